This design comes from an exercise in tuning for small area on the open sky130 flow, not from production work. Where RTL was checked, it was by simulation tests only, not by an equivalence proof against the original. Order is by start time. A run may have started before the one above it ended, and the first run may already hold edits. Not every run is shown, and edits may drop behaviour that the tests do not exercise. Function not checked in runs 2 to 4, 6 to 9 and 11: the RTL went through the layout flow alone. No activity file was given, so power comes from the tool's default toggle rates.

**design/flow/config.mk**
```make
export PLATFORM = sky130hd
export DESIGN_NAME = ro_puf_ctrl
export DESIGN_NICKNAME = ro_puf_ctrl
export VERILOG_FILES = /design/flow/design.v
export SDC_FILE = /design/flow/constraint.sdc
export NUM_CORES = 4
export LEC_CHECK = 0
export CAP_MARGIN = 20
export CORE_MARGIN = 2
export CORE_UTILIZATION = 40
export SLEW_MARGIN = 20
```
**design/flow/constraint.sdc**
```tcl
create_clock -name core_clock -period 12.0 [get_ports {clock}]
set_input_delay 2.4000 -clock core_clock [delete_from_list [all_inputs] [get_ports {clock}]]
set_output_delay 2.4000 -clock core_clock [all_outputs]
set_load 0.01 [all_outputs]
```
**design/flow/design.v**
```verilog
`timescale 1ns / 1ps
module PUF_FSM #(parameter CW = 12) (input clock, 
					input reset,
					input puf_out,
					input [CW-1:0] clockcounter_out,
					input [11:0] mux1_out,
					input [11:0] mux2_out,
					input start,
					input puf_request,
					output reg done,
					output [11:0] oc,
					output [255:0] crp,
					output [3:0] sel1,
					output [3:0] sel2,
					output reg [3:0] rng1,
					output reg [3:0] rng2);
	wire [11:0] muxin1, muxin2, mathstuff, CRP_count,CRP_index,onescount;
	reg clearmux2, clearmux1;
	reg clearcrpcountmux,clearindexmux,clearonescount,onescountenable;
	reg enablemux1,enablemux2;
	reg [3:0] rng1t,rng2t;
	reg setrngvals;
	reg [1:0] currentState;
	reg [1:0] nextState;
	wire CRP_DONE;
	reg indexenable;
	reg [255:0] pufgoodtemp, pufgoodmask,crptemp,crpmask;
	reg resetcrp;
	assign CRP_DONE=(&clockcounter_out) ? 1:0;
	assign crp=crptemp; 
	reg sel2mux;
	always @(posedge clock, posedge reset) begin
		if (reset) begin
			currentState<=2'd0;
			rng1<=4'd0;
			rng2<=4'd1;
			pufgoodtemp<=256'd0;
		end
		else begin
			if (setrngvals) begin
				rng1<=rng1t;
				rng2<=rng2t;
			end
			pufgoodtemp<=pufgoodtemp|pufgoodmask;
			currentState<=nextState;
		end
	end
	always @(posedge clock) begin
		if (!reset) begin
			if (resetcrp) begin
				crptemp<=256'd0;
			end
			else begin
				crptemp<=crptemp|crpmask;
			end
		end
	end
	reg [11:0] min_diff;
	reg [11:0] diff_to_add;
	reg [11:0] currentdiff;
	reg [11:0] prev_diff;
	reg resetdiff;
	reg updatediff;
	reg updatemindiff;
	reg diffneg;
		assign oc= currentdiff;
	always @(posedge clock, posedge reset) begin
			if(reset) begin
				min_diff<=12'h000;
				currentdiff<=12'd0;
				prev_diff<=12'd0;
			end
			else begin
				if (resetdiff) begin
					currentdiff<=12'd0;
					prev_diff<=12'd0;
				end
				else if (updatediff) begin
					if(CRP_count!=0)
						currentdiff<=currentdiff+(diff_to_add-prev_diff);
					prev_diff<=diff_to_add;
				end
				if (updatemindiff) begin
					if (diffneg)
						min_diff<=~currentdiff;
					else
						min_diff<=currentdiff;
				end
			end
	end
	always @(currentState or start or CRP_DONE or mathstuff or puf_out or onescount or CRP_count or CRP_index or muxin1 or mux1_out or mux2_out or muxin2 or puf_request or pufgoodtemp or currentdiff or min_diff) begin
		clearcrpcountmux=1'b0;
		enablemux1=1'b0;
		done=1'b0;
		enablemux2=1'b0;
		indexenable=1'b0;
		clearonescount=1'b0;
		clearindexmux=1'b0;
		clearmux2=1'b0;
		clearmux1=1'b0;
		setrngvals=1'b0;
		rng1t=4'd0;
		rng2t=4'd0;
		sel2mux=1'b0;
		crpmask=256'd0;
		pufgoodmask=256'd0;
		resetcrp=1'b0;
		onescountenable=1'b0;
		updatediff=1'b0;
		resetdiff=1'b0;
		updatemindiff=1'b0;
		diffneg=1'b0;
		diff_to_add=12'd0;
		case(currentState)
			2'd0: begin
				nextState=2'd0;
				clearcrpcountmux=1'b1;
				clearindexmux=1'b1;
				clearmux1=1'b1;
				clearmux2=1'b1;
				resetdiff=1'b1;
				if(start) begin
					nextState=2'd1;
				end
			end
			2'd1: begin
				nextState=2'd1;
				if (CRP_DONE) begin
					if (CRP_count==12'd50 || (muxin1[3:0]==muxin2[3:0])) begin
						if (muxin2[3:0]==4'hf) begin
							enablemux1=1'b1;
							clearmux2=1'b1;
							if (muxin1[3:0]==4'hF)
								clearmux1=1'b1;
						end
						enablemux2=1'b1;
						clearcrpcountmux=1'b1;
						indexenable=1'b1;
						clearonescount=1'b1;
						resetdiff=1'b1;
						if ((onescount>12'd45 || onescount<12'd5) && muxin2[3:0]!=muxin1[3:0]) begin
							pufgoodmask[CRP_index] = 1'b1;
						end
						if (muxin1[3:0] != muxin2[3:0]) begin
							if ((mux1_out>mux2_out && mux1_out-mux2_out<=2) ||(mux2_out>mux1_out && mux2_out-mux1_out<=2))begin 
								if (currentdiff[11] && ~currentdiff>=min_diff) begin
									setrngvals=1'b1;
									rng2t=muxin1[3:0];
									rng1t=mathstuff[3:0];
									updatemindiff=1'b1;
									diffneg=1'b1;
								end
								else if (~currentdiff[11] && currentdiff>=min_diff) begin
									setrngvals=1'b1;
									rng2t=muxin1[3:0];
									rng1t=mathstuff[3:0];
									updatemindiff=1'b1;
								end
							end
						end
					end
					if (puf_out)
						onescountenable=1'b1;
					diff_to_add=mux1_out-mux2_out;
					updatediff=1'b1;
				end
				if (CRP_index>=12'd256) begin
					nextState=2'd2;
					clearindexmux=1'b0;
					clearmux1=1'b1;
					clearmux2=1'b1;
					clearonescount=1'b1;
					clearcrpcountmux=1'b1;
				end
			end
			2'd2: begin
				nextState=2'd2;
				done=1'b1;
				if (puf_request) begin
					clearcrpcountmux=1'b1;
					clearonescount=1'b1;
					clearindexmux=1'b1;
					clearmux2=1'b1;
					clearmux1=1'b1;
					nextState=2'd3;
					resetcrp=1'b1;
				end
			end
			2'd3: begin
				nextState=2'd3;
				sel2mux=1'b1;
				if (CRP_DONE) begin
					if (CRP_count==12'd5 || (muxin1[3:0]==muxin2[3:0])) begin
						if (muxin2[3:0]==4'hf) begin
							enablemux1=1'b1;
							clearmux2=1'b1;
							if (muxin1[3:0]==4'hF)
								clearmux1=1'b1;
						end
						enablemux2=1'b1;
						clearcrpcountmux=1'b1;
						indexenable=1'b1;
						clearonescount=1'b1;
						if (~pufgoodtemp[CRP_index]) begin
							crpmask[CRP_index]=1'b0;
						end
						else if (onescount>=12'd3) begin
							crpmask[CRP_index]=1'b1;
						end
						else begin
							crpmask[CRP_index]=1'b0;
						end
					end
					if (puf_out)
						onescountenable=1'b1;
				end
				if (CRP_index>=12'd256) begin
					nextState=2'd2;
					clearindexmux=1'b1;
					clearmux1=1'b1;
					clearmux2=1'b1;
					clearonescount=1'b1;
					clearcrpcountmux=1'b1;
				end
			end
		endcase
	end
	assign mathstuff = muxin2; 
	counter12 muxincoconut  (muxin1, enablemux1, clock, reset, clearmux1);
	counter12 mux2incoconut (muxin2, enablemux2, clock, reset, clearmux2);
	assign sel1=muxin1[3:0];
	assign sel2=(sel2mux) ? mathstuff[3:0]:muxin2;
	counter12 onecounter  	(onescount, CRP_DONE & puf_out, clock, reset, clearonescount);
	counter12 CRP_Counter  	(CRP_count, CRP_DONE, clock, reset, clearcrpcountmux);
	counter12 CRP_index_count (CRP_index, indexenable, clock, reset, clearindexmux);
endmodule
module mux16_1_12(
								 input [11:0] in1,                
                         input [11:0]in2,                
                         input [11:0]in3,                
                         input [11:0]in4,
								 input [11:0]in5,                
                         input [11:0]in6,                
                         input [11:0]in7,                
                         input [11:0]in8,
								 input [11:0]in9,                
                         input [11:0]in10,                
                         input [11:0]in11,                
                         input [11:0]in12,
								 input [11:0]in13,                
                         input [11:0]in14,                
                         input [11:0]in15,                
                         input [11:0]in16,								 
                         input [3:0] sel,               
                         output [11:0]outfinal);             
reg [11:0] out;
assign outfinal=out;
always @(sel or in1 or in2 or in3 or in4 or in5 or in6 or in7 or in8 or in9 or in10 or in11 or in12 or in13 or in14 or in15 or in16)
 case(sel) 
    4'b0000 : out = in1;
    4'b0001 : out = in2;
    4'b0010 : out = in3;
	 4'b0011 : out = in4;
    4'b0100 : out = in5;
    4'b0101 : out = in6;
    4'b0110 : out = in7;
	 4'b0111 : out = in8;	
    4'b1000 : out = in9;
    4'b1001 : out = in10;
    4'b1010 : out = in11;
	 4'b1011 : out = in12;
    4'b1100 : out = in13;
    4'b1101 : out = in14;
    4'b1110 : out = in15;
	 4'b1111 : out = in16;	 
 endcase 
endmodule  
module counter12 #(parameter W = 12) (
    output [W-1:0] count,
    input enable,
    input clk,
    input reset, input clear
);
reg [W-1:0] temp;
assign count=temp;
always @(posedge clk, posedge reset)
if (reset) begin
  temp <= {W{1'b0}} ;
end else if (clear) begin
	temp<={W{1'b0}};
end else if (enable) begin
  temp <= temp + 1;
end
endmodule
`timescale 1ns / 1ps
`default_nettype none
module ro_puf_ctrl #(parameter CW = 6) (
    input  wire         clock,
    input  wire         reset,
    input  wire         enable,
    input  wire         puf_request,
    input  wire [3:0]   select1,
    input  wire [3:0]   select2,
    input  wire [191:0] counter_outs,
    output wire         puf_out,
    output wire         done,
    output wire [255:0] crp,
    output wire [11:0]  oc,
    output wire [3:0]   sel1,
    output wire [3:0]   sel2,
    output wire [3:0]   rng1,
    output wire [3:0]   rng2,
    output wire         ro_enable,
    output wire         ro_reset,
    output wire         cnt_enable,
    output wire         cnt_reset
);
	 wire [11:0] mux1_out, mux2_out;
	 wire [CW-1:0] clockcounter_out;
	 wire [3:0] muxmux, muxmux2;
	 mux16_1_12 mux1 (counter_outs[11:0],counter_outs[23:12],counter_outs[35:24],counter_outs[47:36],counter_outs[59:48],counter_outs[71:60],counter_outs[83:72],counter_outs[95:84],counter_outs[107:96],counter_outs[119:108],counter_outs[131:120],counter_outs[143:132],counter_outs[155:144],counter_outs[167:156],counter_outs[179:168],counter_outs[191:180], muxmux, mux1_out);
	 mux16_1_12 mux2 (counter_outs[11:0],counter_outs[23:12],counter_outs[35:24],counter_outs[47:36],counter_outs[59:48],counter_outs[71:60],counter_outs[83:72],counter_outs[95:84],counter_outs[107:96],counter_outs[119:108],counter_outs[131:120],counter_outs[143:132],counter_outs[155:144],counter_outs[167:156],counter_outs[179:168],counter_outs[191:180], muxmux2, mux2_out);
	 assign muxmux  = (~done) ? sel1:select1;
	 assign muxmux2 = (~done) ? sel2:select2;
	 assign cnt_enable = clockcounter_out != {CW{1'b1}};
	 assign cnt_reset  = (clockcounter_out == 2 || reset) ? 1:0;
	 PUF_FSM #(.CW(CW)) fsm(clock, reset, puf_out, clockcounter_out, mux1_out, mux2_out, enable, puf_request, done, oc, crp, sel1, sel2, rng1, rng2);
	 assign ro_enable = (enable && clockcounter_out > 2) || done ? 1:0;
	 assign ro_reset  = (reset || ((clockcounter_out <= 2) && ~done)) ? 1:0;
	 counter12 #(.W(CW)) clock_counter (clockcounter_out, enable, clock, reset, 1'b0);
	 assign puf_out = (mux1_out > mux2_out) ? 1:0;
endmodule
`default_nettype wire
```
**design/flow/run.sh**
```bash
#!/bin/bash
# synth_recipe.tcl (not shown) runs the flow's synth.tcl, then flattens the netlist and writes it again
# the make line also repeats each setting of config.mk as NAME=value (left out here)
make -C /OpenROAD-flow-scripts/flow DESIGN_CONFIG=/design/flow/config.mk WORK_HOME=/design/flow/orfs CLKGATE_MAP_FILE= SYNTH_SCRIPT=/design/flow/synth_recipe.tcl finish
```
==> results.yml, run 1 <==
timing:
  fmax_ghz: 0.104
  slew_headroom: 0.225
  hold_viol: 0
  fin_worst_skew_ns: 0.0469
  layout_min_cycle_time_ns: 9.60
  rsz0062_at_grt: "false"
  tns_ns: 0
  worst_pin_slew_ns: 1.16
  drv_slew: 0
  setup_viol: 0
  min_period_over_period: 0.800
die:
  io_pins: 494
  placementRows: 103
  core_um2: 78900
  die_w_um: 286
  die_area_um2: 81900
  dieHeight_um: 286
  start_util: 0.404
finish:
  regArea_um2: 16500
  multi_input_area_um2: 14100
  layout-drive-gt1-share: 0.0864
  final_area_um2: 39900
  nets: 3673
  fill_cells: 7095
  area_delta_synth_final_pct: 25.2
synthesis:
  synth_top_area_share: 0.276
  synth.ff_latch_count: 608
  synth_top_cell_by_area: "dfrtp_1"
  synth_cells: 2958
  syn_area_per_cell_um2: 10.8
  synth_ff_type: "dfrtp_1"
  ys_types: 89
  yosysMostFrequentCell: "nand2_1"
  synth.area.top_cells: "dfrtp_1, edfxtp_1, nand2_1"
  yosysSeqAreaShare: 0.518
  yosys_warnings: 4
  synth_edf_count: 256
  ys_top_cells_by_count: "nand2_1, dfrtp_1, edfxtp_1, o21ai_0, o21bai_1"
  synthArstFlopShare: 0.579
  syn_area_um2: 31900
critical_path:
  slowest_stage: "nor2_2"
  crit_top_cell: "clkdlybuf4s50_1"
  r2r_slack_ns: 4.58
  startpoint_type: "primary input"
  endpoint_kind: "output port"
  r2r-start: "fsm.currentState[0]$_DFF_PP0_"
  critPathArrivalTime_ns: 7.20
  max_stage_delay_ns: 0.84
  crit_path_cell_trace: "clkdlybuf4s50_1, nor4bb_1, a31oi_1, nor2_2, a22o_1, a221oi_1, and3_1, nand3_1, o21a_1, fa_1, a211oi_1, o21ai_0, a311oi_1, nor2_1, clkdlybuf4s50_1"
  cp.required_ns: 9.60
  critPathKind: "in -> out"
  cp_num_buf_inv: 2
  startpoint: "select1[1]"
  crit_family: "simple AND/OR/NAND/NOR gates"
  cp_max_fo: 12
global_route:
  grt_overflow: 0
  grt_pass1_vias: 27100
  grt_pass1_wl_um: 179000
  grt_max_degree: 256
  antenna_found_initial: 1
  grt_usage: 0.291
clock_tree:
  cts_tree: "done"
  ctsHoldBuffers: 0
  numCtsBuffers: 68
  clockBufferDepth: 3
  cts_max_level: 3
  cts_resized: 0
  cts-root-buf: "clkbuf_16"
  clk_latency_ns: 0.63
  post_cts_buffers: 0
  clock_sinks: 608
  clkTransAtPathRegs_ns: 0.05
pwr:
  power_leakage_nw: 16.4
  power_density_nw_per_um2: 145
  ir_drop_uv: 115
routing:
  vias: 26600
  wirelength_um: 122000
  drt-wirelength-per-cell_um: 27.1
  dr.pass1.iters: 6
  drc: 0
  drtIter0Drc: 2321
  postRouteAntennaNets: 0
  viasPerCell: 5.92
worst_hold_path:
  min-delay-path-class: "reg -> reg"
  hp-start: "fsm.pufgoodtemp[120]$_DFF_PP0_"
placement:
  dp_hpwl_um: 86600
  post_dp_cell_area_um2: 37700
  portBuffers: 493
  place.gp.congestion: 0.930
outcome:
  status: "finished clean"
flow_run:
  maxCapViolCount: 0
==> state kept, by name (all words and copies together) (netlist names) <==
name and cells:
fsm.min_diff 12, fsm.CRP_Counter.temp 12, fsm.currentdiff 12, fsm.rng2 4, fsm.CRP_index_count.temp 12, clock_counter.temp 6, fsm.prev_diff 12, fsm.onecounter.temp 12
fsm.crptemp 256, fsm.pufgoodtemp 256, fsm.currentState 2, fsm.mux2incoconut.temp 4, fsm.muxincoconut.temp 4, fsm.rng1 4
==> logic make-up after synthesis <==
family | after synthesis | share of synthesized area
AOI/OAI and AO/OA | 928 | 0.199
and+or+nand+nor | 854 | 0.123
DFF | 608 | 0.518
buffers and inverters | 301 | 0.0428
muxes | 105 | 0.0590
adders and majority gates | 86 | 0.0368
xor gates and xnor gates | 76 | 0.0213
==> per-stage QoR <==
step	setup slack [ns]	instances	utilization	total power, W	hold slack [ns]
floorplan	-2.44	2958	-	0.00325	0.423
global placement	2.53	4363	0.478	0.00374	0.432
detailed placement	2.51	4363	0.478	0.00375	0.440
CTS	2.49	4486	0.506	0.00582	0.454
global route	2.14	4487	0.506	0.00603	0.466
finish	2.40	4488	0.506	0.00579	0.449
==> cells in the final DEF (no fill, tap or decap), drive strengths merged, types with 26 or more instances in the layout <==
master | synthesis | routed
nor2 | 156 | 156
nand4 | 43 | 43
xor2 | 28 | 28
edfxtp | 256 | 256
o21ai | 304 | 304
xnor2 | 47 | 47
clkbuf | 113 | 97
o21bai | 200 | 200
nand2 | 446 | 446
ha | 73 | 73
and3 | 26 | 26
a21oi | 43 | 43
inv | 98 | 101
a22oi | 123 | 123
nand3 | 27 | 27
a21o | 45 | 45
dfrtp | 351 | 351
buf | 89 | 64
mux2i | 28 | 28
nor3 | 38 | 38
mux4 | 65 | 65
a22o | 31 | 31
clkdlybuf4s50 | 0 | 493
==> path summary, 6_finish.rpt <==
path / cells after the start / end
hold reg to reg: 1 / fsm.pufgoodtemp[120]$_DFF_PP0_
min in group asynchronous: 2 / fsm.CRP_index_count.temp[11]$_DFFE_PP0P_
hold / removal: 1 / fsm.pufgoodtemp[120]$_DFF_PP0_
max in group asynchronous: 6 / fsm.min_diff[2]$_DFFE_PP0P_
setup / recovery: 15 / puf_out
setup reg to reg: 24 / fsm.currentdiff[11]$_DFFE_PP0P_
==> report_power, final <==
group / internal [W] / total [W] / switching [W] / leakage, nW
Combinational: 0.000581 / 0.00137 / 0.000793 / 7.97
Sequential: 0.00227 / 0.00236 / 0.0000930 / 7.34
Clock: 0.00117 / 0.00205 / 0.000882 / 1.07
==> area by class of cell <==
type                    instances  area share
diodes                          2    0.000125
inverters                      99     0.00941
flip-flops and latches        608       0.414
well taps                    1050      0.0329
multi-input cells            2049       0.352
repair buffers                557       0.136
clock buffers                  97      0.0479
clock inverters                26     0.00721
==> routing by layer <==
metal | part of all wire | vias up | global-route usage
met5 | 0 | - | 0
met4 | 0.045 | 0 | 0.121
met3 | 0.055 | 291 | 0.0356
met2 | 0.49 | 1081 | 0.493
met1 | 0.41 | 13500 | 0.379
li1 | - | 11700 | -
==> inputs of run 2 (changes only) <==
==> design/flow/design.v (replaced) <==
`timescale 1ns / 1ps
module PUF_FSM (
    input  wire         clock,
    input  wire         reset,
    input  wire         start,
    input  wire         puf_request,
    input  wire         wdone,       
    input  wire         puf_out,     
    input  wire [11:0]  dm1,         
    output wire         done,
    output wire [255:0] crp,
    output wire [11:0]  oc,
    output reg  [3:0]   sel1,
    output reg  [3:0]   sel2,
    output reg  [3:0]   rng1,
    output reg  [3:0]   rng2
);
    reg  [1:0] st;
    reg        idx8;
    wire s0 = (st == 2'd0);
    wire s1 = (st == 2'd1);
    wire s2 = (st == 2'd2);
    wire s3 = (st == 2'd3);
    wire run = st[0];
    assign done = s2;
    reg [5:0] cnt;      
    reg [5:0] ones;     
    reg [11:0] pd;      
    reg [11:0] d0;      
    reg [10:0] md;      
    wire eq = (sel1 == sel2);
    wire last = s1 ? (cnt[5] & cnt[4] & cnt[1]) : (cnt[2] & cnt[0]);
    wire pe = run & wdone & (last | eq);           
    always @(posedge clock, posedge reset) begin
        if (reset) begin
            st   <= 2'd0;
            idx8 <= 1'b0;
            sel1 <= 4'd0;
            sel2 <= 4'd0;
        end else begin
            case (st)
                2'd0: if (start) st <= 2'd1;
                2'd1: if (idx8) st <= 2'd2;
                2'd2: if (puf_request) st <= 2'd3;
                2'd3: if (idx8) st <= 2'd2;
            endcase
            if (s0 | idx8) begin
                idx8 <= 1'b0;
                sel1 <= 4'd0;
                sel2 <= 4'd0;
            end else if (pe) begin
                {idx8, sel1, sel2} <= {1'b0, sel1, sel2} + 9'd1;
            end
        end
    end
    always @(posedge clock) begin
        if (!run | pe) begin
            cnt  <= 6'd0;
            ones <= 6'd0;
        end else if (wdone) begin
            cnt  <= cnt + 6'd1;
            ones <= ones + {5'd0, puf_out};
        end
    end
    wire [11:0] cd = pd - d0;
    assign oc = s0 ? 12'd0 : cd;
    always @(posedge clock) begin
        if (s0 | (s1 & pe)) begin
            pd <= 12'd0;
            d0 <= 12'd0;
        end else if (s1 & wdone) begin
            pd <= dm1;
            if (cnt == 6'd0)
                d0 <= dm1;
        end
    end
    wire close = (dm1[11:1] == 11'd0) | ((&dm1[11:2]) & (dm1[1] ^ dm1[0]));
    wire [10:0] cabs = cd[10:0] ^ {11{cd[11]}};
    wire setrng = s1 & pe & ~eq & close & (cabs >= md);
    always @(posedge clock) begin
        if (s0)
            md <= 11'd0;
        else if (setrng)
            md <= cabs;
    end
    always @(posedge clock, posedge reset) begin
        if (reset) begin
            rng1 <= 4'd0;
            rng2 <= 4'd1;
        end else if (setrng) begin
            rng1 <= sel2;
            rng2 <= sel1;
        end
    end
    wire good = (ones > 6'd45) | (ones < 6'd5);
    wire resp = (ones >= 6'd3);
    wire [15:0] row, col;
    genvar i, j;
    generate
        for (i = 0; i < 16; i = i + 1) begin : g_dec
            assign row[i] = (sel1 == i);
            assign col[i] = (sel2 == i);
        end
    endgenerate
    wire wg = s1 & pe & good;
    wire wr = s3 & pe & resp;
    wire clrcrp = s2 & puf_request;
    wire [255:0] pg, cr;
    generate
        for (i = 0; i < 16; i = i + 1) begin : g_row
            for (j = 0; j < 16; j = j + 1) begin : g_col
                if (i == j) begin : g_diag
                    assign pg[16*i+j] = 1'b0;
                    assign cr[16*i+j] = 1'b0;
                end else begin : g_bit
                    reg g, c;
                    always @(posedge clock) begin
                        if (s0)
                            g <= 1'b0;
                        else if (wg & row[i] & col[j])
                            g <= 1'b1;
                    end
                    always @(posedge clock) begin
                        if (clrcrp)
                            c <= 1'b0;
                        else if (wr & row[i] & col[j] & g)
                            c <= 1'b1;
                    end
                    assign pg[16*i+j] = g;
                    assign cr[16*i+j] = c;
                end
            end
        end
    endgenerate
    assign crp = cr;
endmodule
`timescale 1ns / 1ps
`default_nettype none
module ro_puf_ctrl (
    input  wire         clock,
    input  wire         reset,
    input  wire         enable,
    input  wire         puf_request,
    input  wire [3:0]   select1,
    input  wire [3:0]   select2,
    input  wire [191:0] counter_outs,
    output wire         puf_out,
    output wire         done,
    output wire [255:0] crp,
    output wire [11:0]  oc,
    output wire [3:0]   sel1,
    output wire [3:0]   sel2,
    output wire [3:0]   rng1,
    output wire [3:0]   rng2,
    output wire         ro_enable,
    output wire         ro_reset,
    output wire         cnt_enable,
    output wire         cnt_reset
);
    reg [5:0] cc;
    always @(posedge clock, posedge reset)
        if (reset) cc <= 6'd0;
        else if (enable) cc <= cc + 6'd1;
    wire wdone = &cc;
    wire [3:0] s1 = sel1 | (select1 & {4{done}});
    wire [3:0] s2 = sel2 | (select2 & {4{done}});
    reg [11:0] a, b;
    integer k;
    always @(*) begin
        a = 12'd0;
        b = 12'd0;
        for (k = 0; k < 16; k = k + 1) begin
            a = a | (counter_outs[12*k +: 12] & {12{s1 == k}});
            b = b | (counter_outs[12*k +: 12] & {12{s2 == k}});
        end
    end
    wire [12:0] sum = {1'b0, a} + {1'b0, ~b};    
    assign puf_out = sum[12];
    PUF_FSM fsm (
        .clock(clock), .reset(reset), .start(enable), .puf_request(puf_request),
        .wdone(wdone), .puf_out(puf_out), .dm1(sum[11:0]),
        .done(done), .crp(crp), .oc(oc), .sel1(sel1), .sel2(sel2),
        .rng1(rng1), .rng2(rng2));
    assign cnt_enable = ~wdone;
    assign cnt_reset  = (cc == 6'd2) | reset;
    assign ro_enable  = (enable & (cc > 6'd2)) | done;
    assign ro_reset   = reset | ((cc <= 6'd2) & ~done);
endmodule
`default_nettype wire
==> design/flow/flow/run.sh (new file) <==
#!/bin/bash
# Standard layout, with the port buffers made of buf_1 cells.
set -o pipefail
export BUFFER_PORTS_ARGS="-buffer_cell sky130_fd_sc_hd__buf_1"
bash standard.sh > standard.log 2>&1
==> design/flow/standard.sh (new file) <==
#!/bin/bash
# synth_recipe.tcl (not shown) runs the flow's synth.tcl, then flattens the netlist and writes it again
# the make line also repeats each setting of config.mk as NAME=value (left out here)
make -C /OpenROAD-flow-scripts/flow DESIGN_CONFIG=/design/flow/config.mk WORK_HOME=/design/flow/orfs CLKGATE_MAP_FILE= SYNTH_SCRIPT=/design/flow/synth_recipe.tcl "${@:-finish}"
removed: design/flow/run.sh
==> results.yml, run 2 <==
outcome:
  status: "finished clean"
die:
  io_pins: 494
  start_util: 0.406
  die_area_um2: 63400
  placementRows: 90
  core_um2: 60500
  die_w_um: 252
  dieHeight_um: 252
clock_tree:
  clk_latency_ns: 0.63
  clockBufferDepth: 3
  cts_tree: "done"
  clock_sinks: 552
  cts_resized: 0
  clkTransAtPathRegs_ns: 0.06
  cts_max_level: 2
  ctsHoldBuffers: 0
  cts-root-buf: "clkbuf_16"
  post_cts_buffers: 0
  numCtsBuffers: 58
critical_path:
  endpoint_kind: "output port"
  crit_path_cell_trace: "buf_1, o21ai_0, nand3_1, nor2_1, buf_4, a22o_1, a221oi_1, nand3_1, nor2_1, ha_1, inv_1, fa_1, nor2b_4, o2111a_1, o31ai_2, o21bai_1, a21o_1, buf_1"
  cp.required_ns: 9.60
  slowest_stage: "fa_1"
  max_stage_delay_ns: 0.44
  cp_num_buf_inv: 4
  startpoint_type: "primary input"
  critPathArrivalTime_ns: 5.62
  crit_family: "compound AO/OA/AOI/OAI gates"
  cp_max_fo: 12
  critPathKind: "in -> out"
finish:
  final_cell_mix: "nor2_1, dfxtp_1, buf_1"
  reg_top3: "fsm.g_row.g_col.g_bit.c: 240 flops, fsm.g_row.g_col.g_bit.g: 240 flops"
  area_delta_synth_final_pct: 10.1
  nets: 3235
  layout_commonest_cell: "nor2_1"
  layout-drive-gt1-share: 0.0694
  antenna_cells: 0
  fill_cells: 5951
synthesis:
  ys_types: 78
  synth_ff_type: "dfxtp_1"
  synth_edf_count: 0
  syn_area_um2: 24500
  syn_area_per_cell_um2: 8.65
  yosys_warnings: 2
  synthArstFlopShare: 0.0453
  synth.ff_latch_count: 552
  yosysSeqAreaShare: 0.455
  synth_cells: 2837
  yosysMostFrequentCell: "nor2_1"
  synth_top_cell_by_area: "dfxtp_1"
  synth_top_area_share: 0.430
  ys_top_cells_by_count: "nor2_1, dfxtp_1, a21oi_1, buf_4, a31oi_1"
  synth.area.top_cells: "dfxtp_1, nor2_1, buf_4"
global_route:
  grt_pass1_wl_um: 132000
  antenna_found_initial: 1
  grt_max_degree: 92
  grt_usage: 0.274
  grt_overflow: 0
  grt_pass1_vias: 21000
timing:
  tns_ns: 0
  worst_pin_slew_ns: 1.09
  layout_setup_ws_ns: 3.98
  min_period_over_period: 0.668
  drv_slew: 0
  slew_headroom: 0.268
  fin_worst_skew_ns: 0.0595
  hold_viol: 0
  whs_ns: 0.461
  layout_min_cycle_time_ns: 8.02
  rsz0062_at_grt: "false"
  fmax_ghz: 0.125
  setup_viol: 0
pwr:
  pwr-share-seq: 0.350
  p_comb_frac: 0.325
  intPower_w: 0.00374
  swShare: 0.328
  switchingPower_w: 0.00182
  power_density_nw_per_um2: 206
  power_leakage_nw: 10.6
  ir_drop_uv: 331
  clock_power_share: 0.325
flow_run:
  maxCapViolCount: 0
routing:
  drtIter0Drc: 1963
  dr.pass1.iters: 6
  viasPerCell: 5.77
  wirelength_um: 90600
  drt-wirelength-per-cell_um: 23.8
  postRouteAntennaNets: 0
  drc: 0
  vias: 22000
placement:
  dp_hpwl_um: 62000
  portBuffers: 477
  place.gp.congestion: 1.00
  pre_cts_slack_ns: 4.01
worst_hold_path:
  min-delay-path-class: "reg -> reg"
[run 2: cell count changes after synthesis, moves of 214 or more]
cell      before  now
a21oi_1       43  279
a31oi_1       20  242
buf_4         18  265
dfrtp_1      351   24
dfxtp_1        0  527
edfxtp_1     256    0
nand2_1      446   70
nor2_1       156  592
o21ai_0      231   17
[run 2: cell type report]
type | count | area [µm²] | area share
Sequential cell | 552 | 11200 | 0.414
Multi-Input combinational cell | 1800 | 10600 | 0.391
Timing Repair Buffer | 533 | 2210 | 0.0818
Clock buffer | 85 | 1710 | 0.0634
Tap cell | 782 | 978 | 0.0362
Clock inverter | 18 | 235 | 0.00871
Inverter | 40 | 150 | 0.00556
[run 2: worst register-to-register path, cell delays in order, from the launching register on]
cell and delay, ns:
dfrtp_1 0.63, nor2b_1 0.45, buf_4 0.29, a21o_1 0.17
nand2b_1 0.20, nor2_1 0.07, buf_4 0.22, a22o_1 0.26
a221oi_1 0.22, nand4_1 0.14, ha_1 0.27, inv_1 0.08
fa_1 0.25, nor2b_4 0.06, o2111a_1 0.30, nor4_1 0.64
o22ai_1 0.15, nand4bb_1 0.24, o22ai_2 0.56, buf_4 0.38
mux2_1 0.36
[run 2: power groups by stage]
stage          Clock [W]  Combinational, W  Sequential [W]
2_1_floorplan          0           0.00131         0.00197
3_3_place_gp           0           0.00174         0.00198
3_5_place_dp           0           0.00178         0.00198
4_1_cts          0.00184           0.00180         0.00194
5_1_grt          0.00191           0.00199         0.00195
6_report         0.00181           0.00181         0.00194
[run 2: final timing paths]
kind / startpoint / end / slack [ns] / depth (start not counted)
max in group asynchronous: reset / fsm.rng2[0]$_DFFE_PP1P_ / 9.79 / 3
hold / removal: fsm.g_row[10].g_col[4].g_bit.c$_SDFFE_PP0P_ / fsm.g_row[10].g_col[4].g_bit.c$_SDFFE_PP0P_ / 0.46 / 2
min in group asynchronous: reset / fsm.rng2[2]$_DFFE_PP0P_ / 1.81 / 3
setup / recovery: select2[0] / puf_out / 3.98 / 18
setup reg to reg: fsm.st[1]$_DFFE_PP0P_ / fsm.rng2[2]$_DFFE_PP0P_ / 5.99 / 20
hold reg to reg: fsm.g_row[10].g_col[4].g_bit.c$_SDFFE_PP0P_ / fsm.g_row[10].g_col[4].g_bit.c$_SDFFE_PP0P_ / 0.46 / 2
[run 2: metal layers]
metal / track usage / up-vias / routed length (µm)
li1: - / 10000 / -
met1: 0.346 / 10700 / 37400
met2: 0.455 / 1067 / 42300
met3: 0.0465 / 218 / 6600
met4: 0.130 / 2 / 4300
met5: 0 / - / 13
[run 2: logic make-up after synthesis]
family	synth area share
flip-flops	0.455
other	0.000153
adder cells (fa/ha/maj)	0.0241
buffers and inverters	0.120
AND/OR/NAND/NOR	0.158
AO/OA/AOI/OAI	0.212
XOR/XNOR	0.0225
multiplexers	0.00897
[run 2: stage by stage]
stage | utilization | instances | total power [W] | area [µm²]
2_1_floorplan | - | 2852 | 0.00328 | 24600
3_3_place_gp | 0.414 | 3705 | 0.00372 | 25000
3_5_place_dp | 0.414 | 3706 | 0.00376 | 25000
4_1_cts | 0.446 | 3809 | 0.00558 | 27000
5_1_grt | 0.447 | 3810 | 0.00585 | 27000
6_report | 0.447 | 3810 | 0.00556 | 27000
==> inputs of run 3 (changes only) <==
==> design/flow/flow/run.sh (replaced) <==
#!/bin/bash
# Standard layout (standard.sh), with two changes:
#  - port buffers are buf_1 cells;
#  - the clock tree uses small clock buffers and no dummy loads.
set -o pipefail
export BUFFER_PORTS_ARGS="-buffer_cell sky130_fd_sc_hd__buf_1"
export CTS_ARGS="-sink_clustering_enable -repair_clock_nets -dont_use_dummy_load -buf_list sky130_fd_sc_hd__clkbuf_4 -sink_clustering_size 8 -sink_clustering_max_diameter 30"
bash standard.sh > standard.log 2>&1
--- a/design/flow/config.mk
+++ b/design/flow/config.mk
@@ -7,5 +7,5 @@
 export LEC_CHECK = 0
 export CAP_MARGIN = 20
 export CORE_MARGIN = 2
-export CORE_UTILIZATION = 40
+export CORE_UTILIZATION = 60
 export SLEW_MARGIN = 20
==> results.yml, run 3 <==
finish:
  reg_top3: "fsm.g_row.g_col.g_bit.c: 240 flops, fsm.g_row.g_col.g_bit.g: 240 flops"
  fin_cells: 3545
  nets: 3261
  layout-drive-gt1-share: 0.0688
  layout_commonest_cell: "nor2_1"
  fill_cells: 3508
  area_delta_synth_final_pct: 3.48
  final_cell_mix: "nor2_1, dfxtp_1, buf_1"
global_route:
  grt_pass1_vias: 21900
  gr-usage-met2: 0.653
  busiest_layer: "met2"
  met3_usage: 0.103
  gr-usage-met1: 0.476
  antenna_found_initial: 6
  grt_pass1_wl_um: 128000
  grt_max_degree: 227
  grt_usage: 0.399
  grt_overflow: 0
critical_path:
  r2r-end: "fsm.md[10]$_SDFFE_PP0P_"
  r2r_cells: 20
  r2r_slack_ns: 5.90
  critPathArrivalTime_ns: 6.11
  cp.required_ns: 9.60
  cp_max_fo: 12
  critPathKind: "in -> out"
  r2r-start: "fsm.st[1]$_DFFE_PP0P_"
  startpoint_type: "primary input"
  endpoint_kind: "output port"
synthesis:
  syn_area_per_cell_um2: 8.65
  synth_simple_gate_area_share: 0.158
  synth_top_area_share: 0.430
  synth_top_family_by_area: "compound AO/OA/AOI/OAI gates"
  yosys_warnings: 2
  synthArstFlopShare: 0.0453
  synthAdderAreaFrac: 0.0241
  synth_compound_area_frac: 0.212
  synth_cells: 2837
  synth.area.top_cells: "dfxtp_1, nor2_1, buf_4"
  synth_ff_type: "dfxtp_1"
  synth_edf_count: 0
  syn_area_um2: 24500
  ys_top_cells_by_count: "nor2_1, dfxtp_1, a21oi_1, buf_4, a31oi_1"
  synth.ff_latch_count: 552
  synthMuxAreaShare: 0.00897
  yosysSeqAreaShare: 0.455
  synth-xor-area-share: 0.0225
  ys_types: 78
  yosysMostFrequentCell: "nor2_1"
  synth_top_cell_by_area: "dfxtp_1"
clock_tree:
  cts_max_level: 3
  clk_latency_ns: 0.86
  numCtsBuffers: 95
  cts-root-buf: "clkbuf_4"
  clockBufferDepth: 3
  clkTransAtPathRegs_ns: 0.08
  post_cts_buffers: 0
  clock_sinks: 552
  ctsHoldBuffers: 0
  cts_resized: 0
  cts_tree: "done"
timing:
  layout_min_cycle_time_ns: 8.51
  tns_ns: 0
  drv_slew: 0
  setup_viol: 0
  rsz0062_at_grt: "false"
  fin_worst_skew_ns: 0.125
  min_period_over_period: 0.709
  hold_viol: 0
  worst_pin_slew_ns: 1.18
  fmax_ghz: 0.117
  slew_headroom: 0.215
worst_hold_path:
  min-delay-path-class: "reg -> reg"
  hp-start: "fsm.g_row[3].g_col[9].g_bit.g$_SDFFE_PP0P_"
  hold_depth: 2
  holdPathEnd: "fsm.g_row[3].g_col[9].g_bit.c$_SDFFE_PP0P_"
routing:
  drc: 0
  vias: 22800
  drt-wirelength-per-cell_um: 24.7
  dr.pass1.iters: 7
  viasPerCell: 6.42
  wirelength_um: 87600
  postRouteAntennaNets: 0
  drtIter0Drc: 2483
pwr:
  power_density_nw_per_um2: 187
  power_leakage_nw: 10.0
  pwr-share-seq: 0.410
  swShare: 0.358
  p_comb_frac: 0.387
  intPower_w: 0.00304
  ir_drop_uv: 618
  switchingPower_w: 0.00170
  clock_power_share: 0.203
placement:
  dp_hpwl_um: 62600
  portBuffers: 477
  place.gp.congestion: 1.00
  dp.cells: 3445
flow_run:
  maxCapViolCount: 0
die:
  core_um2: 40600
  dieHeight_um: 206
  start_util: 0.604
  die_area_um2: 42500
  io_pins: 494
  die_w_um: 206
  placementRows: 74
outcome:
  status: "finished clean"
-- run 3: layout make-up --
| class | instances | area [µm²] | area share |
|---|---|---|---|
| well taps | 532 | 666 | 0.0262 |
| inverters | 40 | 150 | 0.00591 |
| flip-flops and latches | 552 | 11200 | 0.440 |
| repair buffers | 522 | 2140 | 0.0843 |
| clock buffers | 95 | 713 | 0.0281 |
| multi-input cells | 1800 | 10500 | 0.415 |
| diodes | 4 | 10.0 | 0.000394 |
-- run 3: kinds of logic (layout without fill, tap and decap cells) --
group                      count (synthesis)  after routing
and+or+nand+nor                          864            864
DFF                                      552            552
muxes                                     21             21
other                                      1             20
xor gates and xnor gates                  49             49
buffers and inverters                    500            657
AOI/OAI and AO/OA                        804            804
adders and majority gates                 46             46
-- run 3: routing by layer --
metal / wire (µm) / part of all wire
met1: 33100 / 0.38
met2: 41000 / 0.47
met3: 8490 / 0.097
met4: 5100 / 0.058
met5: 0 / 0
-- run 3: worst max-delay path: stages --
cell	delay, ns
buf_1	0.12
a21o_1	0.20
nand2b_1	0.20
nor2_1	0.83
a22o_1	0.28
a221oi_1	0.05
nand4_1	0.15
ha_1	0.24
inv_1	0.08
fa_1	0.44
nor2b_4	0.16
o2111a_1	0.30
o31ai_2	0.14
o21bai_1	0.16
a21o_1	0.18
buf_1	0.18
-- run 3: worst max-delay path by stage --
stage	startpoint	to	cells after the start
finish	select1[3]	puf_out	16
detailed placement	select1[3]	puf_out	16
global route	select1[3]	puf_out	16
CTS	select1[3]	puf_out	16
floorplan	select2[1]	puf_out	16
global placement	select1[3]	puf_out	16
-- run 3: power by group through the flow --
stage          Sequential (W)  Combinational, W  Clock (W)
2_1_floorplan         0.00197           0.00131          0
3_3_place_gp          0.00198           0.00172          0
3_5_place_dp          0.00198           0.00180          0
4_1_cts               0.00194           0.00181   0.000968
5_1_grt               0.00195           0.00203    0.00104
6_report              0.00194           0.00183   0.000963
-- run 3: metrics by stage --
step | hold WS (ns) | util | instance area, µm² | worst slack [ns] | power (W)
2_1_floorplan | 0.436 | - | 24600 | 4.67 | 0.00328
3_3_place_gp | 0.444 | 0.606 | 24600 | 3.60 | 0.00370
3_5_place_dp | 0.453 | 0.607 | 24700 | 3.55 | 0.00378
4_1_cts | 0.430 | 0.624 | 25400 | 3.52 | 0.00472
5_1_grt | 0.479 | 0.625 | 25400 | 3.31 | 0.00502
6_report | 0.441 | 0.625 | 25400 | 3.49 | 0.00474
==> inputs of run 4 (changes only) <==
==> design/flow/flow/run.sh (replaced) <==
#!/bin/bash
# Standard layout (standard.sh), with two changes:
#  - port buffers are buf_1 cells;
#  - the clock tree uses small clock buffers and no dummy loads.
set -o pipefail
export BUFFER_PORTS_ARGS="-buffer_cell sky130_fd_sc_hd__buf_1"
export CTS_ARGS="-sink_clustering_enable -repair_clock_nets -dont_use_dummy_load -buf_list sky130_fd_sc_hd__clkbuf_8 -sink_clustering_size 14 -sink_clustering_max_diameter 40"
bash standard.sh > standard.log 2>&1
==> results.yml, run 4 <==
synthesis:
  synth_top_area_share: 0.430
  yosysMostFrequentCell: "nor2_1"
  synth_top_family_by_area: "compound AO/OA/AOI/OAI gates"
  yosysSeqAreaShare: 0.455
  synthMuxAreaShare: 0.00897
  synthArstFlopShare: 0.0453
  synthAdderAreaFrac: 0.0241
  synth_simple_gate_area_share: 0.158
  ys_types: 78
  synth.area.top_cells: "dfxtp_1, nor2_1, buf_4"
  synth-xor-area-share: 0.0225
  synth_ff_type: "dfxtp_1"
  synth_edf_count: 0
  synth.ff_latch_count: 552
  syn_area_per_cell_um2: 8.65
  synth_compound_area_frac: 0.212
  syn_area_um2: 24500
  ys_top_cells_by_count: "nor2_1, dfxtp_1, a21oi_1, buf_4, a31oi_1"
  synth_top_cell_by_area: "dfxtp_1"
  yosys_warnings: 2
  synth_cells: 2837
timing:
  hold_viol: 0
  fmax_ghz: 0.118
  layout_setup_ws_ns: 3.50
  slew_headroom: 0.256
  min_period_over_period: 0.708
  setup_viol: 0
  tns_ns: 0
  drv_slew: 0
  worst_pin_slew_ns: 1.12
  layout_min_cycle_time_ns: 8.50
  rsz0062_at_grt: "false"
  fin_worst_skew_ns: 0.0760
finish:
  reg_top3: "fsm.g_row.g_col.g_bit.c: 240 flops, fsm.g_row.g_col.g_bit.g: 240 flops"
  fill_cells: 3462
  layout_commonest_cell: "nor2_1"
  final_cell_mix: "nor2_1, dfxtp_1, buf_1"
  post-route-util: 0.627
  nets: 3222
  layout-drive-gt1-share: 0.0569
  area_delta_synth_final_pct: 3.78
global_route:
  grt_pass1_vias: 21700
  grt_max_degree: 227
  grt_pass1_wl_um: 128000
  grt_overflow: 0
  antenna_found_initial: 4
  grt_usage: 0.397
critical_path:
  endpoint_kind: "output port"
  crit_family: "simple AND/OR/NAND/NOR gates"
  cp_num_buf_inv: 3
  max_stage_delay_ns: 0.85
  slowest_stage: "nor2_1"
  r2r_slack_ns: 5.86
  critPathArrivalTime_ns: 6.10
  critPathKind: "in -> out"
  cp_max_fo: 12
  startpoint_type: "primary input"
  crit_path_cell_trace: "buf_1, a21o_1, nand2b_1, nor2_1, a22o_1, a221oi_1, nand4_1, ha_1, inv_1, fa_1, nor2b_4, o2111a_1, o31ai_2, o21bai_1, a21o_1, buf_1"
  cp.required_ns: 9.60
routing:
  vias: 22700
  postRouteAntennaNets: 0
  dr.pass1.iters: 7
  wirelength_um: 88200
  viasPerCell: 6.49
  drt-wirelength-per-cell_um: 25.2
  drtIter0Drc: 2744
  drc: 0
clock_tree:
  cts_tree: "done"
  numCtsBuffers: 57
  cts-root-buf: "clkbuf_8"
  clk_latency_ns: 0.67
  cts_max_level: 2
  cts_resized: 0
  ctsHoldBuffers: 0
  clock_sinks: 552
  clockBufferDepth: 3
  clkTransAtPathRegs_ns: 0.06
  post_cts_buffers: 0
placement:
  pre_cts_slack_ns: 3.55
  portBuffers: 477
  dp_hpwl_um: 62600
  place.gp.congestion: 1.00
die:
  core_um2: 40600
  die_w_um: 206
  placementRows: 74
  dieHeight_um: 206
  start_util: 0.604
  io_pins: 494
  die_area_um2: 42500
worst_hold_path:
  min-delay-path-class: "reg -> reg"
pwr:
  power_density_nw_per_um2: 188
  power_leakage_nw: 10.0
  p_total_w: 0.00480
  ir_drop_uv: 653
flow_run:
  maxCapViolCount: 0
outcome:
  status: "finished clean"
[run 4: cell counts after synthesis]
Identical to the previous run, type by type.
[run 4: area by class of cell]
| class | instances | area, µm² | area share |
|---|---|---|---|
| Tap cell | 532 | 666 | 0.0261 |
| Antenna cell | 2 | 5.00 | 0.000196 |
| Multi-Input combinational cell | 1800 | 10600 | 0.414 |
| Timing Repair Buffer | 521 | 2130 | 0.0837 |
| Sequential cell | 552 | 11200 | 0.439 |
| Clock buffer | 57 | 785 | 0.0308 |
| Inverter | 40 | 150 | 0.00589 |
[run 4: power by group]
part | switching, W | internal (W) | total (W) | leakage (nW)
registers | 0.0000548 | 0.00189 | 0.00195 | 4.59
logic | 0.00105 | 0.000792 | 0.00185 | 5.01
clock network | 0.000591 | 0.000420 | 0.00101 | 0.410
total | 0.00170 | 0.00310 | 0.00480 | 10.0
[run 4: tightest hold or removal path: cells and delay by family, from the launching register on]
kind            cells  cell delay, ns
flops               1            0.32
compound gates      1            0.04
simple gates        1            0.07
[run 4: per-stage QoR]
step	cells	hold slack [ns]	area (µm²)
final	3504	0.466	25500
after global routing	3502	0.483	25500
after floorplan	2852	0.436	24600
after global placement	3444	0.444	24600
after CTS	3502	0.467	25400
after detailed placement	3445	0.453	24700
[run 4: cells by family (layout without fill, tap and decap cells)]
family                     count (synthesis)  after routing
other                                      1             18
xor gates and xnor gates                  49             49
and+or+nand+nor                          864            864
muxes                                     21             21
buffers and inverters                    500            618
AOI/OAI and AO/OA                        804            804
DFF                                      552            552
adders and majority gates                 46             46
[run 4: metal layers]
| metal | vias up | routed length (µm) | share of wire | global-route usage |
|---|---|---|---|---|
| li1 | 9955 | - | - | - |
| met1 | 11000 | 33100 | 0.38 | 0.477 |
| met2 | 1466 | 41000 | 0.46 | 0.654 |
| met3 | 319 | 8870 | 0.10 | 0.0943 |
| met4 | 0 | 5240 | 0.059 | 0.219 |
| met5 | - | 0 | 0 | 0 |
[run 4: worst paths after layout]
path | startpoint | to | cells after the start
hold reg to reg | fsm.g_row[14].g_col[15].g_bit.c$_SDFFE_PP0P_ | fsm.g_row[14].g_col[15].g_bit.c$_SDFFE_PP0P_ | 2
max in group asynchronous | reset | fsm.rng2[0]$_DFFE_PP1P_ | 3
hold / removal | fsm.g_row[14].g_col[15].g_bit.c$_SDFFE_PP0P_ | fsm.g_row[14].g_col[15].g_bit.c$_SDFFE_PP0P_ | 2
setup reg to reg | fsm.st[1]$_DFFE_PP0P_ | fsm.md[0]$_SDFFE_PP0P_ | 20
setup / recovery | select1[3] | puf_out | 16
min in group asynchronous | reset | cc[1]$_DFFE_PP0P_ | 3
==> inputs of run 5 (changes only) <==
--- a/design/flow/design.v
+++ b/design/flow/design.v
@@ -63,9 +63,12 @@
         end
     end
     wire [11:0] cd = pd - d0;
-    assign oc = s0 ? 12'd0 : cd;
-    always @(posedge clock) begin
-        if (s0 | (s1 & pe)) begin
+    assign oc = cd;
+    always @(posedge clock, posedge reset) begin
+        if (reset) begin
+            pd <= 12'd0;
+            d0 <= 12'd0;
+        end else if (s0 | (s1 & pe)) begin
             pd <= 12'd0;
             d0 <= 12'd0;
         end else if (s1 & wdone) begin
@@ -74,7 +77,7 @@
                 d0 <= dm1;
         end
     end
-    wire close = (dm1[11:1] == 11'd0) | ((&dm1[11:2]) & (dm1[1] ^ dm1[0]));
+    wire close = puf_out ? (dm1[11:1] == 11'd0) : ((&dm1[11:2]) & (dm1[1] ^ dm1[0]));
     wire [10:0] cabs = cd[10:0] ^ {11{cd[11]}};
     wire setrng = s1 & pe & ~eq & close & (cabs >= md);
     always @(posedge clock) begin
@@ -175,7 +178,7 @@
         end
     end
     wire [12:0] sum = {1'b0, a} + {1'b0, ~b};    
-    assign puf_out = sum[12];
+    assign puf_out = a > b;
     PUF_FSM fsm (
         .clock(clock), .reset(reset), .start(enable), .puf_request(puf_request),
         .wdone(wdone), .puf_out(puf_out), .dm1(sum[11:0]),
==> design/flow/flow/run.sh (replaced) <==
#!/bin/bash
# Standard layout (standard.sh), with two changes:
#  - port buffers are buf_1 cells;
#  - the clock tree uses small clock buffers and no dummy loads.
set -o pipefail
export BUFFER_PORTS_ARGS="-buffer_cell sky130_fd_sc_hd__buf_1"
export CTS_ARGS="-sink_clustering_enable -repair_clock_nets -dont_use_dummy_load -buf_list sky130_fd_sc_hd__clkbuf_4 -sink_clustering_size 8 -sink_clustering_max_diameter 30"
bash standard.sh > standard.log 2>&1
==> results.yml, run 5 <==
routing:
  postRouteAntennaNets: 0
  dr.pass1.iters: 10
  drt-wirelength-per-cell_um: 24.4
  viasPerCell: 6.38
  drc: 0
  vias: 22400
  wirelength_um: 85700
  drtIter0Drc: 3105
synthesis:
  ys_types: 79
  synth_top_family_by_area: "compound AO/OA/AOI/OAI gates"
  yosysSeqAreaShare: 0.464
  synth.ff_latch_count: 552
  synth_cells: 2818
  synthArstFlopShare: 0.0888
  synth_ff_type: "dfxtp_1"
  syn_area_um2: 24300
  ys_top_cells_by_count: "nor2_1, dfxtp_1, buf_4, a21oi_1, a31oi_1"
  synth_top_area_share: 0.414
  synthAdderAreaFrac: 0.0248
  synth_simple_gate_area_share: 0.159
  synth.area.top_cells: "dfxtp_1, nor2_1, buf_4"
  syn_area_per_cell_um2: 8.63
  synth-xor-area-share: 0.0187
  yosys_warnings: 2
  synth_compound_area_frac: 0.204
  synth_edf_count: 0
  synth_top_cell_by_area: "dfxtp_1"
  yosysMostFrequentCell: "nor2_1"
  synthMuxAreaShare: 0.00823
clock_tree:
  ctsHoldBuffers: 0
  numCtsBuffers: 94
  cts_resized: 0
  clock_sinks: 552
  clockBufferDepth: 3
  cts_tree: "done"
  cts_max_level: 3
  clk_latency_ns: 0.80
  clkTransAtPathRegs_ns: 0.08
  post_cts_buffers: 0
  cts-root-buf: "clkbuf_4"
pwr:
  power_leakage_nw: 10.1
  ir_drop_uv: 140
  power_density_nw_per_um2: 165
  p_total_w: 0.00416
worst_hold_path:
  holdPathEnd: "fsm.st[0]$_DFFE_PP0P_"
  hold_depth: 1
  hp-start: "fsm.idx8$_DFFE_PP0P_"
  min-delay-path-class: "reg -> reg"
timing:
  drv_slew: 0
  worst_pin_slew_ns: 1.16
  tns_ns: 0
  layout_setup_ws_ns: 3.66
  rsz0062_at_grt: "false"
  slew_headroom: 0.228
  fin_worst_skew_ns: 0.0792
  setup_viol: 0
  hold_viol: 0
  min_period_over_period: 0.695
  layout_min_cycle_time_ns: 8.34
  fmax_ghz: 0.120
placement:
  portBuffers: 477
  place.gp.congestion: 1.08
  post_dp_cell_area_um2: 24400
  dp_hpwl_um: 59500
  pre_cts_slack_ns: 3.53
global_route:
  antenna_found_initial: 8
  grt_pass1_vias: 21400
  grt_usage: 0.394
  grt_pass1_wl_um: 126000
  grt_max_degree: 241
  grt_overflow: 0
outcome:
  status: "finished clean"
critical_path:
  crit_path_cell_trace: "buf_1, a21o_1, nand2b_1, nor2_2, a22oi_1, nand4_1, nor2_1, ha_1, nand2_1, o41ai_1, o31ai_1, a21oi_1, buf_1"
  r2r-start: "fsm.st[0]$_DFFE_PP0P_"
  startpoint_type: "primary input"
  cp.required_ns: 9.60
  critPathKind: "in -> out"
  r2r_cells: 19
  endpoint_kind: "output port"
  r2r-end: "fsm.rng1[1]$_DFFE_PP0P_"
  crit_top_cell: "buf_1"
  critPathArrivalTime_ns: 5.94
  slowest_stage: "nor2_2"
  r2r_slack_ns: 6.04
  max_stage_delay_ns: 0.71
  cp_max_fo: 12
  crit_family: "compound AO/OA/AOI/OAI gates"
  cp_num_buf_inv: 2
die:
  die_area_um2: 42200
  placementRows: 73
  start_util: 0.610
  dieHeight_um: 205
  die_w_um: 205
  core_um2: 39900
  io_pins: 494
finish:
  area_delta_synth_final_pct: 3.50
  final_area_um2: 25200
  layout-drive-gt1-share: 0.0704
  nets: 3235
  final_cell_mix: "nor2_1, dfxtp_1, buf_1"
  fill_cells: 3504
  layout_commonest_cell: "nor2_1"
  post-route-util: 0.631
  multi_input_area_um2: 10200
  reg_top3: "fsm.g_row.g_col.g_bit.c: 240 flops, fsm.g_row.g_col.g_bit.g: 240 flops"
  regArea_um2: 11300
flow_run:
  maxCapViolCount: 0
## run 5: cell types whose count changed after synthesis, moves of 10 or more
cell and change:
a21oi_1 -20, a221oi_1 -64, a222oi_1 +48, a22o_1 -63
a22oi_1 +59, and4_1 +10, dfrtp_1 +24, dfxtp_1 -24
nand2_1 +31, nand3_1 -13, o31ai_1 +14
## run 5: logic make-up (layout without fill, tap and decap cells)
logic type / count (synthesis) / after routing
adders and majority gates: 47 / 47
DFF: 552 / 552
other: 1 / 24
buffers and inverters: 501 / 650
xor gates and xnor gates: 52 / 52
AOI/OAI and AO/OA: 769 / 769
muxes: 19 / 19
and+or+nand+nor: 877 / 877
## run 5: power by group
part	switching [W]	internal, W	total [W]
Combinational	0.000796	0.000476	0.00127
Clock	0.000597	0.000358	0.000954
Sequential	0.0000443	0.00189	0.00193
Total	0.00144	0.00272	0.00416
## run 5: how the worst max path moves through the flow
stage	end	start	cells after the start	slack, ns
6_report	puf_out	select2[3]	13	3.66
5_1_grt	puf_out	select2[3]	13	3.57
4_1_cts	puf_out	select2[3]	13	3.51
3_5_place_dp	puf_out	select2[3]	13	3.53
3_3_place_gp	puf_out	select2[0]	14	3.63
2_1_floorplan	puf_out	select1[1]	13	4.79
## run 5: metal layers
| metal | vias to the layer above | global-route usage | routed length, µm |
|---|---|---|---|
| met5 | - | 0 | 0 |
| met4 | 0 | 0.218 | 4950 |
| met3 | 293 | 0.115 | 10000 |
| met2 | 1378 | 0.613 | 38100 |
| met1 | 10800 | 0.490 | 32600 |
| li1 | 9971 | - | - |
## run 5: layout make-up
cell class | instances | share of cell area
Tap cell | 525 | 0.0261
Clock buffer | 94 | 0.0280
Antenna cell | 8 | 0.000795
Multi-Input combinational cell | 1780 | 0.407
Sequential cell | 552 | 0.449
Timing Repair Buffer | 510 | 0.0827
Inverter | 46 | 0.00686
## run 5: stage by stage
step                      cells  hold slack [ns]
after floorplan            2833            0.435
after global placement     3410            0.445
after detailed placement   3412            0.455
after CTS                  3506            0.463
after global routing       3515            0.486
final                      3515            0.460
==> inputs of run 6 (changes only) <==
--- a/design/flow/design.v
+++ b/design/flow/design.v
@@ -7,6 +7,8 @@
     input  wire         wdone,       
     input  wire         puf_out,     
     input  wire [11:0]  dm1,         
+    input  wire [15:0]  row,         
+    input  wire [15:0]  col,         
     output wire         done,
     output wire [255:0] crp,
     output wire [11:0]  oc,
@@ -34,7 +36,6 @@
     always @(posedge clock, posedge reset) begin
         if (reset) begin
             st   <= 2'd0;
-            idx8 <= 1'b0;
             sel1 <= 4'd0;
             sel2 <= 4'd0;
         end else begin
@@ -45,14 +46,15 @@
                 2'd3: if (idx8) st <= 2'd2;
             endcase
             if (s0 | idx8) begin
-                idx8 <= 1'b0;
                 sel1 <= 4'd0;
                 sel2 <= 4'd0;
             end else if (pe) begin
-                {idx8, sel1, sel2} <= {1'b0, sel1, sel2} + 9'd1;
+                {sel1, sel2} <= {sel1, sel2} + 8'd1;
             end
         end
     end
+    always @(posedge clock)
+        idx8 <= ~s0 & ~idx8 & pe & (&{sel1, sel2});
     always @(posedge clock) begin
         if (!run | pe) begin
             cnt  <= 6'd0;
@@ -97,14 +99,7 @@
     end
     wire good = (ones > 6'd45) | (ones < 6'd5);
     wire resp = (ones >= 6'd3);
-    wire [15:0] row, col;
     genvar i, j;
-    generate
-        for (i = 0; i < 16; i = i + 1) begin : g_dec
-            assign row[i] = (sel1 == i);
-            assign col[i] = (sel2 == i);
-        end
-    endgenerate
     wire wg = s1 & pe & good;
     wire wr = s3 & pe & resp;
     wire clrcrp = s2 & puf_request;
@@ -167,21 +162,29 @@
     wire wdone = &cc;
     wire [3:0] s1 = sel1 | (select1 & {4{done}});
     wire [3:0] s2 = sel2 | (select2 & {4{done}});
+    wire [15:0] h1, h2;
+    genvar i;
+    generate
+        for (i = 0; i < 16; i = i + 1) begin : g_dec
+            assign h1[i] = (s1 == i);
+            assign h2[i] = (s2 == i);
+        end
+    endgenerate
     reg [11:0] a, b;
     integer k;
     always @(*) begin
         a = 12'd0;
         b = 12'd0;
         for (k = 0; k < 16; k = k + 1) begin
-            a = a | (counter_outs[12*k +: 12] & {12{s1 == k}});
-            b = b | (counter_outs[12*k +: 12] & {12{s2 == k}});
+            a = a | (counter_outs[12*k +: 12] & {12{h1[k]}});
+            b = b | (counter_outs[12*k +: 12] & {12{h2[k]}});
         end
     end
     wire [12:0] sum = {1'b0, a} + {1'b0, ~b};    
     assign puf_out = a > b;
     PUF_FSM fsm (
         .clock(clock), .reset(reset), .start(enable), .puf_request(puf_request),
-        .wdone(wdone), .puf_out(puf_out), .dm1(sum[11:0]),
+        .wdone(wdone), .puf_out(puf_out), .dm1(sum[11:0]), .row(h1), .col(h2),
         .done(done), .crp(crp), .oc(oc), .sel1(sel1), .sel2(sel2),
         .rng1(rng1), .rng2(rng2));
     assign cnt_enable = ~wdone;
==> design/flow/flow/run.sh (replaced) <==
#!/bin/bash
# Standard layout (standard.sh), with two changes:
#  - port buffers are buf_1 cells;
#  - the clock tree uses small clock buffers and no dummy loads.
set -o pipefail
export BUFFER_PORTS_ARGS="-buffer_cell sky130_fd_sc_hd__buf_1"
export CTS_ARGS="-sink_clustering_enable -repair_clock_nets -dont_use_dummy_load -buf_list sky130_fd_sc_hd__clkbuf_4 -sink_clustering_size 9 -sink_clustering_max_diameter 60"
bash standard.sh > standard.log 2>&1
==> results.yml, run 6 <==
clock_tree:
  cts_max_level: 3
  clkTransAtPathRegs_ns: 0.10
  ctsHoldBuffers: 0
  cts-root-buf: "clkbuf_4"
  clockBufferDepth: 3
  cts_tree: "done"
  cts_resized: 0
  clk_latency_ns: 0.78
  clock_sinks: 552
  post_cts_buffers: 0
  numCtsBuffers: 73
die:
  die_w_um: 205
  placementRows: 73
  io_pins: 494
  core_um2: 39700
  start_util: 0.608
  dieHeight_um: 205
  die_area_um2: 41900
critical_path:
  r2r-start: "fsm.st[1]$_DFFE_PP0P_"
  cp.depth: 16
  cp_num_buf_inv: 4
  r2r_cells: 18
  startpoint_type: "primary input"
  critPathKind: "in -> out"
  cp_max_fo: 22
  crit_family: "compound AO/OA/AOI/OAI gates"
  endpoint_kind: "output port"
  max_stage_delay_ns: 0.63
  critPathArrivalTime_ns: 6.78
  slowest_stage: "nor2_4"
  cp.required_ns: 9.60
  r2r_slack_ns: 4.82
  startpoint: "select2[3]"
  crit_path_cell_trace: "buf_1, a21o_1, nand2b_1, nor2_4, buf_4, a22o_1, a221oi_1, nand3_1, nor2_1, ha_1, a21oi_1, o21ai_1, a22o_1, o41ai_1, inv_1, buf_1"
  r2r-end: "fsm.rng1[3]$_DFFE_PP0P_"
timing:
  fin_worst_skew_ns: 0.0841
  setup_viol: 0
  worst_pin_slew_ns: 1.14
  rsz0062_at_grt: "false"
  tns_ns: 0
  whs_ns: 0.456
  layout_min_cycle_time_ns: 9.18
  hold_viol: 0
  slew_headroom: 0.241
  min_period_over_period: 0.765
  fmax_ghz: 0.109
  drv_slew: 0
placement:
  dp_hpwl_um: 57800
  place.gp.congestion: 0.993
  portBuffers: 477
finish:
  fill_cells: 3573
  final_cell_mix: "nor2_1, dfxtp_1, buf_1"
  nets: 3230
  layout_commonest_cell: "nor2_1"
  layout-drive-gt1-share: 0.0614
  area_delta_synth_final_pct: 3.87
  reg_top3: "fsm.g_row.g_col.g_bit.c: 240 flops, fsm.g_row.g_col.g_bit.g: 240 flops"
synthesis:
  synth_top_area_share: 0.417
  yosysSeqAreaShare: 0.467
  synth_cells: 2816
  synth_top_cell_by_area: "dfxtp_1"
  synth_edf_count: 0
  yosysMostFrequentCell: "nor2_1"
  ys_top_cells_by_count: "nor2_1, dfxtp_1, a21oi_1, buf_4, a31oi_1"
  synth_ff_type: "dfxtp_1"
  syn_area_per_cell_um2: 8.58
  yosys_warnings: 2
  synthArstFlopShare: 0.0870
  synth.area.top_cells: "dfxtp_1, nor2_1, buf_4"
  syn_area_um2: 24200
  ys_types: 64
  synth.ff_latch_count: 552
global_route:
  grt_usage: 0.392
  grt_max_degree: 102
  grt_pass1_vias: 21300
  antenna_found_initial: 5
  grt_overflow: 0
  grt_pass1_wl_um: 126000
pwr:
  ir_drop_uv: 183
  power_density_nw_per_um2: 174
  power_leakage_nw: 10.4
routing:
  viasPerCell: 6.36
  drc: 0
  postRouteAntennaNets: 0
  vias: 22300
  dr.pass1.iters: 9
  drt-wirelength-per-cell_um: 24.3
  wirelength_um: 85200
  drtIter0Drc: 2604
worst_hold_path:
  hold_depth: 2
  hp-start: "fsm.g_row[3].g_col[8].g_bit.g$_SDFFE_PP0P_"
  holdPathEnd: "fsm.g_row[3].g_col[8].g_bit.c$_SDFFE_PP0P_"
  min-delay-path-class: "reg -> reg"
flow_run:
  maxCapViolCount: 0
outcome:
  status: "finished clean"
-- run 6: worst max-delay path by stage --
| stage | endpoint | slack [ns] |
|---|---|---|
| after detailed placement | puf_out | 3.00 |
| after CTS | puf_out | 2.98 |
| after global placement | puf_out | 3.06 |
| after floorplan | puf_out | 4.42 |
| final | puf_out | 2.82 |
| after global routing | puf_out | 2.69 |
-- run 6: kinds of logic after synthesis --
| group | synth area share |
|---|---|
| other | 0.000155 |
| multiplexers | 0.00958 |
| AO/OA/AOI/OAI | 0.212 |
| AND/OR/NAND/NOR | 0.147 |
| buffers and inverters | 0.119 |
| adder cells (fa/ha/maj) | 0.0234 |
| XOR/XNOR | 0.0227 |
| flip-flops | 0.467 |
-- run 6: area by class of cell --
cell class / count / area (µm²) / share of cell area
tap: 525 / 657 / 0.0262
multi-input combinational: 1784 / 10200 / 0.408
antenna: 3 / 7.51 / 0.000299
clock buffer: 73 / 548 / 0.0218
sequential: 552 / 11300 / 0.450
timing repair buffer: 529 / 2190 / 0.0874
inverter: 42 / 159 / 0.00633
-- run 6: worst register-to-register path, delay by kind of cell (launching register included) --
kind | cells | cell delay, ns
AND/OR/NAND/NOR | 6 | 1.58
multiplexers | 1 | 0.39
AO/OA/AOI/OAI | 8 | 3.05
buffers and inverters | 2 | 1.02
adder cells (fa/ha/maj) | 1 | 0.38
flip-flops | 1 | 0.63
-- run 6: routing by layer --
metal  global-route usage  part of all wire
met5                    0           0.00029
met1                0.495              0.39
met3                0.120              0.11
met4                0.194             0.053
met2                0.609              0.45
-- run 6: where the power goes --
part           switching [W]  total (W)  internal [W]
Clock               0.000587   0.000868      0.000280
Combinational       0.000933    0.00155      0.000620
Sequential         0.0000494    0.00194       0.00189
-- run 6: per-stage QoR --
step / power (W) / setup WS (ns) / utilization / cell area, µm² / instances
2_1_floorplan: 0.00308 / 4.42 / - / 24200 / 2831
3_3_place_gp: 0.00346 / 3.06 / 0.616 / 24500 / 3428
3_5_place_dp: 0.00351 / 3.00 / 0.616 / 24500 / 3428
4_1_cts: 0.00436 / 2.98 / 0.630 / 25000 / 3501
5_1_grt: 0.00461 / 2.69 / 0.632 / 25100 / 3508
6_report: 0.00436 / 2.82 / 0.632 / 25100 / 3508
==> inputs of run 7 (changes only) <==
==> design/flow/flow/run.sh (replaced) <==
#!/bin/bash
# Standard layout (standard.sh), with these changes:
#  - port buffers are buf_1 cells;
#  - the clock tree uses small clock buffers and no dummy loads;
#  - after global routing, gates off the critical paths are downsized.
set -o pipefail
export BUFFER_PORTS_ARGS="-buffer_cell sky130_fd_sc_hd__buf_1"
export CTS_ARGS="-sink_clustering_enable -repair_clock_nets -dont_use_dummy_load -buf_list sky130_fd_sc_hd__clkbuf_4 -sink_clustering_size 9 -sink_clustering_max_diameter 60"
export RECOVER_POWER=100
bash standard.sh > standard.log 2>&1
==> results.yml, run 7 <==
outcome:
  status: "complete, but fails checks"
  so.violations: "capacitance limit, slew limit"
pwr:
  power_leakage_nw: 10.3
  power_density_nw_per_um2: 174
  ir_drop_uv: 183
die:
  dieHeight_um: 205
  die_area_um2: 41900
  die_w_um: 205
  placementRows: 73
  start_util: 0.608
  io_pins: 494
  core_um2: 39700
critical_path:
  critPathArrivalTime_ns: 7.82
  r2r-end: "fsm.g_row[14].g_col[0].g_bit.g$_SDFFE_PP0P_"
  crit_family: "simple AND/OR/NAND/NOR gates"
  cp_max_fo: 22
  endpoint_kind: "output port"
  crit_path_cell_trace: "buf_1, a21o_1, nand2b_1, nor2_1, buf_4, a22o_1, a221oi_1, nand3_1, nor2_1, ha_1, a21oi_1, o21ai_0, a22o_1, o41ai_1, inv_1, buf_1"
  cp.required_ns: 9.60
  startpoint_type: "primary input"
  max_stage_delay_ns: 1.53
  r2r-start: "fsm.st[1]$_DFFE_PP0P_"
  r2r_cells: 5
  cp_num_buf_inv: 4
  r2r_slack_ns: 1.99
  slowest_stage: "nor2_1"
  critPathKind: "in -> out"
synthesis:
  yosysSeqAreaShare: 0.467
  ys_top_cells_by_count: "nor2_1, dfxtp_1, a21oi_1, buf_4, a31oi_1"
  syn_area_per_cell_um2: 8.58
  synth_ff_type: "dfxtp_1"
  synth_top_cell_by_area: "dfxtp_1"
  synthArstFlopShare: 0.0870
  synth_edf_count: 0
  synth_cells: 2816
  synth.ff_latch_count: 552
  synth.area.top_cells: "dfxtp_1, nor2_1, buf_4"
  ys_types: 64
  yosysMostFrequentCell: "nor2_1"
  yosys_warnings: 2
  syn_area_um2: 24200
  synth_top_area_share: 0.417
clock_tree:
  cts_tree: "done"
  clockBufferDepth: 3
  post_cts_buffers: 0
  clk_latency_ns: 0.78
  ctsHoldBuffers: 0
  cts_max_level: 3
  clkTransAtPathRegs_ns: 0.09
  clock_sinks: 552
  cts-root-buf: "clkbuf_4"
  cts_resized: 0
  numCtsBuffers: 73
global_route:
  gr-usage-met1: 0.495
  grt_pass1_wl_um: 126000
  grt_max_degree: 102
  grt_pass1_vias: 21300
  met3_usage: 0.120
  antenna_found_initial: 5
  busiest_layer: "met2"
  grt_overflow: 0
  grt_usage: 0.392
  gr-usage-met2: 0.609
routing:
  vias: 22400
  wirelength_um: 85200
  drc: 0
  drt-wirelength-per-cell_um: 24.3
  postRouteAntennaNets: 0
  drtIter0Drc: 2467
  viasPerCell: 6.38
  dr.pass1.iters: 6
timing:
  tns_ns: 0
  worst_pin_slew_ns: 4.76
  rsz0062_at_grt: "false"
  slew_headroom: -2.17
  hold_viol: 0
  setup_viol: 0
  fin_worst_skew_ns: 0.0836
  min_period_over_period: 0.851
  fmax_ghz: 0.0979
  layout_min_cycle_time_ns: 10.22
  drv_slew: 326
  layout_setup_ws_ns: 1.78
worst_hold_path:
  hold_depth: 2
  hp-start: "fsm.g_row[3].g_col[8].g_bit.g$_SDFFE_PP0P_"
  holdPathEnd: "fsm.g_row[3].g_col[8].g_bit.c$_SDFFE_PP0P_"
  min-delay-path-class: "reg -> reg"
flow_run:
  maxCapViolCount: 6
placement:
  post_dp_cell_area_um2: 24500
  pre_cts_slack_ns: 3.00
  dp_hpwl_um: 57800
  place.gp.congestion: 0.993
  portBuffers: 477
finish:
  layout_commonest_cell: "nor2_1"
  reg_top3: "fsm.g_row.g_col.g_bit.c: 240 flops, fsm.g_row.g_col.g_bit.g: 240 flops"
  layout-drive-gt1-share: 0.0510
  final_cell_mix: "nor2_1, dfxtp_1, buf_1"
  post-route-util: 0.629
  nets: 3230
  final_area_um2: 25000
  area_delta_synth_final_pct: 3.34
==> run 7: cell counts after synthesis <==
Identical to the previous run, type by type.
==> run 7: final cells by class <==
| type | count | area (µm²) |
|---|---|---|
| Antenna cell | 3 | 7.51 |
| Clock buffer | 73 | 548 |
| Fill cell | 3602 | 14800 |
| Inverter | 42 | 159 |
| Multi-Input combinational cell | 1784 | 10200 |
| Sequential cell | 552 | 11300 |
| Tap cell | 525 | 657 |
| Timing Repair Buffer | 529 | 2130 |
==> run 7: stage by stage <==
stage	hold WS, ns	power, W	cells
2_1_floorplan	0.421	0.00308	2831
3_5_place_dp	0.452	0.00351	3428
5_1_grt	0.494	0.00460	3508
4_1_cts	0.452	0.00436	3501
3_3_place_gp	0.446	0.00346	3428
6_report	0.458	0.00435	3508
==> run 7: worst reg2reg max path, delay by kind of cell (launching register included) <==
family | cells | cell delay, ns
buf+inv | 3 | 8.02
simple gates | 2 | 1.18
flops | 1 | 0.53
==> run 7: cells by family (layout without fill, tap and decap cells) <==
logic type	after synthesis	after routing	synth area share
buf+inv	495	644	0.119
flops	552	552	0.467
xor+xnor	61	61	0.0227
other cells	1	19	0.000155
compound gates	796	796	0.212
mux	22	22	0.00958
simple gates	845	845	0.147
fa+ha+maj	44	44	0.0234
==> run 7: power breakdown <==
part | internal (W) | switching, W | total, W | leakage, nW
registers | 0.00189 | 0.0000498 | 0.00194 | 4.67
logic | 0.000616 | 0.000929 | 0.00154 | 5.34
clock network | 0.000280 | 0.000587 | 0.000867 | 0.336
total | 0.00279 | 0.00157 | 0.00435 | 10.3
==> run 7: routing by layer <==
metal,part of all wire,vias to the layer above
met3,0.12,296
li1,-,9958
met5,0.00029,-
met4,0.049,4
met1,0.38,10700
met2,0.45,1374
==> run 7: how the worst max path moves through the flow <==
stage                               start                                            to  slack (ns)  cells after the start
finish                         select2[3]                                       puf_out        1.78                     16
global route        fsm.st[1]$_DFFE_PP0P_  fsm.g_row[11].g_col[10].g_bit.g$_SDFFE_PP0P_        1.46                      5
CTS                            select2[3]                                       puf_out        2.98                     16
detailed placement             select2[3]                                       puf_out        3.00                     16
global placement               select2[3]                                       puf_out        3.06                     16
floorplan                      select1[3]                                       puf_out        4.42                     14
==> inputs of run 8 (changes only) <==
--- a/design/flow/design.v
+++ b/design/flow/design.v
@@ -65,12 +65,9 @@
         end
     end
     wire [11:0] cd = pd - d0;
-    assign oc = cd;
-    always @(posedge clock, posedge reset) begin
-        if (reset) begin
-            pd <= 12'd0;
-            d0 <= 12'd0;
-        end else if (s0 | (s1 & pe)) begin
+    assign oc = s0 ? 12'd0 : cd;
+    always @(posedge clock) begin
+        if (s0 | (s1 & pe)) begin
             pd <= 12'd0;
             d0 <= 12'd0;
         end else if (s1 & wdone) begin
==> design/flow/flow/run.sh (replaced) <==
#!/bin/bash
# Standard layout (standard.sh), with these changes:
#  - port buffers are buf_1 cells;
#  - the clock tree uses small clock buffers and no dummy loads.
set -o pipefail
export BUFFER_PORTS_ARGS="-buffer_cell sky130_fd_sc_hd__buf_1"
export CTS_ARGS="-sink_clustering_enable -repair_clock_nets -dont_use_dummy_load -buf_list sky130_fd_sc_hd__clkbuf_4 -sink_clustering_size 9 -sink_clustering_max_diameter 60"
bash standard.sh > standard.log 2>&1
==> results.yml, run 8 <==
global_route:
  grt_pass1_vias: 21300
  antenna_found_initial: 3
  grt_pass1_wl_um: 128000
  grt_max_degree: 220
  grt_overflow: 0
  grt_usage: 0.398
pwr:
  power_leakage_nw: 10.3
  ir_drop_uv: 137
  power_density_nw_per_um2: 178
synthesis:
  yosysSeqAreaShare: 0.458
  ys_top_cells_by_count: "nor2_1, dfxtp_1, a21oi_1, buf_4, a31oi_1"
  synth_top_cell_by_area: "dfxtp_1"
  synth.ff_latch_count: 552
  synth_top_area_share: 0.433
  yosysMostFrequentCell: "nor2_1"
  synth_ff_type: "dfxtp_1"
  ys_types: 83
  syn_area_um2: 24400
  synth.area.top_cells: "dfxtp_1, nor2_1, buf_4"
  synth_cells: 2842
  synthArstFlopShare: 0.0435
  synth_edf_count: 0
  syn_area_per_cell_um2: 8.58
  yosys_warnings: 2
die:
  core_um2: 39900
  die_w_um: 206
  placementRows: 73
  dieHeight_um: 206
  start_util: 0.611
  io_pins: 494
  die_area_um2: 42300
finish:
  layout_commonest_cell: "nor2_1"
  area_delta_synth_final_pct: 3.63
  layout-drive-gt1-share: 0.0638
  final_area_um2: 25300
  reg_top3: "fsm.g_row.g_col.g_bit.c: 240 flops, fsm.g_row.g_col.g_bit.g: 240 flops"
  fill_cells: 3376
  nets: 3245
  final_cell_mix: "nor2_1, dfxtp_1, buf_1"
clock_tree:
  cts_resized: 0
  numCtsBuffers: 72
  clkTransAtPathRegs_ns: 0.09
  clockBufferDepth: 3
  clk_latency_ns: 0.78
  cts-root-buf: "clkbuf_4"
  post_cts_buffers: 0
  cts_max_level: 3
  clock_sinks: 552
  ctsHoldBuffers: 0
  cts_tree: "done"
critical_path:
  startpoint: "select2[1]"
  critPathKind: "in -> out"
  startpoint_type: "primary input"
  endpoint_kind: "output port"
  r2r-end: "fsm.md[6]$_SDFFE_PP0P_"
  cp.required_ns: 9.60
  r2r_slack_ns: 5.02
  cp_max_fo: 25
  critPathArrivalTime_ns: 6.50
  r2r-start: "fsm.st[0]$_DFFE_PP0P_"
  r2r_cells: 20
  cp-endpoint: "puf_out"
routing:
  drt-wirelength-per-cell_um: 24.6
  viasPerCell: 6.41
  vias: 22600
  drtIter0Drc: 2867
  wirelength_um: 86600
  postRouteAntennaNets: 0
  drc: 0
  dr.pass1.iters: 9
placement:
  portBuffers: 477
  dp_hpwl_um: 61000
  place.gp.congestion: 1.05
  post_dp_cell_area_um2: 24700
timing:
  fmax_ghz: 0.112
  setup_viol: 0
  drv_slew: 0
  min_period_over_period: 0.742
  rsz0062_at_grt: "false"
  layout_min_cycle_time_ns: 8.90
  slew_headroom: 0.237
  fin_worst_skew_ns: 0.0801
  tns_ns: 0
  worst_pin_slew_ns: 1.14
  hold_viol: 0
flow_run:
  maxCapViolCount: 0
outcome:
  status: "finished clean"
worst_hold_path:
  min-delay-path-class: "reg -> reg"
run 8: metrics by stage:
step | total power (W) | util | setup WS, ns | std cells | hold slack [ns]
3_3_place_gp | 0.00362 | 0.617 | 3.20 | 3445 | 0.441
4_1_cts | 0.00449 | 0.631 | 3.19 | 3518 | 0.468
3_5_place_dp | 0.00367 | 0.618 | 3.20 | 3446 | 0.453
5_1_grt | 0.00474 | 0.633 | 2.97 | 3523 | 0.493
6_report | 0.00450 | 0.633 | 3.10 | 3523 | 0.464
2_1_floorplan | 0.00316 | - | 4.56 | 2857 | 0.421
run 8: cells by family after synthesis:
family	after synthesis	synth area share
AO/OA/AOI/OAI	768	0.202
multiplexers	32	0.0148
flip-flops	552	0.458
adder cells (fa/ha/maj)	44	0.0232
AND/OR/NAND/NOR	903	0.162
buffers and inverters	496	0.118
other	1	0.000154
XOR/XNOR	46	0.0219
run 8: worst min path at each step:
stage / from / cells after the start / slack, ns / end
final: fsm.md[1]$_SDFFE_PP0P_ / 2 / 0.46 / fsm.md[1]$_SDFFE_PP0P_
after global routing: fsm.pd[10]$_SDFFE_PP0P_ / 2 / 0.49 / fsm.pd[10]$_SDFFE_PP0P_
after CTS: fsm.md[1]$_SDFFE_PP0P_ / 2 / 0.47 / fsm.md[1]$_SDFFE_PP0P_
after detailed placement: fsm.g_row[4].g_col[9].g_bit.c$_SDFFE_PP0P_ / 2 / 0.45 / fsm.g_row[4].g_col[9].g_bit.c$_SDFFE_PP0P_
after global placement: fsm.idx8$_DFF_P_ / 1 / 0.44 / fsm.st[0]$_DFFE_PP0P_
after floorplan: fsm.idx8$_DFF_P_ / 1 / 0.42 / fsm.st[0]$_DFFE_PP0P_
run 8: worst max-delay path, cell delays in order:
cell      delay [ns]
buf_1           0.11
a21o_1          0.20
nand2b_1        0.32
nor2_4          0.82
buf_4           0.46
a222oi_1        0.17
nand3_1         0.12
nor2_1          0.06
ha_1            0.57
nand4_1         0.22
or4_1           0.55
o221ai_1        0.15
inv_2           0.11
buf_1           0.22
run 8: final cells by class:
cell class	count	area (µm²)	area share
clock buffer	72	541	0.0214
sequential	552	11200	0.442
inverter	42	158	0.00624
antenna	3	7.51	0.000297
multi-input combinational	1809	10600	0.418
timing repair buffer	520	2180	0.0862
tap	525	657	0.0260
run 8: layer usage:
layer | track usage | share of wire
met1 | 0.514 | 0.40
met2 | 0.612 | 0.44
met3 | 0.110 | 0.11
met4 | 0.194 | 0.051
met5 | 0 | 0
run 8: report_power, final:
part / leakage (nW) / switching, W / total (W) / internal [W]
clock network: 0.331 / 0.000574 / 0.000851 / 0.000277
logic: 5.38 / 0.000994 / 0.00172 / 0.000727
registers: 4.57 / 0.0000465 / 0.00193 / 0.00188
==> inputs of run 9 (changes only) <==
--- a/design/flow/design.v
+++ b/design/flow/design.v
@@ -65,9 +65,12 @@
         end
     end
     wire [11:0] cd = pd - d0;
-    assign oc = s0 ? 12'd0 : cd;
-    always @(posedge clock) begin
-        if (s0 | (s1 & pe)) begin
+    assign oc = cd;
+    always @(posedge clock, posedge reset) begin
+        if (reset) begin
+            pd <= 12'd0;
+            d0 <= 12'd0;
+        end else if (s0 | (s1 & pe)) begin
             pd <= 12'd0;
             d0 <= 12'd0;
         end else if (s1 & wdone) begin
--- a/design/flow/config.mk
+++ b/design/flow/config.mk
@@ -7,5 +7,5 @@
 export LEC_CHECK = 0
 export CAP_MARGIN = 20
 export CORE_MARGIN = 2
-export CORE_UTILIZATION = 60
+export CORE_UTILIZATION = 72
 export SLEW_MARGIN = 20
==> results.yml, run 9 <==
critical_path:
  cp.required_ns: 9.60
  critPathArrivalTime_ns: 6.57
  startpoint_type: "primary input"
  endpoint_kind: "output port"
  cp_max_fo: 7
  critPathKind: "in -> out"
die:
  io_pins: 494
  die_w_um: 187
  placementRows: 67
  core_um2: 33300
  start_util: 0.726
  dieHeight_um: 187
  die_area_um2: 35000
placement:
  dp.cells: 3352
  place.gp.congestion: 1.05
  portBuffers: 477
  dp_hpwl_um: 55800
timing:
  setup_viol: 0
  fmax_ghz: 0.111
  worst_pin_slew_ns: 1.17
  fin_worst_skew_ns: 0.0821
  rsz0062_at_grt: "false"
  hold_viol: 0
  slew_headroom: 0.217
  drv_slew: 0
  min_period_over_period: 0.748
  tns_ns: 0
  layout_min_cycle_time_ns: 8.97
synthesis:
  synth.area.top_cells: "dfxtp_1, nor2_1, buf_4"
  synth.ff_latch_count: 552
  syn_area_per_cell_um2: 8.58
  synth_cells: 2816
  synth_top_area_share: 0.417
  synthArstFlopShare: 0.0870
  synth_ff_type: "dfxtp_1"
  ys_types: 64
  synth_top_cell_by_area: "dfxtp_1"
  synth_edf_count: 0
  yosysSeqAreaShare: 0.467
  syn_area_um2: 24200
  yosysMostFrequentCell: "nor2_1"
  yosys_warnings: 2
  ys_top_cells_by_count: "nor2_1, dfxtp_1, a21oi_1, buf_4, a31oi_1"
worst_hold_path:
  min-delay-path-class: "reg -> reg"
routing:
  dr.pass1.iters: 9
  viasPerCell: 6.62
  drtIter0Drc: 3234
  drt-wirelength-per-cell_um: 23.5
  postRouteAntennaNets: 0
  vias: 22700
  drc: 0
  wirelength_um: 80800
finish:
  area_delta_synth_final_pct: 3.43
  reg_top3: "fsm.g_row.g_col.g_bit.c: 240 flops, fsm.g_row.g_col.g_bit.g: 240 flops"
  final_cell_mix: "nor2_1, dfxtp_1, buf_1"
  regArea_um2: 11300
  fill_cells: 2479
  layout-drive-gt1-share: 0.0571
  layout_commonest_cell: "nor2_1"
  multi_input_area_um2: 10200
  fin_cells: 3436
  nets: 3227
global_route:
  grt_overflow: 0
  antenna_found_initial: 10
  grt_usage: 0.441
  grt_max_degree: 186
  grt_pass1_wl_um: 121000
  grt_pass1_vias: 21400
clock_tree:
  cts_resized: 0
  clock_sinks: 552
  cts_max_level: 3
  clkTransAtPathRegs_ns: 0.09
  numCtsBuffers: 72
  cts-root-buf: "clkbuf_4"
  cts_tree: "done"
  ctsHoldBuffers: 0
  post_cts_buffers: 0
  clockBufferDepth: 3
  clk_latency_ns: 0.73
pwr:
  power_density_nw_per_um2: 174
  power_leakage_nw: 10.4
  ir_drop_uv: 279
outcome:
  status: "finished clean"
flow_run:
  maxCapViolCount: 0
run 9: cell count changes in the layout (fill, tap and decap cells not counted), sizes merged, moves of 20 or more:
cell	before	now
a221oi	4	54
a222oi	46	0
a22o	5	54
a22oi	117	89
dfrtp	23	47
dfxtp	528	504
nor2	626	601
xnor2	14	34
run 9: logic make-up (layout without fill, tap and decap cells):
family | count (synthesis) | in the layout | share of synthesized area
AO/OA/AOI/OAI | 796 | 796 | 0.212
XOR/XNOR | 61 | 61 | 0.0227
adder cells (fa/ha/maj) | 44 | 44 | 0.0234
buffers and inverters | 495 | 641 | 0.119
flip-flops | 552 | 552 | 0.467
multiplexers | 22 | 22 | 0.00958
other | 1 | 27 | 0.000155
AND/OR/NAND/NOR | 845 | 845 | 0.147
run 9: worst max-delay path: stages:
cell and delay (ns):
buf_1 0.20, a21oi_1 0.18, or2_2 0.38, nor2_1 0.83
buf_4 0.32, a22o_1 0.16, a221oi_1 0.05, nand4_1 0.14
ha_1 0.31, a21oi_1 0.18, o21ai_1 0.14, a22o_1 0.26
o41ai_1 0.64, inv_1 0.20, buf_1 0.20
run 9: where the power goes:
part | switching (W) | internal, W | leakage (nW)
Sequential | 0.0000504 | 0.00189 | 4.67
Combinational | 0.000934 | 0.000614 | 5.40
Clock | 0.000573 | 0.000277 | 0.331
run 9: cell type report:
class	count	share of cell area
multi-input cells	1784	0.409
repair buffers	527	0.0878
diodes	11	0.00110
inverters	42	0.00636
flip-flops and latches	552	0.452
clock buffers	72	0.0216
well taps	448	0.0224
run 9: path summary, 6_finish.rpt:
check | from | end | slack, ns | cells past startpoint
max | select1[0] | puf_out | 3.03 | 15
min | fsm.g_row[9].g_col[3].g_bit.g$_SDFFE_PP0P_ | fsm.g_row[9].g_col[3].g_bit.c$_SDFFE_PP0P_ | 0.46 | 2
max reg2reg | fsm.st[1]$_DFFE_PP0P_ | fsm.rng1[3]$_DFFE_PP0P_ | 4.97 | 20
min reg2reg | fsm.g_row[9].g_col[3].g_bit.g$_SDFFE_PP0P_ | fsm.g_row[9].g_col[3].g_bit.c$_SDFFE_PP0P_ | 0.46 | 2
max in group asynchronous | reset | fsm.rng1[3]$_DFFE_PP0P_ | 9.66 | 2
min in group asynchronous | reset | fsm.pd[4]$_DFFE_PP0P_ | 1.80 | 2
run 9: metrics by stage:
stage                     setup slack (ns)  utilization  power [W]  hold slack [ns]  area, µm²
after global routing                  2.83        0.751    0.00455            0.484      25000
after floorplan                       4.42            -    0.00308            0.421      24200
after CTS                             2.77        0.749    0.00431            0.446      24900
after detailed placement              2.78        0.733    0.00350            0.452      24400
after global placement                2.92        0.732    0.00344            0.445      24400
final                                 3.03        0.751    0.00434            0.459      25000
run 9: layer usage:
layer | track usage | up-vias | share of wire
li1 | - | 9946 | -
met1 | 0.543 | 10800 | 0.36
met2 | 0.676 | 1674 | 0.44
met3 | 0.137 | 368 | 0.13
met4 | 0.278 | 0 | 0.068
met5 | 0 | - | 0
==> inputs of run 10 (changes only) <==
--- a/design/flow/design.v
+++ b/design/flow/design.v
@@ -181,7 +181,7 @@
         end
     end
     wire [12:0] sum = {1'b0, a} + {1'b0, ~b};    
-    assign puf_out = a > b;
+    assign puf_out = sum[12];
     PUF_FSM fsm (
         .clock(clock), .reset(reset), .start(enable), .puf_request(puf_request),
         .wdone(wdone), .puf_out(puf_out), .dm1(sum[11:0]), .row(h1), .col(h2),
--- a/design/flow/config.mk
+++ b/design/flow/config.mk
@@ -7,5 +7,5 @@
 export LEC_CHECK = 0
 export CAP_MARGIN = 20
 export CORE_MARGIN = 2
-export CORE_UTILIZATION = 72
+export CORE_UTILIZATION = 60
 export SLEW_MARGIN = 20
==> results.yml, run 10 <==
routing:
  drc: 0
  viasPerCell: 6.44
  drt-wirelength-per-cell_um: 25.1
  wirelength_um: 86700
  postRouteAntennaNets: 0
  drtIter0Drc: 2833
  vias: 22200
  dr.pass1.iters: 12
synthesis:
  syn_area_per_cell_um2: 8.72
  synth_top_cell_by_area: "dfxtp_1"
  synth_ff_type: "dfxtp_1"
  synth_edf_count: 0
  synthArstFlopShare: 0.0870
  yosysSeqAreaShare: 0.467
  ys_top_cells_by_count: "nor2_1, dfxtp_1, buf_4, a21oi_1, a31oi_1"
  ys_types: 80
  syn_area_um2: 24200
  yosys_warnings: 2
  synth_cells: 2774
  yosysMostFrequentCell: "nor2_1"
  synth.ff_latch_count: 552
  synth_top_area_share: 0.417
  synth.area.top_cells: "dfxtp_1, nor2_1, buf_4"
placement:
  dp_hpwl_um: 60200
  dp.cells: 3373
  portBuffers: 477
  place.gp.congestion: 1.04
timing:
  drv_slew: 0
  setup_viol: 0
  tns_ns: 0
  slew_headroom: 0.114
  layout_min_cycle_time_ns: 8.96
  fmax_ghz: 0.112
  rsz0062_at_grt: "false"
  fin_worst_skew_ns: 0.0878
  min_period_over_period: 0.747
  hold_viol: 0
  worst_pin_slew_ns: 1.33
pwr:
  ir_drop_uv: 126
  power_leakage_nw: 10.3
  power_density_nw_per_um2: 165
clock_tree:
  clkTransAtPathRegs_ns: 0.10
  clockBufferDepth: 3
  cts-root-buf: "clkbuf_4"
  numCtsBuffers: 73
  ctsHoldBuffers: 0
  cts_tree: "done"
  cts_resized: 0
  clock_sinks: 552
  post_cts_buffers: 0
  clk_latency_ns: 0.78
  cts_max_level: 3
die:
  die_w_um: 205
  placementRows: 73
  dieHeight_um: 205
  start_util: 0.608
  io_pins: 494
  die_area_um2: 41900
  core_um2: 39700
worst_hold_path:
  min-delay-path-class: "reg -> reg"
  hold_depth: 2
  hp-start: "fsm.g_row[3].g_col[6].g_bit.g$_SDFFE_PP0P_"
  holdPathEnd: "fsm.g_row[3].g_col[6].g_bit.c$_SDFFE_PP0P_"
finish:
  nets: 3171
  layout_commonest_cell: "nor2_1"
  final_cell_mix: "nor2_1, dfxtp_1, buf_1"
  area_delta_synth_final_pct: 3.01
  fill_cells: 3556
  layout-drive-gt1-share: 0.0619
  fin_cells: 3450
  reg_top3: "fsm.g_row.g_col.g_bit.c: 240 flops, fsm.g_row.g_col.g_bit.g: 240 flops"
global_route:
  grt_usage: 0.400
  grt_pass1_wl_um: 128000
  grt_pass1_vias: 20900
  grt_overflow: 0
  grt_max_degree: 241
  antenna_found_initial: 3
critical_path:
  r2r-start: "fsm.st[0]$_DFFE_PP0P_"
  slowest_stage: "nor2_4"
  r2r-end: "fsm.rng1[0]$_DFFE_PP0P_"
  critPathKind: "in -> out"
  crit_path_cell_trace: "buf_1, a21o_1, nand2b_1, nor2_4, buf_4, a22oi_1, nand4_1, nor2_1, ha_1, fa_1, a21o_1, a221oi_4, o21ai_0, a21oi_1, o21bai_1, nand2_1, nand2_1, buf_1"
  r2r_cells: 19
  endpoint_kind: "output port"
  cp_max_fo: 26
  r2r_slack_ns: 5.29
  max_stage_delay_ns: 0.58
  cp.required_ns: 9.60
  startpoint_type: "primary input"
  critPathArrivalTime_ns: 6.56
outcome:
  status: "finished clean"
flow_run:
  maxCapViolCount: 0
-- run 10: changes by cell type after synthesis, sizes merged, moves of 6 or more --
cell / before / now
a221oi: 54 / 1
a222oi: 0 / 48
a22o: 54 / 7
a22oi: 89 / 121
and4: 8 / 14
buf: 305 / 319
clkbuf: 148 / 135
nand2: 98 / 80
nand2b: 14 / 23
o31ai: 12 / 5
xnor2: 34 / 24
xnor3: 1 / 9
-- run 10: how the worst max path moves through the flow --
stage	depth (start not counted)	to	start
6_report	18	puf_out	select2[2]
5_1_grt	18	puf_out	select2[2]
4_1_cts	18	puf_out	select2[2]
3_5_place_dp	18	puf_out	select2[2]
3_3_place_gp	18	puf_out	select2[2]
2_1_floorplan	16	puf_out	select1[0]
-- run 10: metal layers --
| layer | up-vias | track usage | routed length (µm) |
|---|---|---|---|
| li1 | 9809 | - | - |
| met1 | 10700 | 0.508 | 33500 |
| met2 | 1412 | 0.624 | 38600 |
| met3 | 311 | 0.118 | 10100 |
| met4 | 2 | 0.192 | 4560 |
| met5 | - | 0 | 9 |
-- run 10: logic make-up (layout without fill, tap and decap cells) --
| kind of cell | after synthesis | in the layout | share of synthesized area |
|---|---|---|---|
| AOI/OAI and AO/OA | 774 | 774 | 0.206 |
| and+or+nand+nor | 833 | 833 | 0.148 |
| other | 1 | 19 | 0.000155 |
| muxes | 23 | 23 | 0.00999 |
| buffers and inverters | 493 | 626 | 0.121 |
| xor gates and xnor gates | 55 | 55 | 0.0250 |
| DFF | 552 | 552 | 0.467 |
| adders and majority gates | 43 | 43 | 0.0229 |
-- run 10: critical path: cells and delay by family --
kind                     cells  cell delay (ns)
AO/OA/AOI/OAI                7             1.39
adder cells (fa/ha/maj)      2             0.65
AND/OR/NAND/NOR              6             1.25
buffers and inverters        3             0.85
-- run 10: power breakdown --
group	switching, W	leakage, nW	internal (W)	total, W
clock	0.000580	0.336	0.000280	0.000861
sequential	0.0000480	4.67	0.00188	0.00193
combinational	0.000760	5.30	0.000555	0.00132
-- run 10: cell type report --
type                    instances  area, µm²  share of cell area
flip-flops and latches        552      11300               0.453
diodes                          3       7.51            0.000301
multi-input cells            1744      10200               0.408
inverters                      39        148             0.00593
repair buffers                514       2080              0.0836
clock buffers                  73        548              0.0220
well taps                     525        657              0.0264
-- run 10: stage by stage --
step	hold WS [ns]	setup WS [ns]	util	instance area, µm²	total power (W)
after detailed placement	0.452	3.18	0.612	24300	0.00326
after CTS	0.445	3.18	0.626	24900	0.00410
after global routing	0.472	2.89	0.627	24900	0.00432
after global placement	0.444	3.26	0.612	24300	0.00322
after floorplan	0.421	4.30	-	24200	0.00289
final	0.439	3.04	0.627	24900	0.00411
==> inputs of run 11 (changes only) <==
--- a/design/flow/design.v
+++ b/design/flow/design.v
@@ -65,17 +65,12 @@
         end
     end
     wire [11:0] cd = pd - d0;
-    assign oc = cd;
-    always @(posedge clock, posedge reset) begin
-        if (reset) begin
-            pd <= 12'd0;
-            d0 <= 12'd0;
-        end else if (s0 | (s1 & pe)) begin
-            pd <= 12'd0;
-            d0 <= 12'd0;
-        end else if (s1 & wdone) begin
+    wire cnt0 = (cnt == 6'd0);
+    assign oc = (s1 & ~cnt0) ? cd : 12'd0;
+    always @(posedge clock) begin
+        if (s1 & wdone) begin
             pd <= dm1;
-            if (cnt == 6'd0)
+            if (cnt0)
                 d0 <= dm1;
         end
     end
==> results.yml, run 11 <==
clock_tree:
  clk_latency_ns: 0.81
  clock_sinks: 552
  post_cts_buffers: 0
  clkTransAtPathRegs_ns: 0.11
  cts-root-buf: "clkbuf_4"
  cts_resized: 0
  clockBufferDepth: 3
  numCtsBuffers: 73
  ctsHoldBuffers: 0
  cts_max_level: 3
  cts_tree: "done"
synthesis:
  yosysSeqAreaShare: 0.474
  synth_ff_type: "dfxtp_1"
  yosys_warnings: 2
  synth_cells: 2741
  synth.area.top_cells: "dfxtp_1, nor2_1, buf_4"
  synth_top_area_share: 0.419
  syn_area_um2: 24100
  ys_types: 72
  synthArstFlopShare: 0.0435
  syn_area_per_cell_um2: 8.79
  yosysMostFrequentCell: "nor2_1"
  ys_top_cells_by_count: "nor2_1, dfxtp_1, buf_4, a21oi_1, a31oi_1"
  synth.ff_latch_count: 552
  synth_edf_count: 24
  synth_top_cell_by_area: "dfxtp_1"
finish:
  reg_top3: "fsm.g_row.g_col.g_bit.c: 240 flops, fsm.g_row.g_col.g_bit.g: 240 flops"
  nets: 3158
  post-route-util: 0.630
  final_area_um2: 25000
  layout-drive-gt1-share: 0.0626
  multi_input_area_um2: 10000
  fill_cells: 3531
  regArea_um2: 11400
  layout_commonest_cell: "nor2_1"
  area_delta_synth_final_pct: 3.65
  final_cell_mix: "nor2_1, dfxtp_1, buf_1"
global_route:
  grt_usage: 0.395
  grt_pass1_wl_um: 126000
  grt_overflow: 0
  antenna_found_initial: 7
  grt_max_degree: 96
  grt_pass1_vias: 20600
routing:
  drtIter0Drc: 2401
  drt-wirelength-per-cell_um: 24.9
  wirelength_um: 85500
  dr.pass1.iters: 9
  wl_met1_um: 32900
  route.met3.wl_um: 10100
  drc: 0
  highest_layer: "met5"
  dr_wl_met2_um: 38500
  vias: 22100
  viasPerCell: 6.41
  postRouteAntennaNets: 0
timing:
  fin_worst_skew_ns: 0.140
  min_period_over_period: 0.766
  drv_slew: 0
  slew_headroom: 0.219
  worst_pin_slew_ns: 1.17
  fmax_ghz: 0.109
  rsz0062_at_grt: "false"
  tns_ns: 0
  setup_viol: 0
  layout_min_cycle_time_ns: 9.19
  hold_viol: 0
worst_hold_path:
  hold_depth: 2
  min-delay-path-class: "reg -> reg"
  holdPathEnd: "fsm.g_row[1].g_col[14].g_bit.c$_SDFFE_PP0P_"
  hp-start: "fsm.g_row[1].g_col[14].g_bit.g$_SDFFE_PP0P_"
die:
  placementRows: 73
  die_area_um2: 41800
  start_util: 0.608
  io_pins: 494
  die_w_um: 204
  core_um2: 39600
  dieHeight_um: 204
placement:
  post_dp_cell_area_um2: 24400
  place.gp.congestion: 1.03
  portBuffers: 477
  dp_hpwl_um: 59600
critical_path:
  endpoint_kind: "output port"
  r2r-start: "fsm.st[0]$_DFFE_PP0P_"
  r2r-end: "fsm.rng1[0]$_DFFE_PP0P_"
  startpoint_type: "primary input"
  cp_max_fo: 23
  cp.required_ns: 9.60
  r2r_slack_ns: 5.36
  r2r_cells: 19
  critPathArrivalTime_ns: 6.79
  critPathKind: "in -> out"
pwr:
  p_total_w: 0.00326
  power_density_nw_per_um2: 130
  ir_drop_uv: 84.1
  power_leakage_nw: 10.2
outcome:
  status: "finished clean"
flow_run:
  maxCapViolCount: 0
[run 11: final cells by class]
| class | instances | area share |
|---|---|---|
| flip-flops and latches | 552 | 0.457 |
| multi-input cells | 1718 | 0.401 |
| repair buffers | 525 | 0.0867 |
| well taps | 525 | 0.0263 |
| clock buffers | 73 | 0.0219 |
| inverters | 41 | 0.00616 |
| diodes | 6 | 0.000601 |
[run 11: kinds of logic (layout without fill, tap and decap cells)]
| logic type | after synthesis | count (layout) | share of synthesized area |
|---|---|---|---|
| other | 1 | 22 | 0.000156 |
| XOR/XNOR | 49 | 49 | 0.0218 |
| adder cells (fa/ha/maj) | 43 | 43 | 0.0230 |
| AO/OA/AOI/OAI | 777 | 777 | 0.208 |
| buffers and inverters | 486 | 639 | 0.120 |
| AND/OR/NAND/NOR | 815 | 815 | 0.145 |
| flip-flops | 552 | 552 | 0.474 |
| multiplexers | 18 | 18 | 0.00784 |
[run 11: worst max path at each step]
stage	from	endpoint	depth (start not counted)
after detailed placement	select2[3]	puf_out	17
after floorplan	select1[0]	puf_out	15
after CTS	select2[3]	puf_out	17
after global routing	select2[3]	puf_out	17
final	select2[3]	puf_out	17
after global placement	select2[3]	puf_out	17
[run 11: metal layers]
| metal | GRT usage | vias to the layer above |
|---|---|---|
| met4 | 0.189 | 2 |
| met5 | 0 | - |
| li1 | - | 9760 |
| met1 | 0.504 | 10600 |
| met3 | 0.114 | 274 |
| met2 | 0.618 | 1435 |
[run 11: critical path, cell delays in order]
cell and delay (ns):
buf_1 0.14, a21o_1 0.21, nand2b_1 0.33, nor2_4 0.68, buf_4 0.45, a22oi_1 0.14, nand4_1 0.14, nor2_1 0.07
ha_1 0.23, fa_1 0.43, a21oi_2 0.20, o211ai_2 0.16, o41ai_2 0.44, and2b_1 0.23, o21ai_0 0.15, nand2b_1 0.19
buf_1 0.18
[run 11: stage by stage]
| step | hold WS [ns] | std cells | setup WS, ns |
|---|---|---|---|
| global placement | 0.445 | 3357 | 3.02 |
| finish | 0.441 | 3440 | 2.81 |
| floorplan | 0.421 | 2756 | 4.19 |
| CTS | 0.462 | 3433 | 2.90 |
| detailed placement | 0.453 | 3360 | 2.93 |
| global route | 0.491 | 3440 | 2.74 |
[run 11: power by group]
group	switching (W)	internal (W)	leakage, nW	total [W]
logic	0.000320	0.000170	5.24	0.000490
registers	0.0000247	0.00188	4.59	0.00191
clock network	0.000581	0.000280	0.336	0.000861
==> inputs of run 12 (changes only) <==
--- a/design/flow/design.v
+++ b/design/flow/design.v
@@ -65,12 +65,17 @@
         end
     end
     wire [11:0] cd = pd - d0;
-    wire cnt0 = (cnt == 6'd0);
-    assign oc = (s1 & ~cnt0) ? cd : 12'd0;
-    always @(posedge clock) begin
-        if (s1 & wdone) begin
+    assign oc = cd;
+    always @(posedge clock, posedge reset) begin
+        if (reset) begin
+            pd <= 12'd0;
+            d0 <= 12'd0;
+        end else if (s0 | (s1 & pe)) begin
+            pd <= 12'd0;
+            d0 <= 12'd0;
+        end else if (s1 & wdone) begin
             pd <= dm1;
-            if (cnt0)
+            if (cnt == 6'd0)
                 d0 <= dm1;
         end
     end
--- a/design/flow/config.mk
+++ b/design/flow/config.mk
@@ -5,7 +5,7 @@
 export SDC_FILE = /design/flow/constraint.sdc
 export NUM_CORES = 4
 export LEC_CHECK = 0
-export CAP_MARGIN = 20
+export CAP_MARGIN = 10
 export CORE_MARGIN = 2
 export CORE_UTILIZATION = 60
-export SLEW_MARGIN = 20
+export SLEW_MARGIN = 10
==> results.yml, run 12 <==
synthesis:
  ys_top_cells_by_count: "nor2_1, dfxtp_1, buf_4, a21oi_1, a31oi_1"
  ys_types: 80
  synth_cells: 2774
  yosys_warnings: 2
  synthArstFlopShare: 0.0870
  synth_top_area_share: 0.417
  synth.area.top_cells: "dfxtp_1, nor2_1, buf_4"
  yosysSeqAreaShare: 0.467
  syn_area_um2: 24200
  yosysMostFrequentCell: "nor2_1"
  synth_ff_type: "dfxtp_1"
  syn_area_per_cell_um2: 8.72
  synth_edf_count: 0
  synth_top_cell_by_area: "dfxtp_1"
  synth.ff_latch_count: 552
critical_path:
  critPathKind: "in -> out"
  startpoint_type: "primary input"
  cp_max_fo: 26
  cp.required_ns: 9.60
  endpoint_kind: "output port"
  critPathArrivalTime_ns: 6.63
finish:
  fin_cells: 3450
  multi_input_area_um2: 10200
  regArea_um2: 11300
  final_cell_mix: "nor2_1, dfxtp_1, buf_1"
  area_delta_synth_final_pct: 2.97
  layout-drive-gt1-share: 0.0599
  layout_commonest_cell: "nor2_1"
  reg_top3: "fsm.g_row.g_col.g_bit.c: 240 flops, fsm.g_row.g_col.g_bit.g: 240 flops"
  nets: 3170
  fill_cells: 3519
clock_tree:
  post_cts_buffers: 0
  ctsHoldBuffers: 0
  cts_tree: "done"
  clk_latency_ns: 0.78
  numCtsBuffers: 71
  clock_sinks: 552
  clkTransAtPathRegs_ns: 0.10
  clockBufferDepth: 3
  cts_max_level: 3
  cts_resized: 0
  cts-root-buf: "clkbuf_4"
die:
  core_um2: 39700
  die_area_um2: 41900
  io_pins: 494
  placementRows: 73
  die_w_um: 205
  start_util: 0.608
  dieHeight_um: 205
placement:
  dp.cells: 3375
  portBuffers: 477
  dp_hpwl_um: 60300
  place.gp.congestion: 1.04
  pre_cts_slack_ns: 3.17
pwr:
  power_leakage_nw: 10.3
  ir_drop_uv: 126
  clock_power_share: 0.207
  swShare: 0.338
  intPower_w: 0.00271
  pwr-share-seq: 0.472
  p_comb_frac: 0.322
  switchingPower_w: 0.00138
  power_density_nw_per_um2: 165
timing:
  fmax_ghz: 0.111
  drv_slew: 0
  rsz0062_at_grt: "false"
  tns_ns: 0
  slew_headroom: 0.147
  fin_worst_skew_ns: 0.0791
  min_period_over_period: 0.753
  worst_pin_slew_ns: 1.27
  setup_viol: 0
  whs_ns: 0.469
  layout_setup_ws_ns: 2.97
  hold_viol: 0
  layout_min_cycle_time_ns: 9.03
routing:
  postRouteAntennaNets: 0
  vias: 22300
  dr.pass1.iters: 11
  drtIter0Drc: 2801
  drc: 0
  wirelength_um: 86900
  drt-wirelength-per-cell_um: 25.2
  viasPerCell: 6.45
global_route:
  grt_max_degree: 241
  grt_overflow: 0
  grt_usage: 0.401
  antenna_found_initial: 4
  grt_pass1_vias: 20900
  grt_pass1_wl_um: 128000
flow_run:
  maxCapViolCount: 0
outcome:
  status: "finished clean"
worst_hold_path:
  min-delay-path-class: "reg -> reg"
## run 12: changes by cell type after synthesis, sizes merged, moves of 9 or more
cell	before	now
and4	1	14
a22oi	78	121
edfxtp	24	0
nand4	46	32
a222oi	0	48
nand2b	13	23
dfrtp	23	47
nand3	19	28
buf	300	319
a22o	58	7
a221oi	58	1
clkbuf	145	135
nand2	59	80
## run 12: worst paths after layout
kind | start | depth (start not counted) | slack (ns) | endpoint
setup / recovery | select2[2] | 18 | 2.97 | puf_out
hold / removal | fsm.md[8]$_SDFFE_PP0P_ | 2 | 0.47 | fsm.md[8]$_SDFFE_PP0P_
setup reg to reg | fsm.st[0]$_DFFE_PP0P_ | 19 | 5.25 | fsm.rng1[3]$_DFFE_PP0P_
hold reg to reg | fsm.md[8]$_SDFFE_PP0P_ | 2 | 0.47 | fsm.md[8]$_SDFFE_PP0P_
max in group asynchronous | reset | 2 | 9.49 | fsm.d0[9]$_DFFE_PP0P_
min in group asynchronous | reset | 2 | 1.85 | fsm.rng1[2]$_DFFE_PP0P_
## run 12: worst max-delay path: stages
cell and delay [ns]:
buf_1 0.14, a21o_1 0.21, nand2b_1 0.34, nor2_4 0.61, buf_4 0.52, a22oi_1 0.17
nand4_1 0.11, nor2_1 0.06, ha_1 0.24, fa_1 0.43, a21o_1 0.23, a221oi_4 0.38
o21ai_0 0.14, a21oi_1 0.19, o21bai_1 0.09, nand2_1 0.07, nand2_1 0.09, buf_1 0.18
## run 12: area by class of cell
| cell class | count | area share |
|---|---|---|
| Multi-Input combinational cell | 1744 | 0.408 |
| Sequential cell | 552 | 0.454 |
| Antenna cell | 4 | 0.000402 |
| Timing Repair Buffer | 515 | 0.0842 |
| Tap cell | 525 | 0.0264 |
| Inverter | 39 | 0.00588 |
| Clock buffer | 71 | 0.0214 |
## run 12: cells by family after synthesis
| logic type | synth area share |
|---|---|
| flops | 0.467 |
| buf+inv | 0.121 |
| xor+xnor | 0.0250 |
| compound gates | 0.206 |
| other cells | 0.000155 |
| mux | 0.00999 |
| simple gates | 0.148 |
| fa+ha+maj | 0.0229 |
## run 12: metal layers
layer	up-vias	part of all wire	global-route usage	routed length (µm)
met3	307	0.12	0.122	10700
met1	10700	0.38	0.510	33100
met4	0	0.050	0.190	4350
met2	1411	0.45	0.622	38800
met5	-	0	0	0
li1	9801	-	-	-
## run 12: per-stage QoR
step / instance area [µm²] / utilization / power [W]
after CTS: 24900 / 0.626 / 0.00408
final: 24900 / 0.627 / 0.00410
after floorplan: 24200 / - / 0.00289
after global placement: 24300 / 0.612 / 0.00322
after detailed placement: 24300 / 0.613 / 0.00325
after global routing: 24900 / 0.627 / 0.00431
## run 12: power groups by stage
stage / registers (W) / clock network [W] / logic [W]
2_1_floorplan: 0.00196 / 0 / 0.000931
3_5_place_dp: 0.00197 / 0 / 0.00128
5_1_grt: 0.00194 / 0.000927 / 0.00144
4_1_cts: 0.00193 / 0.000858 / 0.00130
6_report: 0.00193 / 0.000848 / 0.00132
3_3_place_gp: 0.00197 / 0 / 0.00125

## separate check: timing with driven ports
The results above use ideal ports. As a check the final layouts listed here were re-extracted and re-timed, cells and wires unchanged.
Step 1 (the two cells are an assumption about what drives the block):
set clk [get_ports {clock}]
set_driving_cell -lib_cell sky130_fd_sc_hd__clkbuf_16 $clk
set_driving_cell -lib_cell sky130_fd_sc_hd__buf_2 [delete_from_list [all_inputs] $clk]
Step 2 adds t to the input delays and takes it off the output delays; t is the mean of the earliest and latest rising clock arrival at the registers after step 1. Input paths then give back, and output paths get back, about the clock's delay inside the block.
Slacks: no drivers / after step 1 / after step 2; pairs: no drivers / after step 1.
run | shift t [ns] | setup slack, ns | worst hold slack (ns) | clock arrival spread, ns | worst slew at a driven data input, ns
run 1 | 0.668 | 2.395 / 2.365 / 2.365 | 0.449 / 0.449 / 0.449 | 0.047 / 0.047 | 0.13
run 2 | 0.657 | 3.979 / 3.955 / 3.955 | 0.461 / 0.461 / 0.461 | 0.060 / 0.061 | 0.11
run 3 | 0.857 | 3.488 / 3.464 / 3.464 | 0.441 / 0.441 / 0.441 | 0.126 / 0.125 | 0.12
run 4 | 0.685 | 3.502 / 3.476 / 3.476 | 0.466 / 0.466 / 0.466 | 0.076 / 0.076 | 0.10
run 5 | 0.820 | 3.657 / 3.637 / 3.637 | 0.460 / 0.460 / 0.460 | 0.079 / 0.080 | 0.11
run 6 | 0.795 | 2.816 / 2.783 / 2.783 | 0.456 / 0.456 / 0.456 | 0.093 / 0.093 | 0.11
run 7 | 0.795 | 1.783 / 1.750 / 1.529 | 0.458 / 0.458 / 0.458 | 0.093 / 0.093 | 0.11
run 8 | 0.801 | 3.096 / 3.061 / 3.061 | 0.464 / 0.464 / 0.464 | 0.087 / 0.087 | 0.10
run 9 | 0.746 | 3.028 / 2.975 / 2.975 | 0.459 / 0.459 / 0.459 | 0.096 / 0.096 | 0.17
run 10 | 0.794 | 3.036 / 3.004 / 3.004 | 0.439 / 0.439 / 0.439 | 0.100 / 0.100 | 0.12
run 11 | 0.795 | 2.814 / 2.785 / 2.785 | 0.441 / 0.441 / 0.441 | 0.141 / 0.142 | 0.19
run 12 | 0.795 | 2.968 / 2.931 / 2.931 | 0.469 / 0.469 / 0.469 | 0.079 / 0.079 | 0.10
For run 7, which loses most, drivers alone change the setup slack by -0.033 ns; drivers and shift together by -0.254 ns.
